This is an optimization exercise on Yosys and OpenROAD, whose aim is small area, not a production implementation.
In this exercise RTL edits were held to simulation tests only and were not proved equivalent to the original.
The runs stand in the order in which they began. Some may have run side by side, so a run need not build on the results above it, and the first need not be the original design.
Some runs may be left out. An edit can pass the tests and still lose a function that they never use.
The clock cells of runs 5 to 10 come from the design's own scripts or RTL, not from TritonCTS.
The clock input has no modelled driver; a real chip could not lean on it and would need a root buffer or a full tree.

==> design/flow/run.sh <==
#!/bin/bash
# synth_recipe.tcl (not shown) runs the flow's synth.tcl, then flattens the netlist and writes it again
# the make line also repeats each setting of config.mk as NAME=value (left out here)
make -C /OpenROAD-flow-scripts/flow DESIGN_CONFIG=/design/flow/config.mk WORK_HOME=/design/flow/orfs CLKGATE_MAP_FILE= SYNTH_SCRIPT=/design/flow/synth_recipe.tcl finish
==> design/flow/config.mk <==
export PLATFORM = sky130hd
export DESIGN_NAME = qspi_wrap
export DESIGN_NICKNAME = qspi_wrap
export VERILOG_FILES = /design/flow/design.v
export SDC_FILE = /design/flow/constraint.sdc
export NUM_CORES = 4
export LEC_CHECK = 0
export CAP_MARGIN = 20
export CORE_MARGIN = 2
export CORE_UTILIZATION = 40
export SLEW_MARGIN = 20
==> design/flow/constraint.sdc <==
create_clock -name core_clock -period 10.0 [get_ports {clk}]
set_input_delay 2.0000 -clock core_clock [delete_from_list [all_inputs] [get_ports {clk}]]
set_output_delay 2.0000 -clock core_clock [all_outputs]
set_load 0.01 [all_outputs]
==> design/flow/design.v <==
module dfflr # (
  parameter DW = 32
) (
  input               lden,
  input      [DW-1:0] dnxt,
  output     [DW-1:0] qout,
  input               clk,
  input               rst_n
);
reg [DW-1:0] qout_r;
always @(posedge clk or negedge rst_n)
begin : DFFLR_PROC
  if (rst_n == 1'b0)
    qout_r <= {DW{1'b0}};
  else if (lden == 1'b1)
    qout_r <=  dnxt;
end
assign qout = qout_r;
endmodule
module dfflrs # (
  parameter DW = 32
) (
  input               lden,
  input      [DW-1:0] dnxt,
  output     [DW-1:0] qout,
  input               clk,
  input               rst_n
);
reg [DW-1:0] qout_r;
always @(posedge clk or negedge rst_n)
begin : DFFLRS_PROC
  if (rst_n == 1'b0)
    qout_r <= {DW{1'b1}};
  else if (lden == 1'b1)
    qout_r <=  dnxt;
end
assign  qout = qout_r;
endmodule
module qspi (
    input               i_qspi_req_vld,
    output              i_qspi_req_rdy,
    input               i_qspi_req_read,
    input [7:0]         i_qspi_dat,
    input               i_qspi_dummy,
    input [1:0]         i_qspi_type,
    output              o_qspi_rsp_vld,
    input               o_qspi_rsp_rdy,
    output[7:0]         o_qspi_rsp_dat,
    input [1:0]         qspi_param_mode,
    input [3:0]         qspi_param_div,
    input               qspi_param_duxen,
    output              qspi_busy,
    output              qspi_sck,
    output              qspi_dq0_en,
    input               qspi_dq0_i,
    output              qspi_dq0_o,
    output              qspi_dq1_en,
    input               qspi_dq1_i,
    output              qspi_dq1_o,
    output              qspi_dq2_en,
    input               qspi_dq2_i,
    output              qspi_dq2_o,
    output              qspi_dq3_en,
    input               qspi_dq3_i,
    output              qspi_dq3_o,
    input               clk,
    input               rst_n
);
    wire    qspi_i_hsked    =   i_qspi_req_vld  & i_qspi_req_rdy;
    wire [7:0]  qspi_buf_dat_r;
    wire [7:0]  qspi_buf_dat_nxt;
    wire [1:0]  qspi_buf_type_r;
    wire [1:0]  qspi_buf_type_nxt;
    wire        qspi_buf_we_r;
    wire        qspi_buf_we_nxt;
    assign      qspi_buf_type_nxt   =   i_qspi_type;
    assign      qspi_buf_dat_nxt    =   i_qspi_dat;
    assign      qspi_buf_we_nxt     =   ~i_qspi_req_read;
    dfflr #(1)  qspi_buf_we_dfflr(qspi_i_hsked, qspi_buf_we_nxt, qspi_buf_we_r, clk, rst_n);
    dfflr #(8)  qspi_buf_dat_dfflr(qspi_i_hsked, qspi_buf_dat_nxt, qspi_buf_dat_r, clk, rst_n);
    dfflr #(2)  qspi_buf_type_dfflr(qspi_i_hsked, qspi_buf_type_nxt, qspi_buf_type_r, clk, rst_n);
    reg [10:0]  sck_div_count;
    always@(*) begin
        case (qspi_param_div)
            4'b0000 :       sck_div_count   = 11'h000; 
            4'b0001 :       sck_div_count   = 11'h001; 
            4'b0010 :       sck_div_count   = 11'h007; 
            4'b0011 :       sck_div_count   = 11'h00f; 
            4'b0100 :       sck_div_count   = 11'h003;
            4'b0101 :       sck_div_count   = 11'h01f;
            4'b0110 :       sck_div_count   = 11'h03f;
            4'b0111 :       sck_div_count   = 11'h07f;
            4'b1000 :       sck_div_count   = 11'h0ff;
            4'b1001 :       sck_div_count   = 11'h1ff;
            4'b1010 :       sck_div_count   = 11'h3ff;
            4'b1011 :       sck_div_count   = 11'h7ff;
            default :       sck_div_count   = 11'h000;
        endcase
    end
    wire [10:0] sck_div_count_r;
    wire [10:0] sck_div_count_nxt;
    wire        sck_div_count_ena;
    wire        div_counting_complete   =   (sck_div_count_r == sck_div_count);
    assign      sck_div_count_nxt       =   (sck_div_count_r == sck_div_count) ? 0 : sck_div_count_r + 1;
    dfflr #(11) sck_div_count_dfflr(sck_div_count_ena, sck_div_count_nxt, sck_div_count_r, clk, rst_n);
    localparam  QSPI_STATE_IDLE         =   2'b00;
    localparam  QSPI_STATE_DUMMY        =   2'b01;
    localparam  QSPI_STATE_TRANSF       =   2'b10;
    wire [1:0]  qspi_state_r;
    wire [1:0]  qspi_state_nxt;
    wire        qspi_state_ena;
    dfflr #(2)  qspi_state_dfflr(qspi_state_ena, qspi_state_nxt, qspi_state_r, clk, rst_n);
    wire        qspi_state_is_idle      =   (qspi_state_r == QSPI_STATE_IDLE);
    wire        qspi_state_is_transfer  =   (qspi_state_r == QSPI_STATE_TRANSF);
    wire        qspi_state_is_dummy     =   (qspi_state_r == QSPI_STATE_DUMMY);
    wire        qspi_state_idle_ena;
    wire        qspi_state_transfer_ena;
    wire        qspi_state_dummy_ena;
    wire [1:0]  qspi_state_transfer_nxt;
    wire [1:0]  qspi_state_idle_nxt;
    wire [1:0]  qspi_state_dummy_nxt;
    assign      sck_div_count_ena       =   qspi_state_is_transfer | qspi_state_is_dummy;
    localparam  SCK_LOW =   1'b0;
    localparam  SCK_HIGH=   1'b1;
    wire        bit_state_r;
    wire        bit_state_nxt;
    wire        bit_state_ena;
    wire        bit_state_is_sck_high   =   (bit_state_r == SCK_HIGH);
    wire        bit_state_is_sck_low    =   (bit_state_r == SCK_LOW);
    assign      bit_state_ena           =   div_counting_complete | qspi_state_is_idle;
    assign      bit_state_nxt           =   qspi_state_is_idle &(
                                                                qspi_i_hsked ? (
                                                                                     ((qspi_param_mode == 2'b00) | (qspi_param_mode == 2'b11)) & SCK_LOW
                                                                                    |((qspi_param_mode == 2'b10) | (qspi_param_mode == 2'b01)) & SCK_HIGH
                                                                                    ) : qspi_param_mode[1]
                                                                    )
                                           |qspi_state_is_transfer  & (
                                                                        qspi_state_transfer_ena &(
                                                                                                    (qspi_state_transfer_nxt == QSPI_STATE_IDLE)  & qspi_param_mode[1]
                                                                                                   |(qspi_state_transfer_nxt == QSPI_STATE_TRANSF)& ~bit_state_r
                                                                                                   |(qspi_state_transfer_nxt == QSPI_STATE_DUMMY) & ~bit_state_r
                                                                                                    )
                                                                       |~qspi_state_transfer_ena& ~bit_state_r
                                                                        )
                                           |qspi_state_is_dummy     & (
                                                                        qspi_state_dummy_ena & (
                                                                                                    (qspi_state_dummy_nxt == QSPI_STATE_IDLE)   & qspi_param_mode[1]
                                                                                                   |(qspi_state_dummy_nxt == QSPI_STATE_TRANSF) & ~bit_state_r
                                                                                                   |(qspi_state_dummy_nxt == QSPI_STATE_DUMMY)  & ~bit_state_r
                                                                                                    )
                                                                       |~qspi_state_dummy_ena & ~bit_state_r
                                                                        );    
    dfflr #(1)  bit_state_dfflr(bit_state_ena, bit_state_nxt, bit_state_r, clk, rst_n);                                             
    wire [7:0]  bit_count_r;
    wire [7:0]  bit_count_nxt;
    wire        bit_count_ena;
    assign      bit_count_nxt           =   {8{qspi_state_is_transfer}} & (
                                                                            {8{~qspi_i_hsked}} & (
                                                                                                    ({8{qspi_buf_type_r == 2'b00}} & (bit_count_r + 1))
                                                                                                |   ({8{qspi_buf_type_r == 2'b01}} & (bit_count_r + 2))
                                                                                                |   ({8{qspi_buf_type_r == 2'b10}} & (bit_count_r + 4))
                                                                                                    )
                                                                        |   {8{qspi_i_hsked}} & 8'h00
                                                                            )
                                        |   {8{qspi_state_is_dummy}}    &   (
                                                                                {8{~qspi_i_hsked}} & (bit_count_r + 1)
                                                                            |   {8{qspi_i_hsked}}  & 8'h00
                                                                                )
                                        |   {8{qspi_state_is_idle}}     &   8'd0;
    assign      bit_count_ena           =   qspi_state_is_idle 
                                        |   qspi_state_is_transfer  & (
                                                                        ((qspi_param_mode == 2'b00) | (qspi_param_mode == 2'b11)) & bit_state_is_sck_high& bit_state_ena
                                                                    |   ((qspi_param_mode == 2'b01) | (qspi_param_mode == 2'b10)) & bit_state_is_sck_low & bit_state_ena
                                                                        )
                                        |   qspi_state_is_dummy     & (
                                                                        ((qspi_param_mode == 2'b00) | (qspi_param_mode == 2'b11)) & bit_state_is_sck_high& bit_state_ena
                                                                    |   ((qspi_param_mode == 2'b01) | (qspi_param_mode == 2'b10)) & bit_state_is_sck_low & bit_state_ena
                                                                        );
    dfflr #(8)  bit_count_dfflr(bit_count_ena, bit_count_nxt, bit_count_r, clk, rst_n);
    wire [7:0]  qspi_bit_idx            =   8'b10000000 >> bit_count_r;
    wire [7:0]  qspi_dat_rx_r;
    wire [7:0]  qspi_dat_rx_nxt;
    wire [7:0]  qspi_dat_rx_ena;
    wire        qspi_dat_rx_vld_r;
    wire        qspi_dat_rx_vld_nxt;
    wire        qspi_dat_rx_vld_set;
    wire        qspi_dat_rx_vld_clr;
    wire        qspi_dat_rx_vld_ena;
    assign      qspi_dat_rx_vld_set     =   qspi_state_is_transfer & (
                                                                        (qspi_buf_type_r == 2'b00) & ( 
                                                                                                        ((qspi_param_mode == 2'b00) | (qspi_param_mode == 2'b11)) & bit_state_is_sck_low & bit_state_ena & (bit_count_r == 7)
                                                                                                    |   ((qspi_param_mode == 2'b01) | (qspi_param_mode == 2'b10)) & bit_state_is_sck_high& bit_state_ena & (bit_count_r == 7)
                                                                                                        ) & (~qspi_buf_we_r | qspi_buf_we_r & qspi_param_duxen)
                                                                    |   (qspi_buf_type_r == 2'b01) & ( 
                                                                                                        ((qspi_param_mode == 2'b00) | (qspi_param_mode == 2'b11)) & bit_state_is_sck_low & bit_state_ena & (bit_count_r == 6)
                                                                                                    |   ((qspi_param_mode == 2'b01) | (qspi_param_mode == 2'b10)) & bit_state_is_sck_high& bit_state_ena & (bit_count_r == 6)
                                                                                                        ) & ~qspi_buf_we_r                                                                                                        
                                                                    |   (qspi_buf_type_r == 2'b10) & ( 
                                                                                                        ((qspi_param_mode == 2'b00) | (qspi_param_mode == 2'b11)) & bit_state_is_sck_low & bit_state_ena & (bit_count_r == 4)
                                                                                                    |   ((qspi_param_mode == 2'b01) | (qspi_param_mode == 2'b10)) & bit_state_is_sck_high& bit_state_ena & (bit_count_r == 4)
                                                                                                        ) & ~qspi_buf_we_r                                                                                                        
                                                                        );
    wire        qspi_rsp_hsked          =   o_qspi_rsp_vld & o_qspi_rsp_rdy;
    assign      qspi_dat_rx_vld_clr     =   qspi_rsp_hsked;
    assign      qspi_dat_rx_vld_ena     =   qspi_dat_rx_vld_set | qspi_dat_rx_vld_clr;
    assign      qspi_dat_rx_vld_nxt     =   qspi_dat_rx_vld_set | ~qspi_dat_rx_vld_clr;
    dfflr #(1)  qspi_dat_rx_vld_dfflr(qspi_dat_rx_vld_ena, qspi_dat_rx_vld_nxt, qspi_dat_rx_vld_r, clk, rst_n);
    assign      o_qspi_rsp_vld          =   qspi_dat_rx_vld_r;
    assign      o_qspi_rsp_dat          =   qspi_dat_rx_r;
    genvar i;
    generate
        for(i=0; i<8; i=i+1) begin
            assign  qspi_dat_rx_ena[i]  =   qspi_state_is_transfer & (
                                                                        (qspi_buf_type_r == 2'b00) & ( 
                                                                                                        ((qspi_param_mode == 2'b00) | (qspi_param_mode == 2'b11)) & bit_state_is_sck_low & bit_state_ena
                                                                                                    |   ((qspi_param_mode == 2'b10) | (qspi_param_mode == 2'b01)) & bit_state_is_sck_high& bit_state_ena
                                                                                                        ) & (qspi_param_duxen | ~qspi_buf_we_r) & (qspi_bit_idx == (8'b00000001 << i))
                                                                    |   (qspi_buf_type_r == 2'b01) & ( 
                                                                                                        ((qspi_param_mode == 2'b00) | (qspi_param_mode == 2'b11)) & bit_state_is_sck_low & bit_state_ena
                                                                                                    |   ((qspi_param_mode == 2'b01) | (qspi_param_mode == 2'b10)) & bit_state_is_sck_high& bit_state_ena
                                                                                                        ) & ~qspi_buf_we_r & ((qspi_bit_idx == (8'b00000001 << i)) | ((qspi_bit_idx >> 1) == (8'b00000001 << i)))
                                                                    |   (qspi_buf_type_r == 2'b10) & ( 
                                                                                                        ((qspi_param_mode == 2'b00) | (qspi_param_mode == 2'b11)) & bit_state_is_sck_low & bit_state_ena
                                                                                                    |   ((qspi_param_mode == 2'b01) | (qspi_param_mode == 2'b10)) & bit_state_is_sck_high& bit_state_ena
                                                                                                        ) & ~qspi_buf_we_r & (
                                                                                                                                ((qspi_bit_idx) == (8'b00000001 << i))
                                                                                                                            |   ((qspi_bit_idx >> 1) == (8'b00000001 << i))
                                                                                                                            |   ((qspi_bit_idx >> 2) == (8'b00000001 << i))
                                                                                                                            |   ((qspi_bit_idx >> 3) == (8'b00000001 << i))
                                                                                                                                )                                                                                      
                                                                        );
            assign  qspi_dat_rx_nxt[i]  =   (qspi_buf_type_r == 2'b00) & qspi_dq0_i
                                        |   (qspi_buf_type_r == 2'b01) & (
                                                                            ((8'b00000001 << i) == (qspi_bit_idx)) & qspi_dq1_i
                                                                        |   ((8'b00000001 << i) == (qspi_bit_idx >> 1)) & qspi_dq0_i
                                                                            )
                                        |   (qspi_buf_type_r == 2'b10) & (
                                                                            ((8'b00000001 << i) == (qspi_bit_idx)) & qspi_dq3_i    
                                                                        |   ((8'b00000001 << i) == (qspi_bit_idx >> 1)) & qspi_dq2_i  
                                                                        |   ((8'b00000001 << i) == (qspi_bit_idx >> 2)) & qspi_dq1_i  
                                                                        |   ((8'b00000001 << i) == (qspi_bit_idx >> 3)) & qspi_dq0_i  
                                        );                 
            dfflr #(1) qspi_dat_rx_dfflr(qspi_dat_rx_ena[i], qspi_dat_rx_nxt[i], qspi_dat_rx_r[i], clk, rst_n);                                                                                                   
        end
    endgenerate
    assign      qspi_state_idle_ena     =   qspi_state_is_idle & qspi_i_hsked;
    assign      qspi_state_dummy_ena    =   qspi_state_is_dummy     &   (
                                                                            ((qspi_param_mode == 2'b00) | (qspi_param_mode == 2'b11)) & bit_state_is_sck_high & bit_state_ena
                                                                        |   ((qspi_param_mode == 2'b01) | (qspi_param_mode == 2'b10)) & bit_state_is_sck_low  & bit_state_ena
                                                                            ) & (bit_count_r == qspi_buf_dat_r);
    assign      qspi_state_transfer_ena =   qspi_state_is_transfer  & (
                                                                        (qspi_buf_type_r == 2'b00) & ( 
                                                                                                        ((qspi_param_mode == 2'b00) | (qspi_param_mode == 2'b11)) & bit_state_is_sck_high& bit_state_ena & (bit_count_r == 7)
                                                                                                    |   ((qspi_param_mode == 2'b01) | (qspi_param_mode == 2'b10)) & bit_state_is_sck_low & bit_state_ena & (bit_count_r == 7)
                                                                                                        ) 
                                                                    |   (qspi_buf_type_r == 2'b01) & ( 
                                                                                                        ((qspi_param_mode == 2'b00) | (qspi_param_mode == 2'b11)) & bit_state_is_sck_high& bit_state_ena & (bit_count_r == 6)
                                                                                                    |   ((qspi_param_mode == 2'b01) | (qspi_param_mode == 2'b10)) & bit_state_is_sck_low & bit_state_ena & (bit_count_r == 6)
                                                                                                        )                                                                                                        
                                                                    |   (qspi_buf_type_r == 2'b10) & ( 
                                                                                                        ((qspi_param_mode == 2'b00) | (qspi_param_mode == 2'b11)) & bit_state_is_sck_high& bit_state_ena & (bit_count_r == 4)
                                                                                                    |   ((qspi_param_mode == 2'b01) | (qspi_param_mode == 2'b10)) & bit_state_is_sck_low & bit_state_ena & (bit_count_r == 4)
                                                                                                        )                                                                                                        
                                                                        );
    assign      qspi_state_ena          =   qspi_state_idle_ena | qspi_state_dummy_ena | qspi_state_transfer_ena;
    assign      qspi_state_idle_nxt     =   qspi_dat_rx_vld_r & ~qspi_rsp_hsked ? QSPI_STATE_IDLE :
                                                                                i_qspi_dummy ? QSPI_STATE_DUMMY :
                                                                                               QSPI_STATE_TRANSF;
    assign      qspi_state_dummy_nxt    =   {2{qspi_i_hsked & i_qspi_dummy}} & QSPI_STATE_DUMMY
                                        |   {2{qspi_i_hsked & ~i_qspi_dummy}}& QSPI_STATE_TRANSF
                                        |   {2{~qspi_i_hsked}}               & QSPI_STATE_IDLE;
    assign      qspi_state_transfer_nxt =   {2{qspi_i_hsked & i_qspi_dummy}} & QSPI_STATE_DUMMY
                                        |   {2{qspi_i_hsked & ~i_qspi_dummy}}& QSPI_STATE_TRANSF
                                        |   {2{~qspi_i_hsked}}               & QSPI_STATE_IDLE;     
    assign      qspi_state_nxt          =   {2{qspi_state_is_idle}} & qspi_state_idle_nxt
                                        |   {2{qspi_state_is_dummy}}& qspi_state_dummy_nxt
                                        |   {2{qspi_state_is_transfer}} & qspi_state_transfer_nxt;                                                    
    assign      i_qspi_req_rdy          =   qspi_state_is_idle & (~qspi_dat_rx_vld_r | qspi_dat_rx_vld_clr)
                                        |   qspi_state_dummy_ena
                                        |   qspi_state_transfer_ena;                                                               
    assign      qspi_sck                =   bit_state_is_sck_high;
    assign      qspi_dq0_o              =   (qspi_buf_type_r == 2'b00) & |(qspi_buf_dat_r & qspi_bit_idx)
                                        |   (qspi_buf_type_r == 2'b01) & |(qspi_buf_dat_r & (qspi_bit_idx >> 1))
                                        |   (qspi_buf_type_r == 2'b10) & |(qspi_buf_dat_r & (qspi_bit_idx >> 3));
    assign      qspi_dq0_en             =   qspi_state_is_transfer;
    assign      qspi_dq1_o              =   (qspi_buf_type_r == 2'b01) & |(qspi_buf_dat_r & qspi_bit_idx)
                                        |   (qspi_buf_type_r == 2'b10) & |(qspi_buf_dat_r & (qspi_bit_idx >> 2));
    assign      qspi_dq1_en             =   qspi_state_is_transfer & (qspi_buf_type_r != 2'b00);
    assign      qspi_dq2_o              =   |(qspi_buf_dat_r & (qspi_bit_idx >> 1));
    assign      qspi_dq2_en             =   qspi_state_is_transfer & (qspi_buf_type_r == 2'b10);
    assign      qspi_dq3_o              =   |(qspi_buf_dat_r & qspi_bit_idx);
    assign      qspi_dq3_en             =   qspi_state_is_transfer & (qspi_buf_type_r == 2'b10);
    assign      qspi_busy               =   (qspi_state_r != QSPI_STATE_IDLE);
endmodule
module qspi_wrap(
    input               qspi_if_req_vld,
    output              qspi_if_req_rdy,
    input   [3:0]       qspi_if_req_addr,
    input               qspi_if_req_read,
    input   [7:0]       qspi_if_req_dat,
    output              qspi_if_rsp_vld,
    input               qspi_if_rsp_rdy,
    output  [7:0]       qspi_if_rsp_dat,
    output              qspi_if_switch_qspi,
    output              qspi_if_sck,
    output              qspi_if_csn,
    output              qspi_if_dq0_en,
    input               qspi_if_dq0_i,
    output              qspi_if_dq0_o,
    output              qspi_if_dq1_en,
    input               qspi_if_dq1_i,
    output              qspi_if_dq1_o,
    output              qspi_if_dq2_en,
    input               qspi_if_dq2_i,
    output              qspi_if_dq2_o,
    output              qspi_if_dq3_en,
    input               qspi_if_dq3_i,
    output              qspi_if_dq3_o,
    input               clk,
    input               rst_n
);
    wire    [7:0]       qspi_config0_r;
    wire    [7:0]       qspi_config0_nxt;
    wire                qspi_config0_wen;
    assign              qspi_config0_nxt    =   qspi_if_req_dat;
    dfflr #(8)  qspi_config0_dfflr(qspi_config0_wen, qspi_config0_nxt, qspi_config0_r, clk, rst_n);
    wire    [7:0]       qspi_config1_r;
    wire    [7:0]       qspi_config1_nxt;
    wire                qspi_config1_wen;
    assign              qspi_config1_nxt    =   qspi_if_req_dat;
    dfflr #(7)  qspi_config1_dfflr(qspi_config1_wen, {qspi_config1_nxt[7:4], qspi_config1_nxt[2:0]}, {qspi_config1_r[7:4], qspi_config1_r[2:0]}, clk, rst_n);
    dfflrs #(1) qspi_config1_dfflrs(qspi_config1_wen, qspi_config1_nxt[3], qspi_config1_r[3], clk, rst_n);
    wire    [7:0]       qspi_switch_r;
    wire    [7:0]       qspi_switch_nxt;
    wire                qspi_switch_wen;
    assign              qspi_switch_nxt     =   qspi_if_req_dat;
    dfflr #(8)  qspi_switch_dfflr(qspi_switch_wen, qspi_switch_nxt, qspi_switch_r, clk, rst_n);
    wire    qspi_config0_sel    =   (qspi_if_req_addr == 4'b0000);
    wire    qspi_config1_sel    =   (qspi_if_req_addr == 4'b0001);
    wire    qspi_data_sel       =   (qspi_if_req_addr == 4'b0010);
    wire    qspi_switch_sel     =   (qspi_if_req_addr == 4'b0011);
    wire    qspi_if_req_hsked   =   qspi_if_req_vld & qspi_if_req_rdy;
    assign  qspi_config0_wen    =   qspi_config0_sel & qspi_if_req_hsked;
    assign  qspi_config1_wen    =   qspi_config1_sel & qspi_if_req_hsked;
    assign  qspi_switch_wen     =   qspi_switch_sel  & qspi_if_req_hsked;
    assign  qspi_if_switch_qspi =   qspi_switch_r[0];
    wire        qspi_req_vld;
    wire        qspi_req_rdy;
    wire        qspi_req_read;
    wire [7:0]  qspi_req_dat;
    wire        qspi_dummy;
    wire [1:0]  qspi_type;
    wire        qspi_busy;
    wire        qspi_rsp_vld;
    wire        qspi_rsp_rdy;
    wire [7:0]  qspi_rsp_dat;
    assign      qspi_if_req_rdy =   qspi_req_rdy;
    assign      qspi_req_vld    =   qspi_if_req_vld & qspi_data_sel;
    assign      qspi_req_read   =   qspi_if_req_read;
    assign      qspi_dummy      =   qspi_config0_r[5];
    assign      qspi_type       =   qspi_config0_r[4:3];
    assign      qspi_req_dat    =   qspi_if_req_dat;
    wire        qspi_read_tr_r;
    wire        qspi_read_tr_nxt;
    wire        qspi_read_tr_ena;
    wire        qspi_read_tr_set;
    wire        qspi_read_tr_clr;
    assign      qspi_read_tr_set    =   qspi_if_req_hsked & qspi_data_sel & qspi_if_req_read;
    assign      qspi_read_tr_clr    =   qspi_rsp_vld & qspi_rsp_rdy;
    assign      qspi_read_tr_ena    =   qspi_read_tr_set | qspi_read_tr_clr;
    assign      qspi_read_tr_nxt    =   qspi_read_tr_set | ~qspi_read_tr_clr;
    dfflr #(1)  qspi_read_tr_dfflr(qspi_read_tr_ena, qspi_read_tr_nxt, qspi_read_tr_r, clk, rst_n);
    wire [1:0]  qspi_param_mode;
    wire [3:0]  qspi_param_div;
    wire        qspi_param_duxen;
    assign      qspi_param_mode =   qspi_config0_r[7:6];
    assign      qspi_param_div  =   qspi_config1_r[7:4];
    assign      qspi_param_duxen=   qspi_config0_r[2];
    qspi u_qspi(
        .i_qspi_req_vld(qspi_req_vld),
        .i_qspi_req_rdy(qspi_req_rdy),
        .i_qspi_req_read(qspi_req_read),
        .i_qspi_dat(qspi_req_dat),
        .i_qspi_dummy(qspi_dummy),
        .i_qspi_type(qspi_type),
        .o_qspi_rsp_vld(qspi_rsp_vld),
        .o_qspi_rsp_rdy(qspi_rsp_vld),
        .o_qspi_rsp_dat(qspi_rsp_dat),
        .qspi_param_mode(qspi_param_mode),
        .qspi_param_div(qspi_param_div),
        .qspi_param_duxen(qspi_param_duxen),
        .qspi_busy(qspi_busy),
        .qspi_sck(qspi_if_sck),
        .qspi_dq0_en(qspi_if_dq0_en),
        .qspi_dq0_o(qspi_if_dq0_o),
        .qspi_dq0_i(qspi_if_dq0_i),
        .qspi_dq1_en(qspi_if_dq1_en),
        .qspi_dq1_o(qspi_if_dq1_o),
        .qspi_dq1_i(qspi_if_dq1_i),
        .qspi_dq2_en(qspi_if_dq2_en),
        .qspi_dq2_o(qspi_if_dq2_o),
        .qspi_dq2_i(qspi_if_dq2_i),
        .qspi_dq3_en(qspi_if_dq3_en),
        .qspi_dq3_o(qspi_if_dq3_o),
        .qspi_dq3_i(qspi_if_dq3_i),
        .clk(clk),
        .rst_n(rst_n)
    );
    assign  qspi_if_rsp_vld     =   qspi_read_tr_r ? qspi_rsp_vld : 1'b1;
    assign  qspi_rsp_rdy        =   qspi_if_rsp_rdy;
    assign  qspi_if_rsp_dat     =   {8{qspi_config0_sel}}   & qspi_config0_r
                                   |{8{qspi_config1_sel}}   & {qspi_config1_r[7:3], qspi_busy, 2'b00}   
                                   |{8{qspi_data_sel}}      & qspi_rsp_dat;
    assign  qspi_if_csn         =   qspi_config1_r[3];
endmodule
==> results.toml, run 1 <==
[outcome]
status = "complete, no violations"

[logic_synthesis]
synth_top_area_share_pct = 31.1
async_reset_ff_share_pct = 100
yosysTopAreaCell = "dfrtp_1"
syn_area_per_cell_um2 = 8.72
synth_ff_type = "dfrtp_1"
yosysUniqueCellTypes = 74
yosysWarnings = 7
syn_area_um2 = 4510
syn_nets = 548
synth_edf_count = 0
ys_seq_area_share_pct = 31.7
ys_ff_latch = 57
synth_cells = 517
synth.area.top_cells = "dfrtp_1 31%, mux2_4 4.7%, nand2_1 4.6%"

[job]
cap_violations = 0

[floorplanning]
core-area_um2 = 10900
start_util_pct = 41.2
die-area_um2 = 12100
die_y_um = 110
fp.dieW_um = 110
ioPinCount = 42
placementRows = 38

[final_layout]
syn_to_final_growth_pct = 16.2
drive_gt1_share_pct = 11.7
regArea_um2 = 1430
finalNonFillerCells = 677
fin_util_pct = 47.9
fin_nets = 563
diodes = 0
fill_cells = 1061
multi_input_area_um2 = 2800

[clock_tree]
hold_buffers = 0
cts_resized = 0
cts-htree-levels = 3
clock_sinks = 57
ctsLongestPathBuffers = 2
cts_root_buf = "clkbuf_16"
post-cts-setup-buffer-count = 0
clkTransAtPathRegs_ns = 0.05
cts_buffers = 9
clock_latency_ns = 0.33
cts_tree = "yes"

[timing]
rsz0062_at_grt = "false"
timing.final.crit_period_ns = 6.27
totalNegativeSetupSlack_ns = 0
fmax_mhz = 159
slew_headroom_pct = 32.6
fin_worst_skew_ns = 0.00821
timing.hold.ws_ns = 0.477
tightest_slew_ns = 1.00
slew_violations = 0
setup_viol = 0
hold_viol = 0
finalCritPeriodShare_pct = 62.7

[placed_design]
place_congestion = 0.890
place_hpwl_mm = 9.44
portBuffers = 41
place_inst = 661

[critical_path]
r2r_slack_ns = 6.52
arrival_ns = 4.27
r2r_cells = 8
r2r_end = "qspi_config1_dfflr.qout_r[4]"
path_class = "in2out"
r2r-start = "u_qspi.bit_count_dfflr.qout_r[1]"
cp-end-kind = "output pin"
startpoint_type = "primary input"
required_ns = 8.00
cp_max_fo = 10

[global_routing]
grt_max_degree = 58
grt_pass1_wl_mm = 20.9
grtUsageTotal_pct = 22.3
overflow = 0
antenna_found_initial = 0
grt_pass1_vias = 3917

[drt]
drtIter0Drc = 358
drc = 0
first_pass_iters = 5
routed_wl_mm = 13.0
wl_per_cell_um = 19.2
vias_per_cell = 6.20
detail-route-antenna-nets = 0
vias = 4199

[worst_hold_path]
whs_endpoint = "qspi_read_tr_dfflr.qout_r"
min-delay-start = "qspi_read_tr_dfflr.qout_r"
hold_path_depth = 2
hold_class = "reg2reg"
==> metrics by stage <==
stage / instance area (um2) / setup WS [ns]
4_1_cts: 5240 / 3.71
2_1_floorplan: 4510 / 4.91
3_3_place_gp: 4910 / 3.70
3_5_place_dp: 4920 / 3.73
5_1_grt: 5240 / 3.55
6_report: 5240 / 3.73
==> cells by family after synthesis <==
group                    share of synthesized area, %
flip-flops                                       31.7
AO/OA/AOI/OAI                                    24.1
adder cells (fa/ha/maj)                          2.78
AND/OR/NAND/NOR                                  19.2
XOR/XNOR                                         4.08
buffers and inverters                            6.27
multiplexers                                     12.0
==> critical path, cell delays in order <==
cell and delay [ns]:
clkdlybuf4s50_1 0.51, nor3b_1 0.24, nor2b_1 0.63, a22oi_1 0.21, nand2_1 0.12, clkdlybuf4s50_1 0.55
==> layout by cell type (no fill, tap or decap), types with 5 or more instances in the layout <==
cell,netlist,routed
a21oi_1,18,18
a221oi_1,6,6
a22o_1,15,15
a22oi_1,10,10
a31oi_1,12,12
a32oi_1,5,5
buf_4,3,5
clkbuf_16,0,9
clkdlybuf4s50_1,0,40
dfrtp_1,56,56
ha_1,10,10
inv_1,18,18
mux2_1,5,5
mux2_2,17,17
mux2_4,14,14
mux2i_1,6,6
nand2_1,55,55
nand2b_1,6,6
nand3_1,21,21
nand4_1,8,8
nor2_1,32,32
nor2b_1,6,6
nor3_1,14,14
o21ai_0,33,33
o22ai_1,7,7
xnor2_1,17,17
==> worst max-delay path by stage <==
stage | depth (start not counted) | startpoint | slack, ns | to
2_1_floorplan | 2 | qspi_if_req_addr[0] | 4.91 | qspi_if_rsp_dat[0]
3_3_place_gp | 5 | qspi_if_req_addr[0] | 3.70 | qspi_if_rsp_dat[5]
3_5_place_dp | 6 | qspi_if_req_addr[1] | 3.73 | qspi_if_rsp_dat[5]
4_1_cts | 6 | qspi_if_req_addr[1] | 3.71 | qspi_if_rsp_dat[5]
5_1_grt | 6 | qspi_if_req_addr[1] | 3.55 | qspi_if_rsp_dat[5]
6_report | 6 | qspi_if_req_addr[1] | 3.73 | qspi_if_rsp_dat[5]
==> synth_stat cells (15+ instances only) <==
cell type / instances
a22o_1: 15
nor2_1: 32
xnor2_1: 17
dfrtp_1: 56
o21ai_0: 33
nand2_1: 55
inv_1: 18
mux2_2: 17
nand3_1: 21
a21oi_1: 18
clkbuf_1: 24
==> metal layers <==
metal / vias up / track usage, % / part of all wire, %
met5: - / 0 / 0
met4: 0 / 5.45 / 1.0
met3: 10 / 4.23 / 6.7
met2: 171 / 34.7 / 46
met1: 2057 / 31.9 / 46
li1: 1961 / - / -
==> final cells by class <==
type | count | area share (%)
multi-input cells | 399 | 53.5
flip-flops and latches | 57 | 27.2
repair buffers | 46 | 8.45
clock buffers | 14 | 5.42
well taps | 140 | 3.34
inverters | 19 | 1.36
clock inverters | 2 | 0.669
==> sequential cells by signal, indices dropped and copies added, names as in the netlist, 2 cells and up <==
register / flops
u_qspi.genblk1.qspi_dat_rx_dfflr.qout_r: 8
u_qspi.qspi_buf_dat_dfflr.qout_r: 8
u_qspi.bit_count_dfflr.qout_r: 8
qspi_config0_dfflr.qout_r: 8
u_qspi.qspi_buf_type_dfflr.qout_r: 2
u_qspi.qspi_state_dfflr.qout_r: 2
qspi_config1_dfflr.qout_r: 4
u_qspi.sck_div_count_dfflr.qout_r: 11
Power of run 1 is not shown: the default activity estimate is doubtful for this run.
==> run 2, diff against run 1 <==
==> design/flow/design.v (replaced) <==
module qspi_wrap(
    input               qspi_if_req_vld,
    output              qspi_if_req_rdy,
    input   [3:0]       qspi_if_req_addr,
    input               qspi_if_req_read,
    input   [7:0]       qspi_if_req_dat,
    output              qspi_if_rsp_vld,
    input               qspi_if_rsp_rdy,
    output  [7:0]       qspi_if_rsp_dat,
    output              qspi_if_switch_qspi,
    output              qspi_if_sck,
    output              qspi_if_csn,
    output              qspi_if_dq0_en,
    input               qspi_if_dq0_i,
    output              qspi_if_dq0_o,
    output              qspi_if_dq1_en,
    input               qspi_if_dq1_i,
    output              qspi_if_dq1_o,
    output              qspi_if_dq2_en,
    input               qspi_if_dq2_i,
    output              qspi_if_dq2_o,
    output              qspi_if_dq3_en,
    input               qspi_if_dq3_i,
    output              qspi_if_dq3_o,
    input               clk,
    input               rst_n
);
    reg [7:0]   cfg0;        
    reg [3:0]   div;         
    reg         csn;         
    reg         sw;          
    reg         read_tr;     
    reg         active;      
    reg         sck;
    reg [2:0]   cnt;         
    reg [10:0]  presc;       
    reg [7:0]   buf_dat;     
    reg         buf_we;      
    reg [7:0]   rx;          
    reg         rxv;         
    wire [1:0]  mode    = cfg0[7:6];
    wire        dmy     = cfg0[5];
    wire [1:0]  typ     = cfg0[4:3];
    wire        dux     = cfg0[2];
    wire        pha     = mode[1] ^ mode[0];
    wire        cpol    = mode[1];
    wire        t_sgl   = (typ == 2'b00);
    wire        t_dual  = (typ == 2'b01);
    wire        t_quad  = (typ == 2'b10);
    wire        t_res   = (typ == 2'b11);
    wire [11:0] cy;      
    assign cy[0] = 1'b1;
    genvar g;
    generate
        for (g = 0; g < 11; g = g + 1) begin : g_cy
            assign cy[g+1] = cy[g] & presc[g];
        end
    endgenerate
    reg tick;
    always @(*) begin
        case (div)
            4'd1:    tick = cy[1];
            4'd2:    tick = cy[3];
            4'd3:    tick = cy[4];
            4'd4:    tick = cy[2];
            4'd5:    tick = cy[5];
            4'd6:    tick = cy[6];
            4'd7:    tick = cy[7];
            4'd8:    tick = cy[8];
            4'd9:    tick = cy[9];
            4'd10:   tick = cy[10];
            4'd11:   tick = cy[11];
            default: tick = 1'b1;
        endcase
    end
    wire        e2      = tick & (sck ^ pha);    
    wire        e1      = tick & ~(sck ^ pha);   
    wire        tr      = active & ~dmy;
    wire        dm      = active & dmy;
    wire        last    = t_sgl  & (&cnt)
                        | t_dual & cnt[2] & cnt[1]
                        | t_quad & cnt[2];
    wire        tr_end  = tr & e2 & last;
    wire        dm_end  = dm & e2 & (buf_dat == 8'd0);
    wire        rdy     = ~active | tr_end | dm_end;
    wire        hs_any  = qspi_if_req_vld & rdy;
    wire        hs      = hs_any & (qspi_if_req_addr == 4'd2);
    wire        rd_en   = ~buf_we | (t_sgl & dux);
    always @(posedge clk or negedge rst_n) begin
        if (!rst_n) begin
            cfg0    <= 8'h00;
            div     <= 4'h0;
            csn     <= 1'b1;
            sw      <= 1'b0;
            read_tr <= 1'b0;
        end else begin
            if (hs_any & (qspi_if_req_addr == 4'd0))
                cfg0 <= qspi_if_req_dat;
            if (hs_any & (qspi_if_req_addr == 4'd1)) begin
                div <= qspi_if_req_dat[7:4];
                csn <= qspi_if_req_dat[3];
            end
            if (hs_any & (qspi_if_req_addr == 4'd3))
                sw  <= qspi_if_req_dat[0];
            read_tr <= (hs & qspi_if_req_read) | (read_tr & ~(rxv & qspi_if_rsp_rdy));
        end
    end
    always @(posedge clk or negedge rst_n) begin
        if (!rst_n) begin
            active  <= 1'b0;
            sck     <= 1'b0;
            cnt     <= 3'd0;
        end else begin
            active  <= ~rdy | hs;
            if (rdy)
                sck <= hs ? pha : cpol;
            else if (tick)
                sck <= ~sck;
            if (tr & e2)
                cnt <= cnt + {t_quad, t_dual, t_sgl};
        end
    end
    always @(posedge clk) begin
        presc   <= (active & ~tick) ? presc + 11'd1 : 11'd0;
        if (hs) begin
            buf_dat <= qspi_if_req_dat;
            buf_we  <= ~qspi_if_req_read;
        end else if (dm & e2) begin
            buf_dat <= buf_dat - 8'd1;
        end
        rxv     <= tr & e1 & last & rd_en;
    end
    wire        rx_wr   = tr & e1 & rd_en;
    generate
        for (g = 0; g < 8; g = g + 1) begin : g_rx
            wire [2:0] j = 3'd7 - g;
            wire hit = t_sgl  & (cnt == j)
                     | t_dual & (cnt[2:1] == j[2:1])
                     | t_quad & (cnt[2] == j[2]);
            wire d   = t_sgl  ? qspi_if_dq0_i :
                       t_dual ? (g[0] ? qspi_if_dq1_i : qspi_if_dq0_i) :
                       (g % 4 == 3) ? qspi_if_dq3_i :
                       (g % 4 == 2) ? qspi_if_dq2_i :
                       (g % 4 == 1) ? qspi_if_dq1_i : qspi_if_dq0_i;
            always @(posedge clk)
                if (rx_wr & hit)
                    rx[g] <= d;
        end
    endgenerate
    assign qspi_if_req_rdy      = rdy;
    assign qspi_if_rsp_vld      = ~read_tr | rxv;
    assign qspi_if_rsp_dat      = (qspi_if_req_addr == 4'd0) ? cfg0 :
                                  (qspi_if_req_addr == 4'd1) ? {div, csn, active, 2'b00} :
                                  (qspi_if_req_addr == 4'd2) ? rx : 8'h00;
    assign qspi_if_switch_qspi  = sw;
    assign qspi_if_csn          = csn;
    assign qspi_if_sck          = sck;
    wire [2:0]  i0      = {cnt[2], cnt[1] | typ[1], cnt[0] | typ[1] | typ[0]};
    wire [2:0]  i1      = {cnt[2], cnt[1] | typ[1], 1'b0};
    assign qspi_if_dq0_en       = tr;
    assign qspi_if_dq1_en       = tr & ~t_sgl;
    assign qspi_if_dq2_en       = tr & t_quad;
    assign qspi_if_dq3_en       = tr & t_quad;
    assign qspi_if_dq0_o        = ~t_res & buf_dat[~i0];
    assign qspi_if_dq1_o        = ~t_res & buf_dat[~i1];
    assign qspi_if_dq2_o        = cnt[2] ? buf_dat[2] : buf_dat[6];
    assign qspi_if_dq3_o        = cnt[2] ? buf_dat[3] : buf_dat[7];
endmodule
==> run 2 against run 1 <==
  * Still clean on timing, DRC and antenna
  * Final cell count decreased by 42%
  * Clock skew decreased by 0.0033 ns
  * Area after synthesis decreased by 38%
  * Non-clock buffer count decreased by 4
  * Routed wire length decreased by 51%
  * Maximum frequency decreased by 1.1%
  * Highest routed layer unchanged
==> results.toml, run 2 <==
[critical_path]
r2r_cells = 9
r2r-start = "cfg0[4]"
r2r_slack_ns = 6.90
required_ns = 8.00
arrival_ns = 4.34
startpoint_type = "primary input"
cp_max_fo = 9
path_class = "in2out"
r2r_end = "buf_dat[1]"
cp-end-kind = "output pin"

[global_routing]
grtUsageTotal_pct = 17.9
grt_max_degree = 21
antenna_found_initial = 0
overflow = 0
grt_pass1_vias = 2060
grt_pass1_wl_mm = 10.3

[clock_tree]
post-cts-setup-buffer-count = 0
clock_latency_ns = 0.30
hold_buffers = 0
clkTransAtPathRegs_ns = 0.09
clock_sinks = 49
cts_root_buf = "clkbuf_8"
cts_resized = 0
ctsLongestPathBuffers = 2
cts_tree = "yes"
cts_buffers = 5
cts-htree-levels = 2

[timing]
fmax_mhz = 158
setup_ws_ns = 3.66
slew_violations = 0
finalCritPeriodShare_pct = 63.4
rsz0062_at_grt = "false"
totalNegativeSetupSlack_ns = 0
tightest_slew_ns = 0.940
setup_viol = 0
hold_viol = 0
fin_worst_skew_ns = 0.00487
timing.final.crit_period_ns = 6.34
timing.hold.ws_ns = 0.489
slew_headroom_pct = 37.2

[outcome]
status = "complete, no violations"

[drt]
wl_per_cell_um = 16.1
vias = 2158
routed_wl_mm = 6.33
drc = 0
drtIter0Drc = 110
detail-route-antenna-nets = 0
vias_per_cell = 5.48
first_pass_iters = 4

[final_layout]
largest_reg_flops = 11
syn_to_final_growth_pct = 19.7
final_cell_mix = "41 x clkdlybuf4s50_1, 30 x nor2_1, 23 x nand2_1"
diodes = 0
fin_nets = 341
regMostFlops = "presc"
drive_gt1_share_pct = 6.05
fill_cells = 624
final_common_cell = "clkdlybuf4s50_1"

[logic_synthesis]
syn_nets = 303
synth.area.top_cells = "edfxtp_1 18%, dfrtp_1 17%, dfxtp_1 8.7%"
synth_top_area_share_pct = 18.4
syn_area_per_cell_um2 = 10.1
yosys-top-cells-count = "30 x nor2_1, 23 x nand2_1, 20 x mux2_1"
synth_ff_type = "dfrtp_1"
syn_area_um2 = 2780
yosysUniqueCellTypes = 48
yosysMostFrequentCell = "nor2_1"
yosysWarnings = 1
async_reset_ff_share_pct = 40.8
synth_cells = 275
ys_seq_area_share_pct = 45.1
yosysTopAreaCell = "edfxtp_1"
ys_ff_latch = 49
synth_edf_count = 17

[worst_hold_path]
hold_class = "reg2reg"
min-delay-start = "read_tr"
whs_endpoint = "read_tr"
hold_path_depth = 2

[floorplanning]
core-area_um2 = 6760
die-area_um2 = 7620
placementRows = 30
start_util_pct = 41.1
die_y_um = 87.3
fp.dieW_um = 87.3
ioPinCount = 42

[placed_design]
place_ws_ns = 3.68
place_hpwl_mm = 4.80
place_congestion = 0.780
portBuffers = 41

[job]
cap_violations = 0
==> run 2: cell types whose count changed in the layout (fill, tap and decap cells not counted), sizes merged, moves of 6 or more <==
cell / delta
edfxtp: +17
o22ai: -6
dfrtp: -37
mux2: -10
nand3: -16
nand2: -33
dfxtp: +12
xnor2: -9
clkbuf: -9
nor3: -6
a22o: -15
a21oi: -14
o21ai: -21
==> run 2: routing by layer <==
| metal | vias up | global-route usage (%) | share of wire (%) |
|---|---|---|---|
| met3 | 8 | 4.27 | 5.1 |
| li1 | 1065 | - | - |
| met1 | 1029 | 22.9 | 45 |
| met4 | 0 | 5.31 | 1.0 |
| met5 | - | 0 | 0 |
| met2 | 56 | 30.0 | 49 |
==> run 2: worst max path at each step <==
stage	startpoint	end	slack [ns]	depth (start not counted)
final	qspi_if_req_addr[1]	qspi_if_rsp_dat[6]	3.66	6
after detailed placement	qspi_if_req_addr[1]	qspi_if_rsp_dat[6]	3.68	6
after CTS	qspi_if_req_addr[1]	qspi_if_rsp_dat[6]	3.68	6
after global placement	qspi_if_req_addr[1]	qspi_if_rsp_dat[6]	3.68	6
after floorplan	qspi_if_req_addr[1]	qspi_if_rsp_dat[4]	4.97	4
after global routing	qspi_if_req_addr[1]	qspi_if_rsp_dat[2]	3.46	6
==> run 2: kinds of logic (layout without fill, tap and decap cells) <==
family                     after synthesis  after routing  share of synthesized area [%]
buffers and inverters                   26             65                           4.10
muxes                                   34             34                           13.4
xor gates and xnor gates                17             17                           5.36
adders and majority gates                7              7                           3.42
and+or+nand+nor                         99             99                           17.8
DFF                                     49             49                           45.1
AOI/OAI and AO/OA                       43             43                           10.7
==> run 2: critical path: stages <==
cell	delay (ns)
clkdlybuf4s50_1	0.49
nor3_1	0.71
and2_0	0.36
nand2_1	0.08
o21ai_0	0.12
clkdlybuf4s50_1	0.59
==> run 2: stage by stage <==
step	instances	utilization, %	cell area [um2]
2_1_floorplan	275	-	2780
3_3_place_gp	386	47.9	3240
3_5_place_dp	386	47.9	3240
4_1_cts	394	49.2	3320
5_1_grt	394	49.2	3320
6_report	394	49.2	3320
==> run 2: area by class of cell <==
| type | instances | area [um2] | area share, % |
|---|---|---|---|
| Timing Repair Buffer | 42 | 418 | 12.6 |
| Sequential cell | 49 | 1250 | 37.7 |
| Tap cell | 80 | 100 | 3.01 |
| Clock buffer | 5 | 68.8 | 2.07 |
| Clock inverter | 3 | 17.5 | 0.527 |
| Inverter | 15 | 56.3 | 1.69 |
| Multi-Input combinational cell | 200 | 1410 | 42.4 |
Power of run 2 is not shown: the default activity estimate is doubtful for this run.
==> run 3, diff against run 2 <==
==> design/flow/flow/run.sh (new file) <==
#!/bin/bash
# Standard synthesis, then an area re-mapping of the combinational logic
# (flip-flops untouched), then the standard layout with small port buffers
# and a small clock tree. Each tool's output goes to a log_*.txt file here.
set -euo pipefail
HERE=$(pwd)
RES=$HERE/orfs/results/$FLOW_PLATFORM/qspi_wrap/base

bash standard.sh synth > log_synth.txt 2>&1

cp $RES/1_2_yosys.v $HERE/std_synth.v
if bash flow/remap.sh $HERE/std_synth.v $HERE/remap.v $HERE/flow/area.abc $HERE/log_remap.txt > log_remap_out.txt 2>&1 \
   && python3 flow/check_regs.py $HERE/std_synth.v $HERE/remap.v > log_check_regs.txt 2>&1; then
  echo "using the re-mapped netlist"
  cp $HERE/remap.v $RES/1_2_yosys.v
  rm -f $RES/1_synth.odb $RES/1_synth.sdc
  touch $RES/1_2_yosys.v
else
  echo "re-mapping failed: keeping the standard netlist"
fi

bash standard.sh \
  BUFFER_PORTS_ARGS="-buffer_cell sky130_fd_sc_hd__buf_1" \
  CTS_ARGS="-sink_clustering_enable -repair_clock_nets -dont_use_dummy_load -buf_list sky130_fd_sc_hd__clkbuf_8" \
  finish > log_layout.txt 2>&1
==> design/flow/flow/area.abc (new file) <==
strash
dc2
dc2
dch -f
amap
==> design/flow/flow/check_regs.py (new file) <==
# Check that two netlists hold the same flip-flop instances with the same cell types.
import re, sys
def regs(path):
    txt = open(path).read()
    return sorted(re.findall(r'(sky130_fd_sc_hd__(?:df|edf|sdf|dl)\w*)\s+(\S+)\s*\(', txt))
a, b = regs(sys.argv[1]), regs(sys.argv[2])
print(len(a), "registers in the standard synthesis,", len(b), "after re-mapping")
if a != b:
    print("register mismatch"); sys.exit(1)
==> design/flow/flow/remap.sh (new file) <==
#!/bin/bash
# Re-map the combinational cells of a synthesised netlist for area, keeping
# every flip-flop instance (name, cell type and connections) as it is.
# usage: remap.sh IN.v OUT.v ABC_SCRIPT LOG
set -euo pipefail
IN=$1; OUT=$2; SCR=$3; LOG=$4
PDK=$FLOW_HOME/platforms/sky130hd
LIB=$PDK/lib/sky130_fd_sc_hd__tt_025C_1v80.lib
YOSYS=${YOSYS_EXE:-$(command -v yosys || echo $FLOW_HOME/../tools/install/yosys/bin/yosys)}
SEQ=$(grep -oE "sky130_fd_sc_hd__[a-z0-9_]+" "$IN" | sort -u | grep -E "__(df|edf|sdf|dl|sdl)" | tr '\n' ' ')
DU=$(sed -n '/DONT_USE_CELLS +=/,/^$/p' $PDK/config.mk | grep -oE "sky130_fd_sc_hd__[a-z0-9_]+" | sed 's/^/-dont_use /' | tr '\n' ' ')
"$YOSYS" -l "$LOG" -p "
read_liberty -ignore_miss_func $LIB
setattr -mod -set keep_hierarchy 1 $SEQ
read_verilog $IN
hierarchy -top $FLOW_TOP
flatten
opt -purge
abc -liberty $LIB $DU -script $SCR
opt_clean -purge
hilomap -singleton -hicell sky130_fd_sc_hd__conb_1 HI -locell sky130_fd_sc_hd__conb_1 LO
insbuf -buf sky130_fd_sc_hd__buf_1 A X
splitnets
opt_clean -purge
select $FLOW_TOP
stat -liberty $LIB
write_verilog -noattr -noexpr -nohex -nodec -selected $OUT
"
==> design/flow/standard.sh (new file) <==
#!/bin/bash
# synth_recipe.tcl (not shown) runs the flow's synth.tcl, then flattens the netlist and writes it again
# the make line also repeats each setting of config.mk as NAME=value (left out here)
make -C /OpenROAD-flow-scripts/flow DESIGN_CONFIG=/design/flow/config.mk WORK_HOME=/design/flow/orfs CLKGATE_MAP_FILE= SYNTH_SCRIPT=/design/flow/synth_recipe.tcl "${@:-finish}"
removed: design/flow/run.sh
==> run 3 against run 2 <==
  * Via count decreased by 2.7%
  * Core utilization fell by 1.3 points
  * Sequential share of layout area increased by 9.0 points
  * Global-route usage rose by 1.7 points
  * Count of clock-buffer cells in the layout stayed put
  * First-iteration DRC count increased by 13%
  * Area after synthesis down 15%
  * Synthesized cell count increased by 0.73%
  * Maximum frequency increased by 15%
  * Critical path depth rose by 1
  * Non-clock buffer count rose by 1
  * Critical endpoint is now qspi_if_rsp_dat[7]
  * Largest cell class is now registers
  * Highest routed layer unchanged
==> results.toml, run 3 <==
[global_routing]
grt.met3_usage_pct = 3.78
grt_max_degree = 21
overflow = 0
antenna_found_initial = 0
grt_pass1_wl_mm = 9.85
grtUsageTotal_pct = 19.6
grtUsageMet2_pct = 30.7
grt_pass1_vias = 2024
grt-busiest-layer = "met2"
grt_use_met1_pct = 27.9

[final_layout]
syn_to_final_growth_pct = 13.7
multi_input_area_um2 = 960
diodes = 0
regArea_um2 = 1250
fill_cells = 590
largest_reg_flops = 11
final_cell_mix = "62 x nor2_1, 41 x buf_1, 38 x clkinv_1"
regMostFlops = "presc"
drive_gt1_share_pct = 2.47
final_common_cell = "nor2_1"
fin_nets = 347

[timing]
rsz0062_at_grt = "false"
fin_worst_skew_ns = 0.0307
tightest_slew_ns = 0.684
timing.final.crit_period_ns = 5.50
hold_viol = 0
setup_viol = 0
finalCritPeriodShare_pct = 55.0
totalNegativeSetupSlack_ns = 0
slew_violations = 0
slew_headroom_pct = 54.3
fmax_mhz = 182

[logic_synthesis]
syn_area_um2 = 2360
syn_area_per_cell_um2 = 8.51
yosysWarnings = 1
syn_nets = 298
synth_cells = 277

[clock_tree]
cts_tree = "yes"
hold_buffers = 0
clkTransAtPathRegs_ns = 0.10
cts_resized = 0
cts_buffers = 5
clock_latency_ns = 0.31
cts_root_buf = "clkbuf_8"
clock_sinks = 49
post-cts-setup-buffer-count = 0
cts-htree-levels = 2
ctsLongestPathBuffers = 2

[critical_path]
required_ns = 8.00
arrival_ns = 3.50
cp_max_fo = 6
r2r_cells = 18
startpoint_type = "primary input"
max_stage_delay_ns = 0.31
cp-end-kind = "output pin"
r2r-start = "presc[0]"
r2r_slack_ns = 5.45
crit_buf_inv = 3
crit_chain = "buf_1 -> or2_0 -> or2_0 -> nor2_1 -> clkinv_1 -> o221ai_1 -> buf_1"
r2r_end = "buf_dat[5]"
path_class = "in2out"
crit_slowest_cell = "nor2_1"
crit_family = "simple AND/OR/NAND/NOR gates"

[drt]
drtIter0Drc = 124
drc = 0
routed_wl_mm = 5.80
first_pass_iters = 4
wl_per_cell_um = 14.6
detail-route-antenna-nets = 0
vias_per_cell = 5.30
vias = 2100

[floorplanning]
start_util_pct = 42.1
die-area_um2 = 6530
ioPinCount = 42
fp.dieW_um = 80.8
placementRows = 27
core-area_um2 = 5610
die_y_um = 80.8

[placed_design]
place_congestion = 0.847
place_hpwl_mm = 4.53
portBuffers = 41

[worst_hold_path]
hold_class = "reg2reg"
hold_path_depth = 1
whs_endpoint = "presc[0]"
min-delay-start = "presc[0]"

[job]
cap_violations = 0

[outcome]
status = "complete, no violations"
run 3: per-layer routing:
metal  wire length (um)  vias to the layer above
met1               2780                      967
met3                295                        9
met2               2630                       60
li1                   -                     1064
met5                  0                        -
met4                 84                        0
run 3: how the worst max path moves through the flow:
stage | cells past startpoint | end | startpoint
finish | 7 | qspi_if_rsp_dat[7] | qspi_if_req_addr[3]
global route | 16 | qspi_if_req_rdy | presc[0]
CTS | 7 | qspi_if_rsp_dat[7] | qspi_if_req_addr[3]
global placement | 7 | qspi_if_rsp_dat[6] | qspi_if_req_addr[3]
floorplan | 5 | qspi_if_rsp_dat[4] | qspi_if_req_addr[3]
detailed placement | 7 | qspi_if_rsp_dat[6] | qspi_if_req_addr[3]
run 3: worst reg2reg max path: stages, from the launching register on:
cell	delay [ns]
dfxtp_1	0.39
nand2_1	0.08
clkinv_1	0.08
and3_1	0.20
nand2_1	0.09
clkinv_1	0.07
nand2_1	0.09
clkinv_1	0.08
and3_1	0.22
o211ai_1	0.11
a31oi_1	0.55
nand3_1	0.25
or2_0	0.29
nor2_1	0.16
nor3_1	0.12
nor2_1	0.56
clkinv_1	0.49
o21ai_0	0.19
buf_4	0.20
run 3: through the flow:
stage          area [um2]  setup slack (ns)  std cells  hold WS, ns  utilization (%)
2_1_floorplan        2360              4.86        277        0.426                -
3_3_place_gp         2610              4.55        391        0.447             46.6
3_5_place_dp         2610              4.52        391        0.456             46.6
4_1_cts              2680              4.51        396        0.480             47.8
5_1_grt              2680              4.31        396        0.506             47.8
6_report             2680              4.50        396        0.475             47.8
run 3: layout make-up:
cell class	count	area share, %
sequential	49	46.7
multi-input combinational	189	35.8
timing repair buffer	43	6.30
inverter	38	5.32
tap	72	3.36
clock buffer	5	2.57
Power of run 3 is not shown: the default activity estimate is doubtful for this run.
==> run 4, diff against run 3 <==
--- a/design/flow/design.v
+++ b/design/flow/design.v
@@ -130,23 +130,11 @@
         end
         rxv     <= tr & e1 & last & rd_en;
     end
-    wire        rx_wr   = tr & e1 & rd_en;
-    generate
-        for (g = 0; g < 8; g = g + 1) begin : g_rx
-            wire [2:0] j = 3'd7 - g;
-            wire hit = t_sgl  & (cnt == j)
-                     | t_dual & (cnt[2:1] == j[2:1])
-                     | t_quad & (cnt[2] == j[2]);
-            wire d   = t_sgl  ? qspi_if_dq0_i :
-                       t_dual ? (g[0] ? qspi_if_dq1_i : qspi_if_dq0_i) :
-                       (g % 4 == 3) ? qspi_if_dq3_i :
-                       (g % 4 == 2) ? qspi_if_dq2_i :
-                       (g % 4 == 1) ? qspi_if_dq1_i : qspi_if_dq0_i;
-            always @(posedge clk)
-                if (rx_wr & hit)
-                    rx[g] <= d;
-        end
-    endgenerate
+    always @(posedge clk)
+        if (e1)
+            rx <= t_sgl  ? {rx[6:0], qspi_if_dq0_i} :
+                  t_dual ? {rx[5:0], qspi_if_dq1_i, qspi_if_dq0_i} :
+                           {rx[3:0], qspi_if_dq3_i, qspi_if_dq2_i, qspi_if_dq1_i, qspi_if_dq0_i};
     assign qspi_if_req_rdy      = rdy;
     assign qspi_if_rsp_vld      = ~read_tr | rxv;
     assign qspi_if_rsp_dat      = (qspi_if_req_addr == 4'd0) ? cfg0 :
--- a/design/flow/config.mk
+++ b/design/flow/config.mk
@@ -5,7 +5,8 @@
 export SDC_FILE = /design/flow/constraint.sdc
 export NUM_CORES = 4
 export LEC_CHECK = 0
-export CAP_MARGIN = 20
+export CAP_MARGIN = 0
 export CORE_MARGIN = 2
 export CORE_UTILIZATION = 40
-export SLEW_MARGIN = 20
+export GPL_TIMING_DRIVEN = 0
+export SLEW_MARGIN = 0
==> run 4 against run 3 <==
  * Sequential share of layout area up 0.24 points
  * Synthesized cell count down 0.72%
  * Global-route usage down 1.0 points
  * Non-clock buffer count down 1
  * Flip-flop and latch count unchanged
  * First-iteration DRC count down 4.0%
  * Maximum frequency up 2.1%
  * Critical path depth unchanged
  * Core utilization down 0.25 points
  * Cell area down 0.51%
  * Area after synthesis down 0.11%
  * Count of clock-buffer cells in the layout unchanged
  * Highest routed layer unchanged
==> results.toml, run 4 <==
[outcome]
status = "complete, no violations"

[final_layout]
largest_reg_flops = 11
fin_nets = 344
final_cell_mix = "59 x nor2_1, 42 x buf_1, 39 x clkinv_1"
regMostFlops = "presc"
regArea_um2 = 1250
final_common_cell = "nor2_1"
drive_gt1_share_pct = 1.87
multi_input_area_um2 = 953
fill_cells = 579
diodes = 0
syn_to_final_growth_pct = 13.3
finalNonFillerCells = 393

[clock_tree]
cts-htree-levels = 2
cts_resized = 0
post-cts-setup-buffer-count = 0
cts_tree = "yes"
clock_latency_ns = 0.30
cts_buffers = 5
clkTransAtPathRegs_ns = 0.08
clock_sinks = 49
cts_root_buf = "clkbuf_8"
ctsLongestPathBuffers = 2
hold_buffers = 0

[critical_path]
cp-end-kind = "output pin"
cp_max_fo = 8
crit_chain = "buf_1 -> nor2_1 -> nand2_1 -> nor2_1 -> clkinv_1 -> o221ai_1 -> buf_1"
startpoint_type = "primary input"
crit_slowest_cell = "nor2_1"
arrival_ns = 3.39
r2r_end = "buf_dat[5]"
required_ns = 8.00
max_stage_delay_ns = 0.45
r2r_slack_ns = 5.38
r2r-start = "presc[0]"
r2r_cells = 15
path_class = "in2out"

[timing]
slew_headroom_pct = 17.2
timing.final.crit_period_ns = 5.39
hold_viol = 0
totalNegativeSetupSlack_ns = 0
finalCritPeriodShare_pct = 53.9
fmax_mhz = 186
fin_worst_skew_ns = 0.0120
tightest_slew_ns = 1.23
setup_viol = 0
rsz0062_at_grt = "false"
slew_violations = 0

[drt]
detail-route-antenna-nets = 0
drtIter0Drc = 119
first_pass_iters = 4
vias = 2112
routed_wl_mm = 5.61
drc = 0
wl_per_cell_um = 14.3
vias_per_cell = 5.37

[floorplanning]
core-area_um2 = 5610
die-area_um2 = 6520
die_y_um = 80.7
ioPinCount = 42
start_util_pct = 42.0
fp.dieW_um = 80.7
placementRows = 27

[placed_design]
portBuffers = 41
place_congestion = 0.800
place_hpwl_mm = 4.29
place_inst = 388

[global_routing]
grt_pass1_wl_mm = 9.25
antenna_found_initial = 0
overflow = 0
grt_max_degree = 21
grt_pass1_vias = 1926
grtUsageTotal_pct = 18.6

[worst_hold_path]
hold_path_depth = 2
min-delay-start = "presc[6]"
whs_endpoint = "presc[6]"
hold_class = "reg2reg"

[logic_synthesis]
syn_area_um2 = 2360
synth_cells = 275
yosysWarnings = 1
syn_nets = 296
syn_area_per_cell_um2 = 8.57

[job]
cap_violations = 0
-- run 4: worst max path at each step --
stage                                    from            endpoint  depth (start not counted)
after floorplan           qspi_if_req_addr[3]  qspi_if_rsp_dat[3]                          5
after global placement    qspi_if_req_addr[3]  qspi_if_rsp_dat[3]                          7
after detailed placement  qspi_if_req_addr[3]  qspi_if_rsp_dat[3]                          7
after CTS                 qspi_if_req_addr[3]  qspi_if_rsp_dat[3]                          7
after global routing      qspi_if_req_addr[3]  qspi_if_rsp_dat[3]                          7
final                     qspi_if_req_addr[3]  qspi_if_rsp_dat[3]                          7
-- run 4: cell type report --
type,instances,share of cell area [%]
sequential,49,46.9
timing repair buffer,41,5.77
inverter,39,5.49
buffer,1,0.141
tap,72,3.38
clock buffer,5,2.58
multi-input combinational,186,35.7
-- run 4: worst max-delay path: cells and delay by family --
family                 cells  cell delay [ns]
AOI/OAI and AO/OA          1             0.26
buffers and inverters      3             0.47
and+or+nand+nor            3             0.67
-- run 4: per-layer routing --
metal  wire length, um  vias to the layer above  GRT usage (%)  part of all wire, %
met5                 0                        -              0                    0
met4                83                        0           5.08                  1.5
met3               283                        9           3.44                  5.0
met2              2570                       51           29.2                   46
met1              2670                      992           26.5                   48
li1                  -                     1060              -                    -
-- run 4: per-stage QoR --
stage | util (%) | worst slack, ns | cell area (um2) | hold slack [ns]
after global placement | 46.4 | 4.62 | 2600 | 0.451
after floorplan | - | 5.06 | 2360 | 0.434
after global routing | 47.6 | 4.41 | 2670 | 0.492
after detailed placement | 46.4 | 4.63 | 2600 | 0.458
after CTS | 47.6 | 4.63 | 2670 | 0.475
final | 47.6 | 4.61 | 2670 | 0.477
Power of run 4 is not shown: the default activity estimate is doubtful for this run.
==> run 5, diff against run 4 <==
==> design/flow/flow/run.sh (replaced) <==
#!/bin/bash
# Standard synthesis, then an area re-mapping of the combinational logic
# (flip-flops untouched), then the standard layout with small port buffers,
# with the clock tree replaced by a few clock buffers after CTS.
# Each tool's output goes to a log_*.txt file here.
set -euo pipefail
HERE=$(pwd)
RES=$HERE/orfs/results/$FLOW_PLATFORM/qspi_wrap/base
CLKBUF_CELL=${CLKBUF_CELL:-sky130_fd_sc_hd__clkbuf_16}
CLKBUF_LEVELS=${CLKBUF_LEVELS:-1}
KNOBS=(BUFFER_PORTS_ARGS="-buffer_cell sky130_fd_sc_hd__buf_1"
       CTS_ARGS="-sink_clustering_enable -repair_clock_nets -dont_use_dummy_load")

bash standard.sh synth > log_synth.txt 2>&1

cp $RES/1_2_yosys.v $HERE/std_synth.v
if bash flow/remap.sh $HERE/std_synth.v $HERE/remap.v $HERE/flow/area.abc $HERE/log_remap.txt > log_remap_out.txt 2>&1 \
   && python3 flow/check_regs.py $HERE/std_synth.v $HERE/remap.v > log_check_regs.txt 2>&1; then
  echo "using the re-mapped netlist"
  cp $HERE/remap.v $RES/1_2_yosys.v
  rm -f $RES/1_synth.odb $RES/1_synth.sdc
  touch $RES/1_2_yosys.v
else
  echo "re-mapping failed: keeping the standard netlist"
fi

bash standard.sh "${KNOBS[@]}" cts > log_to_cts.txt 2>&1

cp $RES/4_cts.odb $HERE/4_cts_orig.odb
if CTS_ODB=$RES/4_cts.odb CLKBUF_CELL=$CLKBUF_CELL CLKBUF_LEVELS=$CLKBUF_LEVELS CLK_NET=clk \
     openroad -no_init -exit flow/one_clkbuf.tcl > log_clkbuf.txt 2>&1; then
  echo "clock tree replaced"
  touch $RES/4_cts.odb
else
  echo "clock tree replacement failed: keeping CTS's tree"
  cp $HERE/4_cts_orig.odb $RES/4_cts.odb
fi

bash standard.sh "${KNOBS[@]}" finish > log_layout.txt 2>&1
==> design/flow/flow/one_clkbuf.tcl (new file) <==
# Replace the clock tree that CTS built by a few clock buffers, each driving
# one group of clock sinks directly (the design has about 50 flip-flops).
# The clock port drives the buffers. Groups come from recursive bisection of
# the sinks' locations, so each buffer serves a compact region.
# Env: CTS_ODB (read and written), CLKBUF_CELL, CLKBUF_LEVELS (groups = 2^levels),
# CLK_NET.
read_db $::env(CTS_ODB)
set block [ord::get_db_block]
set db [ord::get_db]
set master [$db findMaster $::env(CLKBUF_CELL)]
set clk [$block findNet $::env(CLK_NET)]

set bufs {}
set nets {}
foreach inst [$block getInsts] {
  if {[string match "clkbuf_*" [$inst getName]] && [string match "sky130_fd_sc_hd__clkbuf_*" [[$inst getMaster] getName]]} {
    lappend bufs $inst
  }
}
foreach net [$block getNets] {
  if {[string match "clknet_*" [$net getName]]} { lappend nets $net }
}
puts "replacing [llength $bufs] clock buffers and [llength $nets] clock nets"

# sinks: {iterm x y}
set sinks {}
set dummies {}
foreach net [concat $nets [list $clk]] {
  foreach it [$net getITerms] {
    set inst [$it getInst]
    if {[lsearch -exact $bufs $inst] >= 0} continue
    if {[$it isOutputSignal]} continue
    # a dummy load CTS may have added drives nothing: drop it
    set drives 0
    foreach o [$inst getITerms] { if {[$o isOutputSignal] && [$o getNet] ne "NULL"} { set drives 1 } }
    if {!$drives && ![string match "*__df*" [[$inst getMaster] getName]] && ![string match "*__edf*" [[$inst getMaster] getName]]} {
      lappend dummies $inst
      continue
    }
    set b [$inst getBBox]
    lappend sinks [list $it [expr {([$b xMin] + [$b xMax]) / 2}] [expr {([$b yMin] + [$b yMax]) / 2}]]
  }
}
puts "clock sinks: [llength $sinks]"

proc bisect {group levels} {
  if {$levels == 0 || [llength $group] < 2} { return [list $group] }
  set xs [lsort -integer [lmap s $group {lindex $s 1}]]
  set ys [lsort -integer [lmap s $group {lindex $s 2}]]
  set axis [expr {([lindex $xs end] - [lindex $xs 0]) >= ([lindex $ys end] - [lindex $ys 0]) ? 1 : 2}]
  set sorted [lsort -integer -index $axis $group]
  set h [expr {[llength $sorted] / 2}]
  return [concat [bisect [lrange $sorted 0 [expr {$h - 1}]] [expr {$levels - 1}]] \
                 [bisect [lrange $sorted $h end] [expr {$levels - 1}]]]
}
set groups [bisect $sinks $::env(CLKBUF_LEVELS)]

foreach s $sinks { [lindex $s 0] disconnect }
foreach inst $bufs { odb::dbInst_destroy $inst }
foreach inst [lsort -unique $dummies] { odb::dbInst_destroy $inst }
puts "dropped [llength [lsort -unique $dummies]] dummy loads"
foreach net $nets { odb::dbNet_destroy $net }

set i 0
foreach g $groups {
  set leaf [odb::dbNet_create $block clknet_leaf_${i}_clk]
  $leaf setSigType CLOCK
  set buf [odb::dbInst_create $block $master clkbuf_leaf_${i}_clk]
  foreach it [$buf getITerms] {
    set m [[$it getMTerm] getName]
    if {$m eq "A"} { $it connect $clk }
    if {$m eq "X"} { $it connect $leaf }
  }
  set sx 0; set sy 0
  foreach s $g {
    [lindex $s 0] connect $leaf
    set sx [expr {$sx + [lindex $s 1]}]; set sy [expr {$sy + [lindex $s 2]}]
  }
  $buf setLocation [expr {$sx / [llength $g]}] [expr {$sy / [llength $g]}]
  $buf setPlacementStatus PLACED
  puts "buffer $i drives [llength $g] sinks"
  incr i
}
detailed_placement
check_placement
write_db $::env(CTS_ODB)
==> run 5 against run 4 <==
  * Still clean on timing, DRC and antenna
  * Flip-flop and latch count is the same
  * Cell area down 0.70%
  * Worst hold slack gained 0.0022 ns
==> results.toml, run 5 <==
[timing]
slew_headroom_pct = 18.1
totalNegativeSetupSlack_ns = 0
finalCritPeriodShare_pct = 53.8
slew_violations = 0
timing.final.crit_period_ns = 5.38
rsz0062_at_grt = "false"
fmax_mhz = 186
hold_viol = 0
fin_worst_skew_ns = 0.00952
setup_viol = 0
tightest_slew_ns = 1.22
timing.hold.ws_ns = 0.479

[floorplanning]
ioPinCount = 42
die-area_um2 = 6520
start_util_pct = 42.0
fp.dieW_um = 80.7
placementRows = 27
die_y_um = 80.7
core-area_um2 = 5610

[placed_design]
place_area_um2 = 2600
place_inst = 388
place_hpwl_mm = 4.29
portBuffers = 41
place_congestion = 0.800

[final_layout]
final_common_cell = "nor2_1"
syn_to_final_growth_pct = 12.5
largest_reg_flops = 11
diodes = 0
final_cell_mix = "59 x nor2_1, 42 x buf_1, 39 x clkinv_1"
final_area_um2 = 2650
drive_gt1_share_pct = 0.943
regMostFlops = "presc"
finalNonFillerCells = 390
fin_nets = 341

[critical_path]
arrival_ns = 3.38
r2r_cells = 15
cp-end-kind = "output pin"
crit_slowest_cell = "nor2_1"
r2r_slack_ns = 5.37
max_stage_delay_ns = 0.44
startpoint_type = "primary input"
path_class = "in2out"
crit_chain = "buf_1 -> nor2_1 -> nand2_1 -> nor2_1 -> clkinv_1 -> o221ai_1 -> buf_1"
required_ns = 8.00
cp_max_fo = 8

[worst_hold_path]
hold_class = "reg2reg"
hold_path_depth = 2

[clock_tree]
clock_latency_ns = 0.16
cts_resized = 0
clock_sinks = 49
hold_buffers = 0
clkTransAtPathRegs_ns = 0.10
post-cts-setup-buffer-count = 0

[logic_synthesis]
yosysWarnings = 1
synth_cells = 275
syn_area_per_cell_um2 = 8.57
syn_area_um2 = 2360
syn_nets = 296

[global_routing]
antenna_found_initial = 0
overflow = 0
grt_pass1_wl_mm = 9.21
grt_pass1_vias = 1950
grt_max_degree = 26
grtUsageTotal_pct = 18.2

[job]
cap_violations = 0

[drt]
wl_per_cell_um = 14.4
drc = 0
routed_wl_mm = 5.61
vias = 2112
detail-route-antenna-nets = 0
drtIter0Drc = 103
first_pass_iters = 4
vias_per_cell = 5.42

[outcome]
status = "complete, no violations"
-- run 5: final timing paths --
kind	startpoint	to
max	qspi_if_req_addr[3]	qspi_if_rsp_dat[3]
min reg2reg	presc[6]	presc[6]
max in group asynchronous	rst_n	div[2]
max reg2reg	presc[0]	buf_dat[0]
min	presc[6]	presc[6]
min in group asynchronous	rst_n	div[3]
-- run 5: metal layers --
layer | track usage [%] | vias to the layer above | part of all wire (%)
met5 | 0 | - | 0
met4 | 3.39 | 0 | 1.2
met3 | 2.78 | 8 | 5.8
met2 | 30.3 | 70 | 47
met1 | 25.7 | 984 | 46
li1 | - | 1050 | -
-- run 5: area by class of cell --
type / count / area (um2)
Timing Repair Buffer: 41 / 154
Buffer: 3 / 53.8
Tap cell: 72 / 90.1
Multi-Input combinational cell: 186 / 953
Fill cell: 583 / 2960
Sequential cell: 49 / 1250
Inverter: 39 / 146
-- run 5: worst max-delay path: cells and delay by family --
kind                   cells  cell delay (ns)
buffers and inverters      3             0.47
and+or+nand+nor            3             0.66
AOI/OAI and AO/OA          1             0.26
-- run 5: metrics by stage --
stage,utilization (%),setup WS (ns)
after global routing,47.3,4.41
after detailed placement,46.4,4.63
final,47.3,4.62
after CTS,47.6,4.63
after global placement,46.4,4.62
after floorplan,-,5.06
Power of run 5 is not shown: the default activity estimate is doubtful for this run.
==> run 6, diff against run 5 <==
--- a/design/flow/flow/run.sh
+++ b/design/flow/flow/run.sh
@@ -14,7 +14,7 @@
 bash standard.sh synth > log_synth.txt 2>&1
 
 cp $RES/1_2_yosys.v $HERE/std_synth.v
-if bash flow/remap.sh $HERE/std_synth.v $HERE/remap.v $HERE/flow/area.abc $HERE/log_remap.txt > log_remap_out.txt 2>&1 \
+if bash flow/remap.sh $HERE/std_synth.v $HERE/remap.v $HERE/log_remap $HERE/flow/*.abc > log_remap.txt 2>&1 \
    && python3 flow/check_regs.py $HERE/std_synth.v $HERE/remap.v > log_check_regs.txt 2>&1; then
   echo "using the re-mapped netlist"
   cp $HERE/remap.v $RES/1_2_yosys.v
==> design/flow/flow/abc1.abc (new file) <==
strash
dc2
dc2
dch -f
amap
==> design/flow/flow/abc2.abc (new file) <==
strash
dc2
dch -f
amap -m -F 2 -A 8
==> design/flow/flow/abc_ds1.abc (new file) <==
strash
&get -n
&deepsyn -T 30 -S 1
&put
dch -f
amap
==> design/flow/flow/abc_ds2.abc (new file) <==
strash
&get -n
&deepsyn -T 30 -S 2
&put
dch -f
amap
==> design/flow/flow/abc_ds3.abc (new file) <==
strash
&get -n
&deepsyn -T 30 -S 3
&put
dch -f
amap
==> design/flow/flow/remap.sh (replaced) <==
#!/bin/bash
# Re-map the combinational cells of a synthesised netlist for area, keeping
# every flip-flop instance (name, cell type and connections) as it is.
# Tries each ABC script given and keeps the smallest result.
# usage: remap.sh IN.v OUT.v LOGDIR SCRIPT...
set -uo pipefail
IN=$1; OUT=$2; LOGD=$3; shift 3
PDK=$FLOW_HOME/platforms/sky130hd
LIB=$PDK/lib/sky130_fd_sc_hd__tt_025C_1v80.lib
YOSYS=${YOSYS_EXE:-$(command -v yosys || echo $FLOW_HOME/../tools/install/yosys/bin/yosys)}
SEQ=$(grep -oE "sky130_fd_sc_hd__[a-z0-9_]+" "$IN" | sort -u | grep -E "__(df|edf|sdf|dl|sdl)" | tr '\n' ' ')
DU=$(sed -n '/DONT_USE_CELLS +=/,/^$/p' $PDK/config.mk | grep -oE "sky130_fd_sc_hd__[a-z0-9_]+" | sed 's/^/-dont_use /' | tr '\n' ' ')
mkdir -p $LOGD
for SCR in "$@"; do
  N=$(basename $SCR .abc)
  "$YOSYS" -l "$LOGD/remap_$N.log" -p "
read_liberty -ignore_miss_func $LIB
setattr -mod -set keep_hierarchy 1 $SEQ
read_verilog $IN
hierarchy -top $FLOW_TOP
flatten
opt -purge
abc -liberty $LIB $DU -script $SCR
opt_clean -purge
hilomap -singleton -hicell sky130_fd_sc_hd__conb_1 HI -locell sky130_fd_sc_hd__conb_1 LO
insbuf -buf sky130_fd_sc_hd__buf_1 A X
splitnets
opt_clean -purge
select $FLOW_TOP
tee -o $LOGD/remap_$N.stat stat -liberty $LIB
write_verilog -noattr -noexpr -nohex -nodec -selected $LOGD/remap_$N.v
" > /dev/null 2>&1 &
done
wait
BEST=""; BA=""
for SCR in "$@"; do
  N=$(basename $SCR .abc)
  A=$(grep "Chip area" $LOGD/remap_$N.stat 2>/dev/null | awk '{print $NF}')
  [[ -n "$A" && -s $LOGD/remap_$N.v ]] || { echo "$N: failed"; continue; }
  echo "$N: $A"
  if [[ -z "$BA" ]] || python3 -c "import sys; sys.exit(0 if $A < $BA else 1)"; then BEST=$N; BA=$A; fi
done
[[ -n "$BEST" ]] || exit 1
echo "best: $BEST ($BA)"
cp $LOGD/remap_$BEST.v $OUT
removed: design/flow/flow/area.abc
==> run 6 against run 5 <==
  * Still clean on timing, DRC and antenna
  * Register-to-register slack worse by 0.12 ns
  * First-iteration DRC count grew 3.9%
  * Setup slack improved by 0.028 ns
  * Die area shrank 1.3%
  * Maximum frequency up 0.52%
  * Area after synthesis fell by 1.3%
  * Critical path depth unchanged
  * Highest routed layer unchanged
==> results.toml, run 6 <==
[drt]
wl_per_cell_um = 14.7
routed_wl_mm = 5.62
drtIter0Drc = 107
vias_per_cell = 5.22
vias = 1998
drc = 0
first_pass_iters = 6
detail-route-antenna-nets = 0

[critical_path]
arrival_ns = 3.36
path_class = "in2out"
startpoint_type = "primary input"
cp_max_fo = 7
r2r_cells = 19
required_ns = 8.00
cp-end-kind = "output pin"

[placed_design]
portBuffers = 41
place_congestion = 0.761
place_ws_ns = 4.63
place_hpwl_mm = 4.36

[final_layout]
syn_to_final_growth_pct = 12.6
fin_util_pct = 47.0
largest_reg_flops = 11
final_common_cell = "clkinv_1"
drive_gt1_share_pct = 0.965
final_cell_mix = "48 x clkinv_1, 46 x nor2_1, 42 x buf_1"
diodes = 0
fin_nets = 334
regMostFlops = "presc"

[timing]
fin_worst_skew_ns = 0.00519
finalCritPeriodShare_pct = 53.6
fmax_mhz = 187
setup_viol = 0
timing.final.crit_period_ns = 5.36
slew_violations = 0
slew_headroom_pct = 19.3
tightest_slew_ns = 1.20
hold_viol = 0
rsz0062_at_grt = "false"
setup_ws_ns = 4.64
totalNegativeSetupSlack_ns = 0

[clock_tree]
post-cts-setup-buffer-count = 0
cts_resized = 0
hold_buffers = 0
clock_sinks = 49
clkTransAtPathRegs_ns = 0.10
clock_latency_ns = 0.16

[global_routing]
antenna_found_initial = 0
overflow = 0
grt_max_degree = 26
grtUsageTotal_pct = 18.7
grt_pass1_wl_mm = 9.37
grt_pass1_vias = 1873

[floorplanning]
start_util_pct = 41.7
core-area_um2 = 5570
ioPinCount = 42
fp.dieW_um = 80.2
die_y_um = 80.2
placementRows = 27
die-area_um2 = 6440

[logic_synthesis]
yosysWarnings = 1
synth_cells = 268
syn_area_per_cell_um2 = 8.67
syn_area_um2 = 2320
syn_nets = 289

[job]
cap_violations = 0

[worst_hold_path]
hold_class = "reg2reg"
hold_path_depth = 1

[outcome]
status = "complete, no violations"
## run 6: cell types whose count changed in the layout (fill, tap and decap cells not counted), moves of 3 or more
| cell | previous run | this run |
|---|---|---|
| a211oi_1 | 5 | 1 |
| a21oi_1 | 19 | 15 |
| a31oi_1 | 4 | 1 |
| and3_1 | 2 | 5 |
| clkinv_1 | 39 | 48 |
| nand2_1 | 29 | 21 |
| nor2_1 | 59 | 46 |
| o21ai_0 | 14 | 17 |
| o22a_1 | 7 | 1 |
| o22ai_1 | 8 | 25 |
## run 6: metrics by stage
step	cells	hold WS (ns)	instance area, um2
floorplan	268	0.430	2320
global placement	381	0.448	2570
detailed placement	381	0.461	2570
CTS	386	0.483	2640
global route	383	0.502	2620
finish	383	0.478	2620
## run 6: layer usage
| metal | vias to the layer above | wire (um) | track usage, % |
|---|---|---|---|
| met5 | - | 0 | 0 |
| met2 | 42 | 2470 | 28.7 |
| met1 | 914 | 2840 | 27.9 |
| met4 | 0 | 110 | 4.92 |
| met3 | 9 | 198 | 2.13 |
| li1 | 1033 | - | - |
## run 6: cell type report
class                   count  area, um2
fillers                   567       2960
flip-flops and latches     49       1250
multi-input cells         170        888
inverters                  48        180
repair buffers             41        154
well taps                  72       90.1
plain buffers               3       53.8
## run 6: final timing paths
| kind | start | to | slack [ns] |
|---|---|---|---|
| setup / recovery | qspi_if_req_addr[3] | qspi_if_rsp_dat[3] | 4.64 |
| hold / removal | presc[0] | presc[0] | 0.48 |
| setup reg to reg | buf_dat[0] | buf_dat[7] | 5.25 |
| hold reg to reg | presc[0] | presc[0] | 0.48 |
| max in group asynchronous | rst_n | div[3] | 7.31 |
| min in group asynchronous | rst_n | read_tr | 2.02 |
## run 6: critical path, cell delays in order
cell	delay [ns]
buf_1	0.07
nor2_1	0.17
nand2b_1	0.10
nor2_1	0.39
clkinv_1	0.23
o21ai_0	0.23
buf_1	0.17
Power of run 6 is not shown: the default activity estimate is doubtful for this run.
==> run 7, diff against run 6 <==
--- a/design/flow/design.v
+++ b/design/flow/design.v
@@ -34,9 +34,9 @@
     reg         sck;
     reg [2:0]   cnt;         
     reg [10:0]  presc;       
-    reg [7:0]   buf_dat;     
+    reg [7:0]   sr;          
+    reg [3:0]   txh;         
     reg         buf_we;      
-    reg [7:0]   rx;          
     reg         rxv;         
     wire [1:0]  mode    = cfg0[7:6];
     wire        dmy     = cfg0[5];
@@ -81,7 +81,7 @@
                         | t_dual & cnt[2] & cnt[1]
                         | t_quad & cnt[2];
     wire        tr_end  = tr & e2 & last;
-    wire        dm_end  = dm & e2 & (buf_dat == 8'd0);
+    wire        dm_end  = dm & e2 & (sr == 8'd0);
     wire        rdy     = ~active | tr_end | dm_end;
     wire        hs_any  = qspi_if_req_vld & rdy;
     wire        hs      = hs_any & (qspi_if_req_addr == 4'd2);
@@ -123,34 +123,34 @@
     always @(posedge clk) begin
         presc   <= (active & ~tick) ? presc + 11'd1 : 11'd0;
         if (hs) begin
-            buf_dat <= qspi_if_req_dat;
+            sr      <= qspi_if_req_dat;
             buf_we  <= ~qspi_if_req_read;
         end else if (dm & e2) begin
-            buf_dat <= buf_dat - 8'd1;
+            sr      <= sr - 8'd1;
+        end else if (tr & e1) begin
+            sr      <= t_sgl  ? {sr[6:0], qspi_if_dq0_i} :
+                       t_dual ? {sr[5:0], qspi_if_dq1_i, qspi_if_dq0_i} :
+                                {sr[3:0], qspi_if_dq3_i, qspi_if_dq2_i, qspi_if_dq1_i, qspi_if_dq0_i};
         end
+        if (e1)
+            txh     <= sr[7:4];
         rxv     <= tr & e1 & last & rd_en;
     end
-    always @(posedge clk)
-        if (e1)
-            rx <= t_sgl  ? {rx[6:0], qspi_if_dq0_i} :
-                  t_dual ? {rx[5:0], qspi_if_dq1_i, qspi_if_dq0_i} :
-                           {rx[3:0], qspi_if_dq3_i, qspi_if_dq2_i, qspi_if_dq1_i, qspi_if_dq0_i};
     assign qspi_if_req_rdy      = rdy;
     assign qspi_if_rsp_vld      = ~read_tr | rxv;
     assign qspi_if_rsp_dat      = (qspi_if_req_addr == 4'd0) ? cfg0 :
                                   (qspi_if_req_addr == 4'd1) ? {div, csn, active, 2'b00} :
-                                  (qspi_if_req_addr == 4'd2) ? rx : 8'h00;
+                                  (qspi_if_req_addr == 4'd2) ? sr : 8'h00;
     assign qspi_if_switch_qspi  = sw;
     assign qspi_if_csn          = csn;
     assign qspi_if_sck          = sck;
-    wire [2:0]  i0      = {cnt[2], cnt[1] | typ[1], cnt[0] | typ[1] | typ[0]};
-    wire [2:0]  i1      = {cnt[2], cnt[1] | typ[1], 1'b0};
+    wire [3:0]  txv     = (sck ^ pha) ? txh : sr[7:4];
     assign qspi_if_dq0_en       = tr;
     assign qspi_if_dq1_en       = tr & ~t_sgl;
     assign qspi_if_dq2_en       = tr & t_quad;
     assign qspi_if_dq3_en       = tr & t_quad;
-    assign qspi_if_dq0_o        = ~t_res & buf_dat[~i0];
-    assign qspi_if_dq1_o        = ~t_res & buf_dat[~i1];
-    assign qspi_if_dq2_o        = cnt[2] ? buf_dat[2] : buf_dat[6];
-    assign qspi_if_dq3_o        = cnt[2] ? buf_dat[3] : buf_dat[7];
+    assign qspi_if_dq0_o        = t_sgl ? txv[3] : t_dual ? txv[2] : t_quad & txv[0];
+    assign qspi_if_dq1_o        = t_dual ? txv[3] : t_quad & txv[1];
+    assign qspi_if_dq2_o        = txv[2];
+    assign qspi_if_dq3_o        = txv[3];
 endmodule
==> run 7 against run 6 <==
  * Clock skew up 0.00063 ns
  * Via count is 1.1% higher
  * First-iteration DRC count up 9.3%
  * Synthesized cell count up 1.1%
  * Critical endpoint is now sr[5]
  * Setup slack worse by 0.21 ns
  * Global-route usage decreased by 0.068 points
  * Largest cell class unchanged
  * Final cell count is 0.78% higher
  * Routed wire length down 2.4%
  * Still clean
  * Maximum frequency shrank 3.8%
  * Register-to-register slack lost 0.82 ns
  * Flip-flop and latch count down 4
==> results.toml, run 7 <==
[outcome]
status = "complete, no violations"

[timing]
totalNegativeSetupSlack_ns = 0
slew_violations = 0
slew_headroom_pct = 16.2
fin_worst_skew_ns = 0.00582
setup_viol = 0
timing.final.crit_period_ns = 5.57
hold_viol = 0
rsz0062_at_grt = "false"
tightest_slew_ns = 1.24
fmax_mhz = 180
finalCritPeriodShare_pct = 55.7

[global_routing]
antenna_found_initial = 0
grt_pass1_wl_mm = 8.96
grtUsageTotal_pct = 18.6
grt_max_degree = 24
overflow = 0
grt_pass1_vias = 1755

[logic_synthesis]
syn_area_um2 = 2240
syn_nets = 292
synth_cells = 271
yosysWarnings = 1
syn_area_per_cell_um2 = 8.28

[critical_path]
crit_slowest_cell = "o311ai_0"
path_class = "reg2reg"
startpoint_type = "flop"
arrival_ns = 5.46
worst-path-stages = 21
crit_chain = "nand2_1 -> clkinv_1 -> nand2_1 -> nor2_1 -> nand2_1 -> clkinv_1 -> nand2_1 -> clkinv_1 -> nand2_1 -> clkinv_1 -> nand2_1 -> o21ai_0 -> nand3_1 -> o311ai_0 -> clkinv_1 -> nor2_1 -> clkinv_1 -> nand2_1 -> nor2_1 -> a221oi_1 -> o221ai_1"
crit_buf_inv = 6
cp-startpoint = "presc[0]"
crit_family = "compound AO/OA/AOI/OAI gates"
cpMostUsedCell = "nand2_1"
required_ns = 9.89
cp_max_fo = 8
r2r-start = "presc[0]"
max_stage_delay_ns = 1.03
r2r_cells = 21
cp-end-kind = "flop"

[final_layout]
drive_gt1_share_pct = 0.955
fin_nets = 337
fin_util_pct = 46.4
reg_top3 = "presc (11), cfg0 (8), sr (8)"
regMostFlops = "presc"
syn_to_final_growth_pct = 13.1
diodes = 0
final_cell_mix = "59 x nor2_1, 45 x clkinv_1, 42 x buf_1"
largest_reg_flops = 11
final_common_cell = "nor2_1"

[drt]
routed_wl_mm = 5.49
wl_per_cell_um = 14.2
vias_per_cell = 5.23
detail-route-antenna-nets = 0
vias = 2020
first_pass_iters = 4
drtIter0Drc = 117
drc = 0

[floorplanning]
start_util_pct = 41.0
ioPinCount = 42
die_y_um = 78.9
core-area_um2 = 5470
fp.dieW_um = 78.9
placementRows = 27
die-area_um2 = 6220

[clock_tree]
clkTransAtPathRegs_ns = 0.09
hold_buffers = 0
post-cts-setup-buffer-count = 0
clock_sinks = 45
cts_resized = 0
clock_latency_ns = 0.16

[job]
cap_violations = 0

[placed_design]
place_congestion = 0.811
place_hpwl_mm = 4.32
portBuffers = 41

[worst_hold_path]
hold_class = "reg2reg"
min-delay-start = "presc[0]"
hold_path_depth = 1
## run 7: metrics by stage
step,cells,hold WS (ns),setup slack (ns),cell area [um2]
floorplan,271,0.426,5.14,2240
global placement,384,0.434,4.68,2490
detailed placement,384,0.448,4.61,2490
CTS,389,0.471,4.35,2560
global route,386,0.485,3.93,2540
finish,386,0.470,4.43,2540
## run 7: per-layer routing
| layer | GRT usage (%) | part of all wire [%] |
|---|---|---|
| met5 | 0 | 0 |
| met4 | 4.31 | 0.66 |
| met3 | 2.39 | 5.9 |
| met2 | 28.0 | 43 |
| met1 | 28.5 | 50 |
## run 7: final cells by class
type	instances	area [um2]
Fill cell	561	2940
Sequential cell	45	1130
Multi-Input combinational cell	180	938
Inverter	45	169
Timing Repair Buffer	41	154
Tap cell	72	90.1
Buffer	3	53.8
## run 7: worst paths after layout
kind | slack [ns] | endpoint
max | 4.43 | sr[5]
min | 0.47 | presc[0]
max reg2reg | 4.43 | sr[5]
min reg2reg | 0.47 | presc[0]
max in group asynchronous | 7.33 | cfg0[0]
min in group asynchronous | 2.02 | read_tr
Power of run 7 is not shown: the default activity estimate is doubtful for this run.
==> run 8, diff against run 7 <==
--- a/design/flow/design.v
+++ b/design/flow/design.v
@@ -86,6 +86,7 @@
     wire        hs_any  = qspi_if_req_vld & rdy;
     wire        hs      = hs_any & (qspi_if_req_addr == 4'd2);
     wire        rd_en   = ~buf_we | (t_sgl & dux);
+    wire [3:0]  txv     = (sck ^ pha) ? txh : sr[7:4];
     always @(posedge clk or negedge rst_n) begin
         if (!rst_n) begin
             cfg0    <= 8'h00;
@@ -132,8 +133,7 @@
                        t_dual ? {sr[5:0], qspi_if_dq1_i, qspi_if_dq0_i} :
                                 {sr[3:0], qspi_if_dq3_i, qspi_if_dq2_i, qspi_if_dq1_i, qspi_if_dq0_i};
         end
-        if (e1)
-            txh     <= sr[7:4];
+        txh     <= txv;
         rxv     <= tr & e1 & last & rd_en;
     end
     assign qspi_if_req_rdy      = rdy;
@@ -144,7 +144,6 @@
     assign qspi_if_switch_qspi  = sw;
     assign qspi_if_csn          = csn;
     assign qspi_if_sck          = sck;
-    wire [3:0]  txv     = (sck ^ pha) ? txh : sr[7:4];
     assign qspi_if_dq0_en       = tr;
     assign qspi_if_dq1_en       = tr & ~t_sgl;
     assign qspi_if_dq2_en       = tr & t_quad;
==> run 8 against run 7 <==
  * Via count shrank 0.84%
  * Synthesized cell count is the same
  * Still clean
  * Clock skew up 0.0015 ns
  * Final cell count stayed put
  * Highest routed layer unchanged
==> results.toml, run 8 <==
[placed_design]
portBuffers = 41
place_hpwl_mm = 4.37
place_congestion = 0.852

[final_layout]
fin_nets = 337
regMostFlops = "presc"
final_common_cell = "nor2_1"
largest_reg_flops = 11
final_cell_mix = "59 x nor2_1, 47 x clkinv_1, 42 x buf_1"
drive_gt1_share_pct = 0.955
fill_cells = 584
syn_to_final_growth_pct = 13.4
reg_top3 = "presc (11), cfg0 (8), sr (8)"
diodes = 0

[clock_tree]
post-cts-setup-buffer-count = 0
clock_latency_ns = 0.16
cts_resized = 0
hold_buffers = 0
clkTransAtPathRegs_ns = 0.09
clock_sinks = 45

[drt]
wl_per_cell_um = 14.0
routed_wl_mm = 5.42
first_pass_iters = 4
vias = 2003
drtIter0Drc = 185
detail-route-antenna-nets = 0
vias_per_cell = 5.19
drc = 0

[critical_path]
crit_chain = "and2_0 -> nand2_1 -> clkinv_1 -> and3_1 -> nand2_1 -> clkinv_1 -> and3_1 -> a222oi_1 -> nor2_1 -> clkinv_1 -> nor2_1 -> a311oi_1 -> clkinv_1 -> buf_1"
max_stage_delay_ns = 0.64
crit_slowest_cell = "a222oi_1"
startpoint_type = "flop"
crit_family = "simple AND/OR/NAND/NOR gates"
r2r_cells = 16
worst-path-stages = 14
r2r_slack_ns = 5.43
r2r-start = "presc[0]"
crit_buf_inv = 5
arrival_ns = 3.30
cp-end-kind = "output pin"
cp_max_fo = 5
r2r_end = "sr[7]"
cpMostUsedCell = "clkinv_1"
path_class = "reg2out"
required_ns = 8.00

[timing]
slew_violations = 0
setup_viol = 0
totalNegativeSetupSlack_ns = 0
finalCritPeriodShare_pct = 53.0
fmax_mhz = 189
tightest_slew_ns = 1.17
fin_worst_skew_ns = 0.00733
rsz0062_at_grt = "false"
hold_viol = 0
timing.final.crit_period_ns = 5.30
slew_headroom_pct = 22.0

[global_routing]
grt_max_degree = 24
grt_pass1_wl_mm = 9.14
grt_pass1_vias = 1924
grtUsageTotal_pct = 19.0
overflow = 0
antenna_found_initial = 0

[outcome]
status = "complete, no violations"

[logic_synthesis]
yosysWarnings = 1
syn_nets = 292
synth_cells = 271
syn_area_um2 = 2200
syn_area_per_cell_um2 = 8.12

[worst_hold_path]
hold_class = "reg2reg"
hold_path_depth = 1
min-delay-start = "presc[0]"
whs_endpoint = "presc[0]"

[floorplanning]
fp.dieW_um = 78.2
ioPinCount = 42
die_y_um = 78.2
placementRows = 27
core-area_um2 = 5410
die-area_um2 = 6110
start_util_pct = 40.7

[job]
cap_violations = 0
run 8: area by class of cell:
type / count / area, um2 / area share [%]
Tap cell: 72 / 90.1 / 3.61
Multi-Input combinational cell: 178 / 928 / 37.2
Inverter: 47 / 176 / 7.07
Sequential cell: 45 / 1090 / 43.8
Buffer: 3 / 53.8 / 2.16
Timing Repair Buffer: 41 / 154 / 6.17
run 8: worst max-delay path by stage:
stage	start	endpoint	slack, ns
3_3_place_gp	qspi_if_req_addr[3]	sr[0]	4.68
5_1_grt	presc[0]	qspi_if_req_rdy	4.28
4_1_cts	presc[0]	qspi_if_req_rdy	4.52
3_5_place_dp	qspi_if_req_addr[3]	sr[4]	4.67
2_1_floorplan	qspi_if_req_addr[3]	qspi_if_rsp_dat[5]	5.12
6_report	presc[0]	qspi_if_req_rdy	4.70
run 8: metrics by stage:
stage / cell area (um2) / setup WS, ns / utilization, % / hold slack (ns) / cells
after floorplan: 2200 / 5.12 / - / 0.422 / 271
after global placement: 2440 / 4.68 / 45.2 / 0.440 / 384
after detailed placement: 2440 / 4.67 / 45.2 / 0.445 / 384
after CTS: 2510 / 4.52 / 46.5 / 0.467 / 389
after global routing: 2490 / 4.28 / 46.2 / 0.511 / 386
final: 2490 / 4.70 / 46.2 / 0.461 / 386
run 8: layer usage:
layer | GRT usage (%) | part of all wire, % | wire [um] | vias up
li1 | - | - | - | 1038
met1 | 25.3 | 47 | 2540 | 934
met2 | 33.2 | 50 | 2710 | 29
met3 | 2.18 | 2.5 | 138 | 2
met4 | 4.56 | 0.66 | 36 | 0
met5 | 0 | 0 | 0 | -
run 8: worst register-to-register path, cell delays in order, from the launching register on:
cell and delay [ns]:
dfxtp_1 0.37, and2_0 0.23, nand2_1 0.10, clkinv_1 0.09
and3_1 0.23, nand2_1 0.13, clkinv_1 0.07, and3_1 0.23
a222oi_1 0.20, nor2_1 0.19, clkinv_1 0.10, nor2_1 0.13
a311oi_1 0.16, nor3_1 0.73, clkinv_1 0.52, nand2_1 0.24
or2_0 0.51
Power of run 8 is not shown: the default activity estimate is doubtful for this run.
==> run 9, diff against run 8 <==
==> design/flow/flow/abc_ds1.abc (replaced) <==
strash
&get -n
&deepsyn -T 30 -S 1
&put
dch -f
amap -m -F 3 -A 10
==> design/flow/flow/abc_ds2.abc (replaced) <==
strash
&get -n
&deepsyn -T 30 -S 2
&put
dch -f
amap -m -F 3 -A 10
==> design/flow/flow/abc_ds3.abc (replaced) <==
strash
&get -n
&deepsyn -T 30 -S 3
&put
dch -f
amap -m -F 3 -A 10
==> design/flow/flow/abc_ds4.abc (new file) <==
strash
&get -n
&deepsyn -T 30 -S 4
&put
dch -f
amap -m -F 3 -A 10
==> design/flow/flow/abc_ds5.abc (new file) <==
strash
&get -n
&deepsyn -T 30 -S 5
&put
dch -f
amap -m -F 3 -A 10
==> design/flow/flow/abc_ds6.abc (new file) <==
strash
&get -n
&deepsyn -T 30 -S 6
&put
dch -f
amap -m -F 3 -A 10
==> run 9 against run 8 <==
  * Still clean on timing, DRC and antenna
  * Global-route usage rose by 0.24 points
  * Maximum frequency decreased by 2.0%
  * Sequential share of layout area rose by 0.29 points
  * Area after synthesis is 0.63% lower
  * Cell area down 0.65%
  * Critical path depth up 5
  * Clock skew grew 0.0033 ns
  * Via count down 0.50%
  * Core utilization grew 1.5 points
  * Synthesized cell count down 2.2%
==> results.toml, run 9 <==
[clock_tree]
post-cts-setup-buffer-count = 0
clock_latency_ns = 0.16
cts_resized = 0
hold_buffers = 0
clkTransAtPathRegs_ns = 0.09
clock_sinks = 45

[placed_design]
place_ws_ns = 4.65
place_area_um2 = 2430
place_hpwl_mm = 4.30
portBuffers = 41
place_congestion = 0.823

[final_layout]
final_common_cell = "nor2_1"
largest_reg_flops = 11
diodes = 0
final_area_um2 = 2480
syn_to_final_growth_pct = 13.3
regMostFlops = "presc"
fin_nets = 331
drive_gt1_share_pct = 0.974
reg_top3 = "presc (11), cfg0 (8), sr (8)"
fill_cells = 530
final_cell_mix = "52 x nor2_1, 45 x clkinv_1, 42 x buf_1"

[timing]
hold_viol = 0
timing.final.crit_period_ns = 5.41
setup_ws_ns = 4.59
totalNegativeSetupSlack_ns = 0
finalCritPeriodShare_pct = 54.1
fin_worst_skew_ns = 0.0107
rsz0062_at_grt = "false"
tightest_slew_ns = 1.16
setup_viol = 0
slew_violations = 0
fmax_mhz = 185
slew_headroom_pct = 22.8

[floorplanning]
die_y_um = 77.9
core-area_um2 = 5200
start_util_pct = 42.0
placementRows = 26
die-area_um2 = 6080
fp.dieW_um = 77.9
ioPinCount = 42

[drt]
routed_wl_mm = 5.43
vias_per_cell = 5.27
detail-route-antenna-nets = 0
wl_per_cell_um = 14.4
drtIter0Drc = 101
drc = 0
first_pass_iters = 5
vias = 1993

[global_routing]
overflow = 0
grt_max_degree = 24
grtUsageTotal_pct = 19.2
antenna_found_initial = 0
grt_pass1_vias = 1901
grt_pass1_wl_mm = 9.26

[logic_synthesis]
syn_area_per_cell_um2 = 8.25
syn_area_um2 = 2190
synth_cells = 265
syn_nets = 286
yosysWarnings = 1

[outcome]
status = "complete, no violations"

[critical_path]
path_class = "reg2out"
cp-end-kind = "output pin"
startpoint_type = "flop"
cp_max_fo = 5
arrival_ns = 3.41
required_ns = 8.00

[job]
cap_violations = 0

[worst_hold_path]
hold_class = "reg2reg"
[run 9: layout make-up]
type / count / area (um2) / area share (%)
buffer: 3 / 53.8 / 2.17
inverter: 45 / 169 / 6.81
multi-input combinational: 174 / 922 / 37.2
sequential: 45 / 1090 / 44.1
tap: 70 / 87.6 / 3.53
timing repair buffer: 41 / 154 / 6.21
[run 9: worst paths after layout]
check | depth (start not counted) | slack (ns) | to | from
setup reg to reg | 24 | 5.29 | sr[4] | presc[0]
setup / recovery | 19 | 4.59 | qspi_if_req_rdy | presc[0]
hold reg to reg | 1 | 0.46 | presc[0] | presc[0]
min in group asynchronous | 1 | 2.05 | cnt[1] | rst_n
hold / removal | 1 | 0.46 | presc[0] | presc[0]
max in group asynchronous | 1 | 7.26 | sw | rst_n
[run 9: routing by layer]
| layer | wire [um] | vias up | track usage, % |
|---|---|---|---|
| met3 | 268 | 6 | 3.02 |
| met1 | 2800 | 902 | 28.7 |
| met5 | 0 | - | 0 |
| met2 | 2290 | 53 | 28.7 |
| li1 | - | 1032 | - |
| met4 | 66 | 0 | 5.79 |
[run 9: critical path, cell delays in order, from the launching register on]
cell      delay [ns]
dfxtp_1         0.34
nand2_1         0.10
clkinv_1        0.08
nand2_1         0.12
clkinv_1        0.09
nand2_1         0.12
clkinv_1        0.08
nand2_1         0.08
clkinv_1        0.09
nand2_1         0.12
nor2_1          0.08
nand2_1         0.13
clkinv_1        0.07
a222oi_1        0.61
nor2_1          0.15
clkinv_1        0.09
nor2_1          0.05
a311oi_1        0.43
clkinv_1        0.25
buf_1           0.18
[run 9: stage by stage]
| step | util, % | hold WS, ns | cells |
|---|---|---|---|
| final | 47.6 | 0.464 | 378 |
| after global routing | 47.6 | 0.478 | 378 |
| after CTS | 48.0 | 0.468 | 381 |
| after detailed placement | 46.7 | 0.445 | 376 |
| after global placement | 46.7 | 0.425 | 376 |
| after floorplan | - | 0.403 | 265 |
Power of run 9 is not shown: the default activity estimate is doubtful for this run.
==> run 10, diff against run 9 <==
==> design/flow/flow/run.sh (replaced) <==
#!/bin/bash
# Standard synthesis, then an area re-mapping of the combinational logic
# (flip-flops untouched), then the standard layout with small port buffers,
# with the clock tree replaced by a few clock buffers after CTS: the
# smallest set of buffers that keeps every clock-pin slew well in limits.
# Each tool's output goes to a log_*.txt file here.
set -euo pipefail
HERE=$(pwd)
RES=$HERE/orfs/results/$FLOW_PLATFORM/qspi_wrap/base
LIB=$FLOW_HOME/platforms/$FLOW_PLATFORM/lib/sky130_fd_sc_hd__tt_025C_1v80.lib
SLEW_LIMIT_PS=${SLEW_LIMIT_PS:-122}
KNOBS=(BUFFER_PORTS_ARGS="-buffer_cell sky130_fd_sc_hd__buf_1"
       CTS_ARGS="-sink_clustering_enable -repair_clock_nets -dont_use_dummy_load")

bash standard.sh synth > log_synth.txt 2>&1

cp $RES/1_2_yosys.v $HERE/std_synth.v
if bash flow/remap.sh $HERE/std_synth.v $HERE/remap.v $HERE/log_remap $HERE/flow/*.abc > log_remap.txt 2>&1 \
   && python3 flow/check_regs.py $HERE/std_synth.v $HERE/remap.v > log_check_regs.txt 2>&1; then
  echo "using the re-mapped netlist"
  cp $HERE/remap.v $RES/1_2_yosys.v
  rm -f $RES/1_synth.odb $RES/1_synth.sdc
  touch $RES/1_2_yosys.v
else
  echo "re-mapping failed: keeping the standard netlist"
fi

bash standard.sh "${KNOBS[@]}" cts > log_to_cts.txt 2>&1
cp $RES/4_cts.odb $HERE/4_cts_orig.odb

# layout from CTS on, with the clock tree replaced by 2^levels buffers of a cell
finish_with() {
  local cell=$1 levels=$2 tag=$3
  cp $HERE/4_cts_orig.odb $RES/4_cts.odb
  rm -f $RES/5_* $RES/6_*
  if CTS_ODB=$RES/4_cts.odb CLKBUF_CELL=$cell CLKBUF_LEVELS=$levels CLK_NET=clk \
       openroad -no_init -exit flow/one_clkbuf.tcl > log_clkbuf_$tag.txt 2>&1; then
    echo "clock tree replaced: $tag"
  else
    echo "clock tree replacement failed: keeping CTS's tree"
    cp $HERE/4_cts_orig.odb $RES/4_cts.odb
  fi
  touch $RES/4_cts.odb
  bash standard.sh "${KNOBS[@]}" finish > log_layout_$tag.txt 2>&1 || return 1
}

# smallest first; keep the first whose largest clock-pin slew is under the limit
for try in "sky130_fd_sc_hd__buf_12 1 b12x2" "sky130_fd_sc_hd__clkbuf_16 1 c16x2"; do
  set -- $try
  finish_with $1 $2 $3 || { echo "layout with $3 failed"; continue; }
  SLEW=$(RES=$RES LIB=$LIB openroad -no_init -exit flow/clkslew.tcl 2>&1 | tee log_clkslew_$3.txt | awk '/CLKSLEW_PS/ {print $2}' || true)
  echo "largest clock-pin slew with $3: ${SLEW:-unknown} ps"
  if [[ -n "$SLEW" ]] && python3 -c "import sys; sys.exit(0 if float('$SLEW') <= $SLEW_LIMIT_PS else 1)"; then
    break
  fi
done
==> design/flow/flow/clkslew.tcl (new file) <==
# Print the largest slew at a clock pin of a flip-flop in the final layout,
# with the extracted parasitics. Env: RES (the results folder), LIB.
read_db $::env(RES)/6_final.odb
read_liberty $::env(LIB)
read_sdc $::env(RES)/6_final.sdc
read_spef $::env(RES)/6_final.spef
set mx 0
foreach p [get_pins -hierarchical */CLK] {
  foreach v [list [get_property $p slew_max_rise] [get_property $p slew_max_fall]] {
    if {$v > $mx} { set mx $v }
  }
}
puts "CLKSLEW_PS [expr {$mx * 1000.0}]"
==> run 10 against run 9 <==
  * Die area did not move
  * Via count fell by 0.20%
  * Synthesized cell count is the same
  * Final cell count stayed put
  * Global-route usage unchanged
==> results.toml, run 10 <==
[outcome]
status = "complete, no violations"

[floorplanning]
fp.dieW_um = 77.9
die_y_um = 77.9
die-area_um2 = 6080
placementRows = 26
core-area_um2 = 5200
ioPinCount = 42
start_util_pct = 42.0

[timing]
tightest_slew_ns = 1.13
timing.final.crit_period_ns = 5.37
totalNegativeSetupSlack_ns = 0
fmax_mhz = 186
finalCritPeriodShare_pct = 53.7
fin_worst_skew_ns = 0.0121
slew_headroom_pct = 24.6
hold_viol = 0
rsz0062_at_grt = "false"
slew_violations = 0
setup_viol = 0

[drt]
drtIter0Drc = 95
drc = 0
vias_per_cell = 5.26
vias = 1989
first_pass_iters = 4
wl_per_cell_um = 14.3
routed_wl_mm = 5.42
detail-route-antenna-nets = 0

[placed_design]
place_hpwl_mm = 4.30
portBuffers = 41
place_congestion = 0.823

[clock_tree]
hold_buffers = 0
clock_latency_ns = 0.13
clock_sinks = 45
clkTransAtPathRegs_ns = 0.09
cts_resized = 0
post-cts-setup-buffer-count = 0

[global_routing]
antenna_found_initial = 0
grt_pass1_vias = 1901
grtUsageTotal_pct = 19.2
grt_max_degree = 24
grt_pass1_wl_mm = 9.26
overflow = 0

[critical_path]
cp-end-kind = "output pin"
required_ns = 8.00
max_stage_delay_ns = 0.61
path_class = "reg2out"
cp_max_fo = 5
crit_family = "compound AO/OA/AOI/OAI gates"
crit_buf_inv = 8
startpoint_type = "flop"
r2r_slack_ns = 5.27
crit_chain = "nand2_1 -> clkinv_1 -> nand2_1 -> clkinv_1 -> nand2_1 -> clkinv_1 -> nand2_1 -> clkinv_1 -> nand2_1 -> nor2_1 -> nand2_1 -> clkinv_1 -> a222oi_1 -> nor2_1 -> clkinv_1 -> nor2_1 -> a311oi_1 -> clkinv_1 -> buf_1"
cpMostUsedCell = "clkinv_1"
crit_slowest_cell = "a222oi_1"
arrival_ns = 3.37

[logic_synthesis]
yosysWarnings = 1
syn_area_per_cell_um2 = 8.25
syn_nets = 286
synth_cells = 265
syn_area_um2 = 2190

[final_layout]
fin_nets = 331
syn_to_final_growth_pct = 12.9
final_common_cell = "nor2_1"
regMostFlops = "presc"
largest_reg_flops = 11
drive_gt1_share_pct = 0.974
diodes = 0
final_cell_mix = "52 x nor2_1, 45 x clkinv_1, 42 x buf_1"
reg_top3 = "presc (11), cfg0 (8), sr (8)"

[worst_hold_path]
hold_class = "reg2reg"

[job]
cap_violations = 0
-- run 10: layout make-up --
| type | count | area [um2] |
|---|---|---|
| well taps | 70 | 87.6 |
| inverters | 45 | 169 |
| multi-input cells | 174 | 922 |
| flip-flops and latches | 45 | 1090 |
| fillers | 533 | 2740 |
| plain buffers | 3 | 43.8 |
| repair buffers | 41 | 154 |
-- run 10: worst paths after layout --
path,cells after the start,end,start
max in group asynchronous,1,sw,rst_n
max reg2reg,24,sr[4],presc[0]
min,1,presc[0],presc[0]
min reg2reg,1,presc[0],presc[0]
max,19,qspi_if_req_rdy,presc[0]
min in group asynchronous,1,cnt[1],rst_n
-- run 10: stage by stage --
step | std cells | util (%) | hold WS, ns | setup WS (ns) | cell area (um2)
after floorplan | 265 | - | 0.403 | 5.11 | 2190
after global placement | 376 | 46.7 | 0.425 | 4.71 | 2430
after detailed placement | 376 | 46.7 | 0.445 | 4.65 | 2430
after CTS | 381 | 48.0 | 0.468 | 4.37 | 2500
after global routing | 378 | 47.4 | 0.478 | 4.09 | 2470
final | 378 | 47.4 | 0.463 | 4.63 | 2470
-- run 10: routing by layer --
layer	share of wire, %	GRT usage, %	vias up
met1	51	28.7	901
li1	-	-	1030
met3	5.3	3.02	7
met5	0	0	-
met2	42	28.7	51
met4	1.5	5.79	0
Power of run 10 is not shown: the default activity estimate is doubtful for this run.

separate check: timing with driven ports:
The flow's constraints put no driver on any port. The routed layouts listed below were extracted and timed again, unchanged, in two steps. Step 1: set_driving_cell puts a clkbuf_16 on clk and a buf_2 on each other input, an assumption about the parent block. Step 2 also shifts input and output timing later by t, the mid clock arrival at the registers, as if the neighbouring blocks saw the same clock. Three values: ideal ports, drivers, drivers and shift; two values: the first two.
run	t, ns	setup WS [ns]	hold WS [ns]	worst setup path after step 2	clock arrival spread, ns
run 1	0.357	3.727 / 3.701 / 3.701	0.477 / 0.477 / 0.477	input to output	0.008 / 0.008
run 2	0.333	3.656 / 3.636 / 3.636	0.489 / 0.489 / 0.489	input to output	0.005 / 0.005
run 3	0.317	4.497 / 4.478 / 4.478	0.475 / 0.475 / 0.475	input to output	0.031 / 0.031
run 4	0.324	4.611 / 4.590 / 4.590	0.477 / 0.477 / 0.477	input to output	0.012 / 0.013
run 5	0.209	4.615 / 4.595 / 4.595	0.479 / 0.479 / 0.479	input to output	0.010 / 0.010
run 6	0.205	4.643 / 4.618 / 4.618	0.478 / 0.478 / 0.478	input to output	0.005 / 0.005
run 7	0.203	4.432 / 4.432 / 4.432	0.470 / 0.470 / 0.470	register to register	0.006 / 0.006
run 8	0.204	4.695 / 4.647 / 4.704	0.461 / 0.461 / 0.461	input to output	0.007 / 0.007
run 9	0.203	4.590 / 4.539 / 4.650	0.464 / 0.464 / 0.464	input to register	0.011 / 0.011
run 10	0.179	4.626 / 4.574 / 4.606	0.463 / 0.463 / 0.463	input to register	0.012 / 0.013
After both steps setup and hold are still met in every run listed. The setup slack of run 1, which loses most, moves by -0.026 ns with the drivers and by -0.026 ns with both steps.
